This design comes from an exercise in tuning for small area on the open sky130 flow, not from production work. Function was checked by simulation only, so behaviour that the tests miss may differ from the original. The runs stand in the order in which they began. Some may have run side by side, so a run need not build on the results above it, and the first need not be the original design. Some runs may be left out. An edit can pass the tests and still lose a function that they never use. Power and IR drop assume default switching activity.

==> design/flow/design.v <==
`timescale 1ns / 1ps
module Digits(input [3:0] digit, input [5:0] row, input [5:0] col, output reg data);
always @(*) begin
	case(digit)
	4'd0: data = (row >= 13 && row < 41 && col >= 36 && col < 43) ||
		(row >= 13 && row < 41 && col >= 14 && col < 21) ||
		(row >= 41 && row < 47 && col >= 21 && col < 37) ||
		(row >= 8 && row < 14 && col >= 20 && col < 36) ||
		(row >= 19 && row < 35 && col >= 9 && col < 21) ||
		(row >= 20 && row < 36 && col >= 36 && col < 48) ||
		(row >= 12 && row < 20 && col >= 31 && col < 42) ||
		(row >= 35 && row < 42 && col >= 15 && col < 26) ||
		(row >= 41 && row < 46 && col >= 20 && col < 38) ||
		(row >= 9 && row < 13 && col >= 19 && col < 37) ||
		(row >= 13 && row < 15 && col >= 22 && col < 29) ||
		(row >= 18 && row < 36 && col >= 10 && col < 13) ||
		(row >= 33 && row < 42 && col >= 36 && col < 42) ||
		(row >= 19 && row < 26 && col >= 36 && col < 47) ||
		(row >= 12 && row < 38 && col >= 15 && col < 21) ||
		(row >= 18 && row < 22 && col >= 44 && col < 46) ||
		(row >= 34 && row < 37 && col >= 13 && col < 21) ||
		(row >= 19 && row < 37 && col >= 46 && col < 47) ||
		(row >= 24 && row < 37 && col >= 36 && col < 44) ||
		(row >= 14 && row < 15 && col >= 30 && col < 43);
	4'd1: data = (row >= 9 && row < 46 && col >= 27 && col < 39) ||
		(row >= 41 && row < 46 && col >= 16 && col < 50) ||
		(row >= 14 && row < 20 && col >= 21 && col < 39);
	4'd2: data = (row >= 25 && row < 36 && col >= 20 && col < 37) ||
		(row >= 41 && row < 46 && col >= 10 && col < 46) ||
		(row >= 9 && row < 14 && col >= 15 && col < 42) ||
		(row >= 13 && row < 24 && col >= 36 && col < 46) ||
		(row >= 30 && row < 41 && col >= 15 && col < 25) ||
		(row >= 14 && row < 20 && col >= 10 && col < 20) ||
		(row >= 20 && row < 30 && col >= 31 && col < 42) ||
		(row >= 36 && row < 43 && col >= 10 && col < 25);
	4'd3: data = (row >= 9 && row < 14 && col >= 15 && col < 46) ||
		(row >= 41 && row < 46 && col >= 15 && col < 42) ||
		(row >= 30 && row < 41 && col >= 36 && col < 46) ||
		(row >= 20 && row < 30 && col >= 25 && col < 36) ||
		(row >= 14 && row < 20 && col >= 32 && col < 42) ||
		(row >= 25 && row < 30 && col >= 20 && col < 41) ||
		(row >= 36 && row < 41 && col >= 10 && col < 20) ||
		(row >= 24 && row < 26 && col >= 25 && col < 37);
	4'd4: data = (row >= 9 && row < 46 && col >= 31 && col < 41) ||
		(row >= 30 && row < 36 && col >= 10 && col < 46) ||
		(row >= 9 && row < 20 && col >= 25 && col < 41) ||
		(row >= 14 && row < 25 && col >= 20 && col < 25) ||
		(row >= 20 && row < 34 && col >= 15 && col < 20) ||
		(row >= 25 && row < 32 && col >= 10 && col < 20);
	4'd5: data = (row >= 9 && row < 14 && col >= 10 && col < 42) ||
		(row >= 25 && row < 41 && col >= 36 && col < 46) ||
		(row >= 20 && row < 25 && col >= 10 && col < 42) ||
		(row >= 41 && row < 46 && col >= 15 && col < 42) ||
		(row >= 11 && row < 22 && col >= 10 && col < 20) ||
		(row >= 36 && row < 41 && col >= 10 && col < 20);
	4'd6: data = (row >= 19 && row < 41 && col >= 10 && col < 20) ||
		(row >= 41 && row < 46 && col >= 15 && col < 42) ||
		(row >= 30 && row < 41 && col >= 36 && col < 46) ||
		(row >= 25 && row < 30 && col >= 10 && col < 41) ||
		(row >= 9 && row < 14 && col >= 20 && col < 41) ||
		(row >= 14 && row < 19 && col >= 15 && col < 25);
	4'd7: data = (row >= 9 && row < 14 && col >= 10 && col < 46) ||
		(row >= 30 && row < 46 && col >= 20 && col < 31) ||
		(row >= 9 && row < 20 && col >= 36 && col < 46) ||
		(row >= 9 && row < 20 && col >= 10 && col < 20) ||
		(row >= 25 && row < 30 && col >= 25 && col < 36) ||
		(row >= 20 && row < 25 && col >= 31 && col < 41);
	4'd8: data = (row >= 41 && row < 46 && col >= 15 && col < 42) ||
		(row >= 30 && row < 36 && col >= 25 && col < 46) ||
		(row >= 14 && row < 25 && col >= 10 && col < 20) ||
		(row >= 9 && row < 14 && col >= 15 && col < 36) ||
		(row >= 25 && row < 30 && col >= 15 && col < 36) ||
		(row >= 13 && row < 24 && col >= 36 && col < 41) ||
		(row >= 30 && row < 41 && col >= 10 && col < 15) ||
		(row >= 31 && row < 41 && col >= 36 && col < 46) ||
		(row >= 20 && row < 28 && col >= 15 && col < 25);
	4'd9: data = (row >= 14 && row < 36 && col >= 36 && col < 46) ||
		(row >= 9 && row < 14 && col >= 15 && col < 42) ||
		(row >= 14 && row < 25 && col >= 10 && col < 20) ||
		(row >= 25 && row < 30 && col >= 15 && col < 46) ||
		(row >= 41 && row < 46 && col >= 15 && col < 36) ||
		(row >= 36 && row < 41 && col >= 31 && col < 41);
	default: data = 1'b0;
	endcase
end
endmodule
`timescale 1ns / 1ps
module Messages_ROM(input [1:0] player, input [5:0] row, input [6:0] col, output reg data);
always @(*) begin
	case(player)
	2'd1: data = (row >= 8 && row < 43 && col >= 27 && col < 32) ||
		(row >= 8 && row < 43 && col >= 86 && col < 91) ||
		(row >= 22 && row < 33 && col >= 42 && col < 57) ||
		(row >= 8 && row < 43 && col >= 65 && col < 69) ||
		(row >= 8 && row < 43 && col >= 76 && col < 80) ||
		(row >= 8 && row < 43 && col >= 4 && col < 8) ||
		(row >= 8 && row < 43 && col >= 53 && col < 57) ||
		(row >= 8 && row < 43 && col >= 42 && col < 46) ||
		(row >= 8 && row < 18 && col >= 115 && col < 121) ||
		(row >= 13 && row < 28 && col >= 15 && col < 19) ||
		(row >= 23 && row < 28 && col >= 95 && col < 106) ||
		(row >= 38 && row < 43 && col >= 95 && col < 106) ||
		(row >= 28 && row < 33 && col >= 4 && col < 17) ||
		(row >= 8 && row < 13 && col >= 60 && col < 73) ||
		(row >= 8 && row < 13 && col >= 4 && col < 17) ||
		(row >= 8 && row < 13 && col >= 95 && col < 104) ||
		(row >= 38 && row < 43 && col >= 60 && col < 73) ||
		(row >= 17 && row < 28 && col >= 76 && col < 84) ||
		(row >= 13 && row < 23 && col >= 93 && col < 97) ||
		(row >= 28 && row < 38 && col >= 104 && col < 108) ||
		(row >= 38 && row < 43 && col >= 23 && col < 36) ||
		(row >= 18 && row < 28 && col >= 113 && col < 117) ||
		(row >= 22 && row < 38 && col >= 84 && col < 91) ||
		(row >= 12 && row < 17 && col >= 101 && col < 106) ||
		(row >= 33 && row < 38 && col >= 93 && col < 97) ||
		(row >= 38 && row < 43 && col >= 110 && col < 113) ||
		(row >= 18 && row < 31 && col >= 48 && col < 51) ||
		(row >= 12 && row < 26 && col >= 76 && col < 82) ||
		(row >= 24 && row < 33 && col >= 82 && col < 91) ||
		(row >= 26 && row < 33 && col >= 113 && col < 115) ||
		(row >= 24 && row < 43 && col >= 42 && col < 47) ||
		(row >= 13 && row < 18 && col >= 25 && col < 32) ||
		(row >= 15 && row < 23 && col >= 115 && col < 119) ||
		(row >= 31 && row < 38 && col >= 51 && col < 57) ||
		(row >= 32 && row < 37 && col >= 42 && col < 48);
	2'd2: data = (row >= 22 && row < 33 && col >= 42 && col < 57) ||
		(row >= 8 && row < 43 && col >= 65 && col < 69) ||
		(row >= 8 && row < 43 && col >= 76 && col < 80) ||
		(row >= 8 && row < 43 && col >= 87 && col < 91) ||
		(row >= 8 && row < 43 && col >= 4 && col < 8) ||
		(row >= 8 && row < 43 && col >= 53 && col < 57) ||
		(row >= 8 && row < 43 && col >= 42 && col < 46) ||
		(row >= 38 && row < 43 && col >= 21 && col < 36) ||
		(row >= 23 && row < 33 && col >= 25 && col < 32) ||
		(row >= 8 && row < 18 && col >= 115 && col < 121) ||
		(row >= 13 && row < 28 && col >= 15 && col < 19) ||
		(row >= 23 && row < 28 && col >= 95 && col < 106) ||
		(row >= 38 && row < 43 && col >= 95 && col < 106) ||
		(row >= 8 && row < 13 && col >= 23 && col < 34) ||
		(row >= 22 && row < 33 && col >= 82 && col < 91) ||
		(row >= 28 && row < 33 && col >= 4 && col < 17) ||
		(row >= 8 && row < 13 && col >= 60 && col < 73) ||
		(row >= 8 && row < 13 && col >= 4 && col < 17) ||
		(row >= 8 && row < 13 && col >= 95 && col < 104) ||
		(row >= 38 && row < 43 && col >= 60 && col < 73) ||
		(row >= 13 && row < 23 && col >= 93 && col < 97) ||
		(row >= 28 && row < 38 && col >= 104 && col < 108) ||
		(row >= 18 && row < 28 && col >= 113 && col < 117) ||
		(row >= 12 && row < 22 && col >= 32 && col < 36) ||
		(row >= 33 && row < 38 && col >= 21 && col < 28) ||
		(row >= 17 && row < 28 && col >= 76 && col < 84) ||
		(row >= 18 && row < 28 && col >= 30 && col < 34) ||
		(row >= 33 && row < 38 && col >= 93 && col < 97) ||
		(row >= 13 && row < 18 && col >= 21 && col < 25) ||
		(row >= 12 && row < 17 && col >= 102 && col < 106) ||
		(row >= 32 && row < 38 && col >= 84 && col < 91) ||
		(row >= 38 && row < 43 && col >= 110 && col < 113) ||
		(row >= 30 && row < 37 && col >= 42 && col < 49) ||
		(row >= 12 && row < 26 && col >= 76 && col < 82) ||
		(row >= 28 && row < 33 && col >= 23 && col < 32) ||
		(row >= 26 && row < 33 && col >= 113 && col < 115) ||
		(row >= 15 && row < 23 && col >= 115 && col < 119) ||
		(row >= 31 && row < 38 && col >= 51 && col < 57) ||
		(row >= 18 && row < 23 && col >= 49 && col < 51) ||
		(row >= 24 && row < 43 && col >= 42 && col < 47);
	default: data = 1'b0;
	endcase
end
endmodule
`timescale 1ns / 1ps
module CLK_DIV #(parameter divider = 250, parameter W = 8) (
    input clk_in,
    input reset,
    output clk_out
    );
	localparam [W-1:0] LAST = divider - 1;
	reg [W-1:0] counter;
	assign clk_out = &(counter | ~LAST);
	always @ (posedge clk_in)
	begin
		if (reset || clk_out)
			counter <= {W{1'b0}};
		else
			counter <= counter + 1'b1;
	end
endmodule
`timescale 1ns / 1ps
module Main(
	input clk,
	input Pause, Reset, P1_Left, P1_Right, P2_Left, P2_Right, P1_Press, P2_Press,
	output reg hsync, vsync,
	output reg [2:0] pixel
	);
	localparam [1:0] LEFT = 2'd0, CENTER = 2'd1, RIGHT = 2'd2;
	localparam DOWN = 1'b0, UP = 1'b1;
	wire input_tick, score_tick;
	CLK_DIV #(.divider(250), .W(8)) input_clk_div(clk, Reset, input_tick);
	CLK_DIV #(.divider(499), .W(9)) score_clk_div(clk, Reset, score_tick);
	reg [3:0] P1_Score, P2_Score;
	reg [9:0] ball_x;
	reg [8:0] ball_y;
	wire goal_top = ball_y <= 9'd10;         
	wire goal_bot = ball_y >= 9'd460;        
	wire win1 = P1_Score == 4'd9;
	wire win2 = !win1 && P2_Score == 4'd9;
	wire ignore = win1 || (P2_Score == 4'd9);
	always @(posedge clk)
		if (Reset) begin
			P1_Score <= 4'd0;
			P2_Score <= 4'd0;
		end else if (score_tick) begin
			if (goal_top)
				P1_Score <= P1_Score + 1'b1;
			else if (goal_bot)
				P2_Score <= P2_Score + 1'b1;
		end
	reg [9:0] paddle1_x, paddle2_x;
	always @(posedge clk)
		if (Reset) begin
			paddle1_x <= 10'd270;
			paddle2_x <= 10'd270;
		end else if (input_tick && !ignore) begin
			if (P1_Left) begin
				if (paddle1_x != 10'd10) paddle1_x <= paddle1_x - 1'b1;
			end else if (P1_Right) begin
				if (paddle1_x != 10'd530) paddle1_x <= paddle1_x + 1'b1;
			end
			if (P2_Left) begin
				if (paddle2_x != 10'd10) paddle2_x <= paddle2_x - 1'b1;
			end else if (P2_Right) begin
				if (paddle2_x != 10'd530) paddle2_x <= paddle2_x + 1'b1;
			end
		end
	reg resting, player, y_direction;
	reg [1:0] x_direction;
	reg n_resting, n_player, n_y_direction, move_x, move_y;
	reg [1:0] n_x_direction;
	wire [9:0] hit_px = ball_y[8] ? paddle2_x : paddle1_x;
	wire [10:0] hit_d = {1'b0, ball_x} + 11'd10 - {1'b0, hit_px};
	wire hit_x = !hit_d[10] && hit_d[9:0] <= 10'd110;
	wire hit = hit_x && ((ball_y >= 9'd440 && ball_y <= 9'd460) || (ball_y <= 9'd30 && ball_y >= 9'd20));
	always @(*) begin
		n_resting = resting;
		n_player = player;
		n_x_direction = x_direction;
		n_y_direction = y_direction;
		move_x = 1'b0;
		move_y = 1'b0;
		if (resting) begin
			if (!player) begin
				n_resting = !P1_Press;
				n_x_direction = P1_Left ? LEFT : P1_Right ? RIGHT : CENTER;
			end else begin
				n_resting = !P2_Press;
				n_x_direction = P2_Left ? LEFT : P2_Right ? RIGHT : CENTER;
			end
		end else begin
			if (goal_top || goal_bot) begin
				n_resting = 1'b1;
				n_player = goal_bot;
			end
			if (hit) begin
				if (x_direction == 2'd3)
					n_x_direction = CENTER;
				if (y_direction == DOWN) begin
					if (P2_Left) n_x_direction = LEFT;
					else if (P2_Right) n_x_direction = RIGHT;
					n_y_direction = UP;
				end else begin
					if (P1_Left) n_x_direction = LEFT;
					else if (P1_Right) n_x_direction = RIGHT;
					n_y_direction = DOWN;
				end
			end
			case (n_x_direction)
				LEFT:
					if (ball_x <= 10'd10)
						n_x_direction = RIGHT;
					else begin
						move_x = 1'b1;
						move_y = 1'b1;
					end
				CENTER:
					move_y = 1'b1;
				RIGHT:
					if (ball_x >= 10'd620)
						n_x_direction = LEFT;
					else begin
						move_x = 1'b1;
						move_y = 1'b1;
					end
				default: ;
			endcase
		end
	end
	always @(posedge clk)
		if (Reset) begin
			ball_x <= 10'd315;
			ball_y <= 9'd35;
			resting <= 1'b1;
			x_direction <= CENTER;
			y_direction <= DOWN;
			player <= 1'b0;
		end else if (input_tick) begin
			if (resting) begin
				ball_x <= (player ? paddle2_x : paddle1_x) + 10'd45;
				ball_y <= player ? 9'd435 : 9'd35;
			end else begin
				if (move_x)
					ball_x <= (n_x_direction == LEFT) ? ball_x - 1'b1 : ball_x + 1'b1;
				if (move_y)
					ball_y <= (n_y_direction == DOWN) ? ball_y + 1'b1 : ball_y - 1'b1;
			end
			resting <= n_resting;
			x_direction <= n_x_direction;
			y_direction <= n_y_direction;
			player <= n_player;
		end
	reg [9:0] hcount, vcount;
	reg [3:0] digit;
	reg [12:0] msg_addr;
	wire visible = hcount < 10'd640 && vcount < 10'd480;
	wire border = vcount < 10'd10 || vcount >= 10'd470 || hcount < 10'd10 || hcount >= 10'd630 ||
	              (vcount >= 10'd235 && vcount < 10'd245);
	wire [10:0] pad_d = {1'b0, hcount} - {1'b0, vcount[8] ? paddle2_x : paddle1_x};
	wire pad_x = !pad_d[10] && pad_d[9:0] < 10'd100;
	wire pad1 = vcount >= 10'd20 && vcount < 10'd30 && pad_x;
	wire pad2 = vcount >= 10'd450 && vcount < 10'd460 && pad_x;
	wire dcol = hcount >= 10'd288 && hcount < 10'd352;
	wire box1 = dcol && vcount >= 10'd161 && vcount < 10'd225;
	wire box2 = dcol && vcount >= 10'd255 && vcount < 10'd319;
	wire mcol = hcount >= 10'd256 && hcount < 10'd384;
	wire msg1 = mcol && vcount >= 10'd87 && vcount < 10'd151 && win2;
	wire msg2 = mcol && vcount >= 10'd329 && vcount < 10'd393 && win1;
	wire [10:0] ball_dy = {1'b0, vcount} - {2'b0, ball_y};
	wire [10:0] ball_dx = {1'b0, hcount} - {1'b0, ball_x};
	wire ball = !ball_dy[10] && ball_dy[9:0] < 10'd10 && !ball_dx[10] && ball_dx[9:0] < 10'd10;
	wire [5:0] drow = box2 ? vcount[5:0] - 6'd63 : vcount[5:0] - 6'd33;
	wire [5:0] dcolumn = {~hcount[5], hcount[4:0]};
	wire digit_data, message_data;
	Digits digits_rom(.digit(digit), .row(drow), .col(dcolumn), .data(digit_data));
	Messages_ROM messages(.player({win2, win1}), .row(msg_addr[12:7]), .col(msg_addr[6:0]), .data(message_data));
	always @(posedge clk)
		if (Reset) begin
			hcount <= 10'd0;
			vcount <= 10'd0;
			hsync <= 1'b1;
			vsync <= 1'b1;
			pixel <= 3'b000;
			digit <= 4'd0;
			msg_addr <= 13'd0;
		end else begin
			if (hcount == 10'd799) begin
				hcount <= 10'd0;
				vcount <= (vcount == 10'd524) ? 10'd0 : vcount + 1'b1;
			end else
				hcount <= hcount + 1'b1;
			vsync <= !(vcount >= 10'd490 && vcount < 10'd492);
			hsync <= !(hcount >= 10'd656 && hcount < 10'd752);
			if (hcount == 10'd351 && vcount == 10'd224)
				digit <= P1_Score;
			else if (hcount == 10'd351 && vcount == 10'd318)
				digit <= P2_Score;
			if (visible && !border && !pad1 && !pad2 && !box1 && !box2 && (msg1 || msg2))
				msg_addr <= msg_addr + 1'b1;
			if (!visible)
				pixel <= 3'b000;
			else if (border)
				pixel <= 3'b010;
			else if (pad1)
				pixel <= 3'b100;
			else if (pad2)
				pixel <= 3'b001;
			else if (box1)
				pixel <= digit_data ? 3'b100 : 3'b000;
			else if (box2)
				pixel <= digit_data ? 3'b001 : 3'b000;
			else if (msg1 || msg2)
				pixel <= message_data ? 3'b111 : 3'b000;
			else if (ball)
				pixel <= 3'b111;
			else
				pixel <= 3'b000;
		end
endmodule
==> design/flow/run.sh <==
#!/bin/bash
# synth_recipe.tcl (not shown) runs the flow's synth.tcl, then flattens the netlist and writes it again
# the make line also repeats each setting of config.mk as NAME=value (left out here)
make -C /OpenROAD-flow-scripts/flow DESIGN_CONFIG=/design/flow/config.mk WORK_HOME=/design/flow/orfs CLKGATE_MAP_FILE= SYNTH_SCRIPT=/design/flow/synth_recipe.tcl finish
==> design/flow/config.mk <==
export PLATFORM = sky130hd
export DESIGN_NAME = Main
export DESIGN_NICKNAME = Main
export VERILOG_FILES = /design/flow/design.v
export SDC_FILE = /design/flow/constraint.sdc
export NUM_CORES = 4
export LEC_CHECK = 0
export CAP_MARGIN = 20
export CORE_MARGIN = 2
export CORE_UTILIZATION = 40
export SLEW_MARGIN = 20
export SYNTH_MEMORY_MAX_BITS = 65536
==> design/flow/constraint.sdc <==
create_clock -name core_clock -period 40.0 [get_ports {clk}]
set_input_delay 8.0000 -clock core_clock [delete_from_list [all_inputs] [get_ports {clk}]]
set_output_delay 8.0000 -clock core_clock [all_outputs]
set_load 0.01 [all_outputs]
==> results of run 1 <==
-- per-layer routing --
metal  track usage, %  share of wire [%]  vias up
met5                0                  0        -
met1             32.2                 46     5947
met4             7.65                2.4        0
met3             2.91                6.1       69
li1                 -                  -     6197
met2             37.2                 45      430
-- cell usage in the layout, fill, tap and decap left out, types with 9 or more instances in the layout --
master / netlist / final
a2111oi_0: 10 / 10
a211o_1: 9 / 9
a211oi_1: 35 / 35
a21o_1: 26 / 26
a21oi_1: 101 / 101
a31oi_1: 24 / 24
and2_1: 12 / 12
and3_1: 20 / 20
buf_4: 0 / 15
clkbuf_16: 0 / 9
clkdlybuf4s50_1: 0 / 11
dfxtp_1: 111 / 111
ha_1: 100 / 100
inv_1: 85 / 85
mux2i_1: 39 / 39
nand2_1: 119 / 119
nand2b_1: 34 / 34
nand3_1: 64 / 64
nand3b_1: 12 / 12
nand4_1: 22 / 22
nor2_1: 197 / 197
nor2b_1: 28 / 28
nor3_1: 54 / 54
nor3b_1: 14 / 14
nor4_1: 28 / 28
o2111ai_1: 11 / 11
o211ai_1: 31 / 31
o21a_1: 16 / 16
o21ai_0: 91 / 91
o22ai_1: 19 / 19
o31ai_1: 13 / 13
or2_2: 12 / 12
or3_1: 11 / 11
or4_1: 11 / 11
xnor2_1: 60 / 60
xor2_1: 45 / 45
-- path summary, 6_finish.rpt --
path | endpoint | depth (start not counted) | start
max reg2reg | ball_x[9]$_SDFFE_PP0P_ | 26 | ball_y[8]$_SDFFE_PP0P_
min reg2reg | score_clk_div.counter[0]$_SDFF_PP0_ | 1 | score_clk_div.counter[0]$_SDFF_PP0_
max | ball_x[9]$_SDFFE_PP0P_ | 20 | P1_Left
min | score_clk_div.counter[0]$_SDFF_PP0_ | 1 | score_clk_div.counter[0]$_SDFF_PP0_
-- worst max-delay path, delay by kind of cell --
kind / cells / cell delay, ns
AND/OR/NAND/NOR: 1 / 0.35
AO/OA/AOI/OAI: 12 / 2.33
multiplexers: 1 / 0.26
XOR/XNOR: 2 / 0.23
adder cells (fa/ha/maj): 1 / 0.29
buffers and inverters: 3 / 1.56
-- sequential cells by signal, indices dropped and copies added, names as in the netlist, 2 cells and up --
| signal | cells |
|---|---|
| P2_Score | 4 |
| vcount | 10 |
| input_clk_div.counter | 8 |
| msg_addr | 13 |
| ball_y | 9 |
| paddle2_x | 10 |
| x_direction | 2 |
| score_clk_div.counter | 9 |
| ball_x | 10 |
| pixel | 3 |
| paddle1_x | 10 |
| hcount | 10 |
| P1_Score | 4 |
| digit | 4 |
-- report_power, final --
part	leakage (nW)	switching [mW]	total, mW	internal [mW]
Sequential	0.897	0.00141	0.113	0.111
Combinational	4.00	0.0126	0.0207	0.00807
Clock	0.167	0.0469	0.106	0.0590
-- cell families (layout without fill, tap and decap cells) --
group,after synthesis,after routing,synth area share [%]
flip-flops,111,111,17.8
buffers and inverters,187,131,5.76
AO/OA/AOI/OAI,493,493,26.9
XOR/XNOR,106,106,7.52
AND/OR/NAND/NOR,664,664,26.8
adder cells (fa/ha/maj),108,108,11.3
multiplexers,46,46,3.86
-- area by class of cell --
type / instances / area [µm²] / area share, %
Clock buffer: 11 / 253 / 1.93
Clock inverter: 5 / 86.3 / 0.658
Inverter: 88 / 330 / 2.52
Multi-Input combinational cell: 1417 / 9510 / 72.5
Sequential cell: 111 / 2220 / 16.9
Tap cell: 396 / 495 / 3.78
Timing Repair Buffer: 27 / 228 / 1.73
==> results.cfg, run 1 <==
[outcome]
status = no timing/DRC/antenna violations

[synth]
async_flop_share_pct = 0
yosys.cell_count.top_type = nor2_1
synth_edf_count = 0
synth_fp_nets = 1832
postSynthAreaPerCell_um2 = 7.26
ys_seq_area_share_pct = 17.8
synth.top_cells.by_area = dfxtp_1 18%, ha_1 10%, nor2_1 5.9%
syn-instance-count = 1715
yosysWarnings = 5
synth_commonest_cells = 197 x nor2_1, 119 x nand2_1, 111 x dfxtp_1, 101 x a21oi_1, 100 x ha_1
synth.cell_area_um2 = 12400
synth.distinct_cells = 83
synth_top_cell_area_share_pct = 17.8
yosysTopAreaCell = dfxtp_1
ys_ff_latch = 111
ys.flop_type = dfxtp_1

[grt]
grt_usage_pct = 23.2
antenna_found_initial = 0
grt_max_degree = 62
grt_pass1_wl_um = 62600
grt.overflow.total = 0
grt_pass1_vias = 11700

[clock_network]
clock-sinks = 111
hold_buffers = 0
cts_tree = done
clk_latency_ns = 0.38
cts_resized = 0
post_cts_buffers = 0
root_buffer = clkbuf_16
clk_pin_slew_worst_paths_ns = 0.08
cts_buffers = 9
cts_max_level = 3
clockBufferDepth = 2

[worst_setup_path]
cp_cell_sequence = clkdlybuf4s50_1, inv_1, o211ai_1, o21ai_0, mux2i_4, a21boi_2, a21oi_1, or2_2, inv_1, ha_1, a21o_1, a21oi_1, o21ai_0, a21oi_1, o21ai_0, a21o_1, a21oi_1, xnor2_1, xnor2_1, o41ai_1
cpPeakStageDelay_ns = 0.97
critical_path_class = input pin to flip-flop
crit_required_ns = 40.28
cp-end-kind = flip-flop
slowest_stage = clkdlybuf4s50_1
r2r_slack_ns = 33.10
start_kind = input pin
cp.arrival_ns = 13.04
crit_fanout = 18
cpMostUsedCell = a21oi_1

[sta]
max_freq_mhz = 78.4
rsz0062_at_grt = no
drv_slew = 0
period_minus_slack_ns = 12.76
finalSetupViolations = 0
hold_viol = 0
fin_setup_tns_ns = 0
min_period_over_period_pct = 31.9
fin_ws_ns = 27.24
maxSlewHeadroom_pct = 28.9
worst_pin_slew_ns = 1.06
fin_hold_ws_ns = 0.470
fin_worst_skew_ns = 0.00866

[die]
core_um2 = 30600
start_util_pct = 40.7
placementRows = 64
die_area_um2 = 32600
die_w_um = 180
pin_count = 14
die_h_um = 180

[final_layout]
fin_cells = 2055
synthToLayoutAreaGrowth_pct = 5.43
utilization_pct = 42.9
fillCellCount = 3202
fin_area_um2 = 13100
drive_gt1_share_pct = 4.10
n_antenna_cell = 0
nets = 1771

[placed_design]
place_inst = 2039
place_ws_ns = 26.93
port_buffers = 12
dpl-instance-area_um2 = 12800
gp_congestion = 0.961
place_hpwl_um = 28200

[job]
max_cap_violations = 0

[route]
ant_nets = 0
drc = 0
drt-initial-drc-count = 1332
avgViaCountPerCell = 6.15
vias = 12600
routedWlPerCell_um = 18.6
routed_wirelength_um = 38300
first_pass_iters = 6

[pwr]
power.density_nw_per_um2 = 18.2
vdd_drop_max_uv = 22.4
power.total_mw = 0.239
p_leak_nw = 5.07

[min_path]
hold_class = flip-flop to flip-flop
==> inputs of run 2 (changes only) <==
==> design/flow/design.v (replaced) <==
`timescale 1ns / 1ps
module Digits(input [3:0] digit, input [5:0] row, input [5:0] col, output reg data);
function ge7; input [6:0] x; input [6:0] k; integer i; reg r; begin r = 1'b1; for (i=0;i<7;i=i+1) r = k[i] ? (x[i] & r) : (x[i] | r); ge7 = r; end endfunction
always @(*) begin
	case(digit)
	4'd0: data = (ge7(row, 7'd13) && !ge7(row, 7'd41) && ge7(col, 7'd36) && !ge7(col, 7'd43)) ||
		(ge7(row, 7'd13) && !ge7(row, 7'd41) && ge7(col, 7'd14) && !ge7(col, 7'd21)) ||
		(ge7(row, 7'd41) && !ge7(row, 7'd47) && ge7(col, 7'd21) && !ge7(col, 7'd37)) ||
		(ge7(row, 7'd8) && !ge7(row, 7'd14) && ge7(col, 7'd20) && !ge7(col, 7'd36)) ||
		(ge7(row, 7'd19) && !ge7(row, 7'd35) && ge7(col, 7'd9) && !ge7(col, 7'd21)) ||
		(ge7(row, 7'd20) && !ge7(row, 7'd36) && ge7(col, 7'd36) && !ge7(col, 7'd48)) ||
		(ge7(row, 7'd12) && !ge7(row, 7'd20) && ge7(col, 7'd31) && !ge7(col, 7'd42)) ||
		(ge7(row, 7'd35) && !ge7(row, 7'd42) && ge7(col, 7'd15) && !ge7(col, 7'd26)) ||
		(ge7(row, 7'd41) && !ge7(row, 7'd46) && ge7(col, 7'd20) && !ge7(col, 7'd38)) ||
		(ge7(row, 7'd9) && !ge7(row, 7'd13) && ge7(col, 7'd19) && !ge7(col, 7'd37)) ||
		(ge7(row, 7'd13) && !ge7(row, 7'd15) && ge7(col, 7'd22) && !ge7(col, 7'd29)) ||
		(ge7(row, 7'd18) && !ge7(row, 7'd36) && ge7(col, 7'd10) && !ge7(col, 7'd13)) ||
		(ge7(row, 7'd33) && !ge7(row, 7'd42) && ge7(col, 7'd36) && !ge7(col, 7'd42)) ||
		(ge7(row, 7'd19) && !ge7(row, 7'd26) && ge7(col, 7'd36) && !ge7(col, 7'd47)) ||
		(ge7(row, 7'd12) && !ge7(row, 7'd38) && ge7(col, 7'd15) && !ge7(col, 7'd21)) ||
		(ge7(row, 7'd18) && !ge7(row, 7'd22) && ge7(col, 7'd44) && !ge7(col, 7'd46)) ||
		(ge7(row, 7'd34) && !ge7(row, 7'd37) && ge7(col, 7'd13) && !ge7(col, 7'd21)) ||
		(ge7(row, 7'd19) && !ge7(row, 7'd37) && ge7(col, 7'd46) && !ge7(col, 7'd47)) ||
		(ge7(row, 7'd24) && !ge7(row, 7'd37) && ge7(col, 7'd36) && !ge7(col, 7'd44)) ||
		(ge7(row, 7'd14) && !ge7(row, 7'd15) && ge7(col, 7'd30) && !ge7(col, 7'd43));
	4'd1: data = (ge7(row, 7'd9) && !ge7(row, 7'd46) && ge7(col, 7'd27) && !ge7(col, 7'd39)) ||
		(ge7(row, 7'd41) && !ge7(row, 7'd46) && ge7(col, 7'd16) && !ge7(col, 7'd50)) ||
		(ge7(row, 7'd14) && !ge7(row, 7'd20) && ge7(col, 7'd21) && !ge7(col, 7'd39));
	4'd2: data = (ge7(row, 7'd25) && !ge7(row, 7'd36) && ge7(col, 7'd20) && !ge7(col, 7'd37)) ||
		(ge7(row, 7'd41) && !ge7(row, 7'd46) && ge7(col, 7'd10) && !ge7(col, 7'd46)) ||
		(ge7(row, 7'd9) && !ge7(row, 7'd14) && ge7(col, 7'd15) && !ge7(col, 7'd42)) ||
		(ge7(row, 7'd13) && !ge7(row, 7'd24) && ge7(col, 7'd36) && !ge7(col, 7'd46)) ||
		(ge7(row, 7'd30) && !ge7(row, 7'd41) && ge7(col, 7'd15) && !ge7(col, 7'd25)) ||
		(ge7(row, 7'd14) && !ge7(row, 7'd20) && ge7(col, 7'd10) && !ge7(col, 7'd20)) ||
		(ge7(row, 7'd20) && !ge7(row, 7'd30) && ge7(col, 7'd31) && !ge7(col, 7'd42)) ||
		(ge7(row, 7'd36) && !ge7(row, 7'd43) && ge7(col, 7'd10) && !ge7(col, 7'd25));
	4'd3: data = (ge7(row, 7'd9) && !ge7(row, 7'd14) && ge7(col, 7'd15) && !ge7(col, 7'd46)) ||
		(ge7(row, 7'd41) && !ge7(row, 7'd46) && ge7(col, 7'd15) && !ge7(col, 7'd42)) ||
		(ge7(row, 7'd30) && !ge7(row, 7'd41) && ge7(col, 7'd36) && !ge7(col, 7'd46)) ||
		(ge7(row, 7'd20) && !ge7(row, 7'd30) && ge7(col, 7'd25) && !ge7(col, 7'd36)) ||
		(ge7(row, 7'd14) && !ge7(row, 7'd20) && ge7(col, 7'd32) && !ge7(col, 7'd42)) ||
		(ge7(row, 7'd25) && !ge7(row, 7'd30) && ge7(col, 7'd20) && !ge7(col, 7'd41)) ||
		(ge7(row, 7'd36) && !ge7(row, 7'd41) && ge7(col, 7'd10) && !ge7(col, 7'd20)) ||
		(ge7(row, 7'd24) && !ge7(row, 7'd26) && ge7(col, 7'd25) && !ge7(col, 7'd37));
	4'd4: data = (ge7(row, 7'd9) && !ge7(row, 7'd46) && ge7(col, 7'd31) && !ge7(col, 7'd41)) ||
		(ge7(row, 7'd30) && !ge7(row, 7'd36) && ge7(col, 7'd10) && !ge7(col, 7'd46)) ||
		(ge7(row, 7'd9) && !ge7(row, 7'd20) && ge7(col, 7'd25) && !ge7(col, 7'd41)) ||
		(ge7(row, 7'd14) && !ge7(row, 7'd25) && ge7(col, 7'd20) && !ge7(col, 7'd25)) ||
		(ge7(row, 7'd20) && !ge7(row, 7'd34) && ge7(col, 7'd15) && !ge7(col, 7'd20)) ||
		(ge7(row, 7'd25) && !ge7(row, 7'd32) && ge7(col, 7'd10) && !ge7(col, 7'd20));
	4'd5: data = (ge7(row, 7'd9) && !ge7(row, 7'd14) && ge7(col, 7'd10) && !ge7(col, 7'd42)) ||
		(ge7(row, 7'd25) && !ge7(row, 7'd41) && ge7(col, 7'd36) && !ge7(col, 7'd46)) ||
		(ge7(row, 7'd20) && !ge7(row, 7'd25) && ge7(col, 7'd10) && !ge7(col, 7'd42)) ||
		(ge7(row, 7'd41) && !ge7(row, 7'd46) && ge7(col, 7'd15) && !ge7(col, 7'd42)) ||
		(ge7(row, 7'd11) && !ge7(row, 7'd22) && ge7(col, 7'd10) && !ge7(col, 7'd20)) ||
		(ge7(row, 7'd36) && !ge7(row, 7'd41) && ge7(col, 7'd10) && !ge7(col, 7'd20));
	4'd6: data = (ge7(row, 7'd19) && !ge7(row, 7'd41) && ge7(col, 7'd10) && !ge7(col, 7'd20)) ||
		(ge7(row, 7'd41) && !ge7(row, 7'd46) && ge7(col, 7'd15) && !ge7(col, 7'd42)) ||
		(ge7(row, 7'd30) && !ge7(row, 7'd41) && ge7(col, 7'd36) && !ge7(col, 7'd46)) ||
		(ge7(row, 7'd25) && !ge7(row, 7'd30) && ge7(col, 7'd10) && !ge7(col, 7'd41)) ||
		(ge7(row, 7'd9) && !ge7(row, 7'd14) && ge7(col, 7'd20) && !ge7(col, 7'd41)) ||
		(ge7(row, 7'd14) && !ge7(row, 7'd19) && ge7(col, 7'd15) && !ge7(col, 7'd25));
	4'd7: data = (ge7(row, 7'd9) && !ge7(row, 7'd14) && ge7(col, 7'd10) && !ge7(col, 7'd46)) ||
		(ge7(row, 7'd30) && !ge7(row, 7'd46) && ge7(col, 7'd20) && !ge7(col, 7'd31)) ||
		(ge7(row, 7'd9) && !ge7(row, 7'd20) && ge7(col, 7'd36) && !ge7(col, 7'd46)) ||
		(ge7(row, 7'd9) && !ge7(row, 7'd20) && ge7(col, 7'd10) && !ge7(col, 7'd20)) ||
		(ge7(row, 7'd25) && !ge7(row, 7'd30) && ge7(col, 7'd25) && !ge7(col, 7'd36)) ||
		(ge7(row, 7'd20) && !ge7(row, 7'd25) && ge7(col, 7'd31) && !ge7(col, 7'd41));
	4'd8: data = (ge7(row, 7'd41) && !ge7(row, 7'd46) && ge7(col, 7'd15) && !ge7(col, 7'd42)) ||
		(ge7(row, 7'd30) && !ge7(row, 7'd36) && ge7(col, 7'd25) && !ge7(col, 7'd46)) ||
		(ge7(row, 7'd14) && !ge7(row, 7'd25) && ge7(col, 7'd10) && !ge7(col, 7'd20)) ||
		(ge7(row, 7'd9) && !ge7(row, 7'd14) && ge7(col, 7'd15) && !ge7(col, 7'd36)) ||
		(ge7(row, 7'd25) && !ge7(row, 7'd30) && ge7(col, 7'd15) && !ge7(col, 7'd36)) ||
		(ge7(row, 7'd13) && !ge7(row, 7'd24) && ge7(col, 7'd36) && !ge7(col, 7'd41)) ||
		(ge7(row, 7'd30) && !ge7(row, 7'd41) && ge7(col, 7'd10) && !ge7(col, 7'd15)) ||
		(ge7(row, 7'd31) && !ge7(row, 7'd41) && ge7(col, 7'd36) && !ge7(col, 7'd46)) ||
		(ge7(row, 7'd20) && !ge7(row, 7'd28) && ge7(col, 7'd15) && !ge7(col, 7'd25));
	4'd9: data = (ge7(row, 7'd14) && !ge7(row, 7'd36) && ge7(col, 7'd36) && !ge7(col, 7'd46)) ||
		(ge7(row, 7'd9) && !ge7(row, 7'd14) && ge7(col, 7'd15) && !ge7(col, 7'd42)) ||
		(ge7(row, 7'd14) && !ge7(row, 7'd25) && ge7(col, 7'd10) && !ge7(col, 7'd20)) ||
		(ge7(row, 7'd25) && !ge7(row, 7'd30) && ge7(col, 7'd15) && !ge7(col, 7'd46)) ||
		(ge7(row, 7'd41) && !ge7(row, 7'd46) && ge7(col, 7'd15) && !ge7(col, 7'd36)) ||
		(ge7(row, 7'd36) && !ge7(row, 7'd41) && ge7(col, 7'd31) && !ge7(col, 7'd41));
	default: data = 1'b0;
	endcase
end
endmodule
`timescale 1ns / 1ps
module Messages_ROM(input [1:0] player, input [5:0] row, input [6:0] col, output reg data);
function ge7; input [6:0] x; input [6:0] k; integer i; reg r; begin r = 1'b1; for (i=0;i<7;i=i+1) r = k[i] ? (x[i] & r) : (x[i] | r); ge7 = r; end endfunction
always @(*) begin
	case(player)
	2'd1: data = (ge7(row, 7'd8) && !ge7(row, 7'd43) && ge7(col, 7'd27) && !ge7(col, 7'd32)) ||
		(ge7(row, 7'd8) && !ge7(row, 7'd43) && ge7(col, 7'd86) && !ge7(col, 7'd91)) ||
		(ge7(row, 7'd22) && !ge7(row, 7'd33) && ge7(col, 7'd42) && !ge7(col, 7'd57)) ||
		(ge7(row, 7'd8) && !ge7(row, 7'd43) && ge7(col, 7'd65) && !ge7(col, 7'd69)) ||
		(ge7(row, 7'd8) && !ge7(row, 7'd43) && ge7(col, 7'd76) && !ge7(col, 7'd80)) ||
		(ge7(row, 7'd8) && !ge7(row, 7'd43) && ge7(col, 7'd4) && !ge7(col, 7'd8)) ||
		(ge7(row, 7'd8) && !ge7(row, 7'd43) && ge7(col, 7'd53) && !ge7(col, 7'd57)) ||
		(ge7(row, 7'd8) && !ge7(row, 7'd43) && ge7(col, 7'd42) && !ge7(col, 7'd46)) ||
		(ge7(row, 7'd8) && !ge7(row, 7'd18) && ge7(col, 7'd115) && !ge7(col, 7'd121)) ||
		(ge7(row, 7'd13) && !ge7(row, 7'd28) && ge7(col, 7'd15) && !ge7(col, 7'd19)) ||
		(ge7(row, 7'd23) && !ge7(row, 7'd28) && ge7(col, 7'd95) && !ge7(col, 7'd106)) ||
		(ge7(row, 7'd38) && !ge7(row, 7'd43) && ge7(col, 7'd95) && !ge7(col, 7'd106)) ||
		(ge7(row, 7'd28) && !ge7(row, 7'd33) && ge7(col, 7'd4) && !ge7(col, 7'd17)) ||
		(ge7(row, 7'd8) && !ge7(row, 7'd13) && ge7(col, 7'd60) && !ge7(col, 7'd73)) ||
		(ge7(row, 7'd8) && !ge7(row, 7'd13) && ge7(col, 7'd4) && !ge7(col, 7'd17)) ||
		(ge7(row, 7'd8) && !ge7(row, 7'd13) && ge7(col, 7'd95) && !ge7(col, 7'd104)) ||
		(ge7(row, 7'd38) && !ge7(row, 7'd43) && ge7(col, 7'd60) && !ge7(col, 7'd73)) ||
		(ge7(row, 7'd17) && !ge7(row, 7'd28) && ge7(col, 7'd76) && !ge7(col, 7'd84)) ||
		(ge7(row, 7'd13) && !ge7(row, 7'd23) && ge7(col, 7'd93) && !ge7(col, 7'd97)) ||
		(ge7(row, 7'd28) && !ge7(row, 7'd38) && ge7(col, 7'd104) && !ge7(col, 7'd108)) ||
		(ge7(row, 7'd38) && !ge7(row, 7'd43) && ge7(col, 7'd23) && !ge7(col, 7'd36)) ||
		(ge7(row, 7'd18) && !ge7(row, 7'd28) && ge7(col, 7'd113) && !ge7(col, 7'd117)) ||
		(ge7(row, 7'd22) && !ge7(row, 7'd38) && ge7(col, 7'd84) && !ge7(col, 7'd91)) ||
		(ge7(row, 7'd12) && !ge7(row, 7'd17) && ge7(col, 7'd101) && !ge7(col, 7'd106)) ||
		(ge7(row, 7'd33) && !ge7(row, 7'd38) && ge7(col, 7'd93) && !ge7(col, 7'd97)) ||
		(ge7(row, 7'd38) && !ge7(row, 7'd43) && ge7(col, 7'd110) && !ge7(col, 7'd113)) ||
		(ge7(row, 7'd18) && !ge7(row, 7'd31) && ge7(col, 7'd48) && !ge7(col, 7'd51)) ||
		(ge7(row, 7'd12) && !ge7(row, 7'd26) && ge7(col, 7'd76) && !ge7(col, 7'd82)) ||
		(ge7(row, 7'd24) && !ge7(row, 7'd33) && ge7(col, 7'd82) && !ge7(col, 7'd91)) ||
		(ge7(row, 7'd26) && !ge7(row, 7'd33) && ge7(col, 7'd113) && !ge7(col, 7'd115)) ||
		(ge7(row, 7'd24) && !ge7(row, 7'd43) && ge7(col, 7'd42) && !ge7(col, 7'd47)) ||
		(ge7(row, 7'd13) && !ge7(row, 7'd18) && ge7(col, 7'd25) && !ge7(col, 7'd32)) ||
		(ge7(row, 7'd15) && !ge7(row, 7'd23) && ge7(col, 7'd115) && !ge7(col, 7'd119)) ||
		(ge7(row, 7'd31) && !ge7(row, 7'd38) && ge7(col, 7'd51) && !ge7(col, 7'd57)) ||
		(ge7(row, 7'd32) && !ge7(row, 7'd37) && ge7(col, 7'd42) && !ge7(col, 7'd48));
	2'd2: data = (ge7(row, 7'd22) && !ge7(row, 7'd33) && ge7(col, 7'd42) && !ge7(col, 7'd57)) ||
		(ge7(row, 7'd8) && !ge7(row, 7'd43) && ge7(col, 7'd65) && !ge7(col, 7'd69)) ||
		(ge7(row, 7'd8) && !ge7(row, 7'd43) && ge7(col, 7'd76) && !ge7(col, 7'd80)) ||
		(ge7(row, 7'd8) && !ge7(row, 7'd43) && ge7(col, 7'd87) && !ge7(col, 7'd91)) ||
		(ge7(row, 7'd8) && !ge7(row, 7'd43) && ge7(col, 7'd4) && !ge7(col, 7'd8)) ||
		(ge7(row, 7'd8) && !ge7(row, 7'd43) && ge7(col, 7'd53) && !ge7(col, 7'd57)) ||
		(ge7(row, 7'd8) && !ge7(row, 7'd43) && ge7(col, 7'd42) && !ge7(col, 7'd46)) ||
		(ge7(row, 7'd38) && !ge7(row, 7'd43) && ge7(col, 7'd21) && !ge7(col, 7'd36)) ||
		(ge7(row, 7'd23) && !ge7(row, 7'd33) && ge7(col, 7'd25) && !ge7(col, 7'd32)) ||
		(ge7(row, 7'd8) && !ge7(row, 7'd18) && ge7(col, 7'd115) && !ge7(col, 7'd121)) ||
		(ge7(row, 7'd13) && !ge7(row, 7'd28) && ge7(col, 7'd15) && !ge7(col, 7'd19)) ||
		(ge7(row, 7'd23) && !ge7(row, 7'd28) && ge7(col, 7'd95) && !ge7(col, 7'd106)) ||
		(ge7(row, 7'd38) && !ge7(row, 7'd43) && ge7(col, 7'd95) && !ge7(col, 7'd106)) ||
		(ge7(row, 7'd8) && !ge7(row, 7'd13) && ge7(col, 7'd23) && !ge7(col, 7'd34)) ||
		(ge7(row, 7'd22) && !ge7(row, 7'd33) && ge7(col, 7'd82) && !ge7(col, 7'd91)) ||
		(ge7(row, 7'd28) && !ge7(row, 7'd33) && ge7(col, 7'd4) && !ge7(col, 7'd17)) ||
		(ge7(row, 7'd8) && !ge7(row, 7'd13) && ge7(col, 7'd60) && !ge7(col, 7'd73)) ||
		(ge7(row, 7'd8) && !ge7(row, 7'd13) && ge7(col, 7'd4) && !ge7(col, 7'd17)) ||
		(ge7(row, 7'd8) && !ge7(row, 7'd13) && ge7(col, 7'd95) && !ge7(col, 7'd104)) ||
		(ge7(row, 7'd38) && !ge7(row, 7'd43) && ge7(col, 7'd60) && !ge7(col, 7'd73)) ||
		(ge7(row, 7'd13) && !ge7(row, 7'd23) && ge7(col, 7'd93) && !ge7(col, 7'd97)) ||
		(ge7(row, 7'd28) && !ge7(row, 7'd38) && ge7(col, 7'd104) && !ge7(col, 7'd108)) ||
		(ge7(row, 7'd18) && !ge7(row, 7'd28) && ge7(col, 7'd113) && !ge7(col, 7'd117)) ||
		(ge7(row, 7'd12) && !ge7(row, 7'd22) && ge7(col, 7'd32) && !ge7(col, 7'd36)) ||
		(ge7(row, 7'd33) && !ge7(row, 7'd38) && ge7(col, 7'd21) && !ge7(col, 7'd28)) ||
		(ge7(row, 7'd17) && !ge7(row, 7'd28) && ge7(col, 7'd76) && !ge7(col, 7'd84)) ||
		(ge7(row, 7'd18) && !ge7(row, 7'd28) && ge7(col, 7'd30) && !ge7(col, 7'd34)) ||
		(ge7(row, 7'd33) && !ge7(row, 7'd38) && ge7(col, 7'd93) && !ge7(col, 7'd97)) ||
		(ge7(row, 7'd13) && !ge7(row, 7'd18) && ge7(col, 7'd21) && !ge7(col, 7'd25)) ||
		(ge7(row, 7'd12) && !ge7(row, 7'd17) && ge7(col, 7'd102) && !ge7(col, 7'd106)) ||
		(ge7(row, 7'd32) && !ge7(row, 7'd38) && ge7(col, 7'd84) && !ge7(col, 7'd91)) ||
		(ge7(row, 7'd38) && !ge7(row, 7'd43) && ge7(col, 7'd110) && !ge7(col, 7'd113)) ||
		(ge7(row, 7'd30) && !ge7(row, 7'd37) && ge7(col, 7'd42) && !ge7(col, 7'd49)) ||
		(ge7(row, 7'd12) && !ge7(row, 7'd26) && ge7(col, 7'd76) && !ge7(col, 7'd82)) ||
		(ge7(row, 7'd28) && !ge7(row, 7'd33) && ge7(col, 7'd23) && !ge7(col, 7'd32)) ||
		(ge7(row, 7'd26) && !ge7(row, 7'd33) && ge7(col, 7'd113) && !ge7(col, 7'd115)) ||
		(ge7(row, 7'd15) && !ge7(row, 7'd23) && ge7(col, 7'd115) && !ge7(col, 7'd119)) ||
		(ge7(row, 7'd31) && !ge7(row, 7'd38) && ge7(col, 7'd51) && !ge7(col, 7'd57)) ||
		(ge7(row, 7'd18) && !ge7(row, 7'd23) && ge7(col, 7'd49) && !ge7(col, 7'd51)) ||
		(ge7(row, 7'd24) && !ge7(row, 7'd43) && ge7(col, 7'd42) && !ge7(col, 7'd47));
	default: data = 1'b0;
	endcase
end
endmodule
`timescale 1ns / 1ps
module CLK_DIV #(parameter W = 8, parameter [W-1:0] TAPS = 8'hB8, parameter [W-1:0] LAST = 8'd236) (
    input clk_in,
    input reset,
    output clk_out
    );
	reg [W-1:0] state;
	assign clk_out = state == LAST;
	always @ (posedge clk_in)
	begin
		if (reset || clk_out)
			state <= {W{1'b0}};
		else
			state <= {state[W-2:0], ~^(state & TAPS)};
	end
endmodule
`timescale 1ns / 1ps
module Main(
	input clk,
	input Pause, Reset, P1_Left, P1_Right, P2_Left, P2_Right, P1_Press, P2_Press,
	output reg hsync, vsync,
	output reg [2:0] pixel
	);
	localparam [1:0] LEFT = 2'd0, CENTER = 2'd1, RIGHT = 2'd2;
	localparam DOWN = 1'b0, UP = 1'b1;
	function ge_k;
		input [10:0] x, k;
		integer i;
		reg r;
		begin
			r = 1'b1;
			for (i = 0; i < 11; i = i + 1)
				r = k[i] ? (x[i] & r) : (x[i] | r);
			ge_k = r;
		end
	endfunction
	function [10:0] sub;
		input [10:0] x, y;
		integer i;
		reg c;
		begin
			c = 1'b1;
			for (i = 0; i < 11; i = i + 1) begin
				sub[i] = x[i] ^ ~y[i] ^ c;
				c = (x[i] & ~y[i]) | (c & (x[i] ^ ~y[i]));
			end
		end
	endfunction
	function [12:0] add;
		input [12:0] x, y;
		integer i;
		reg c;
		begin
			c = 1'b0;
			for (i = 0; i < 13; i = i + 1) begin
				add[i] = x[i] ^ y[i] ^ c;
				c = (x[i] & y[i]) | (c & (x[i] ^ y[i]));
			end
		end
	endfunction
	function [12:0] updn;
		input [12:0] x;
		input down;
		integer i;
		reg t;
		begin
			t = 1'b1;
			for (i = 0; i < 13; i = i + 1) begin
				updn[i] = x[i] ^ t;
				t = t & (x[i] ^ down);
			end
		end
	endfunction
	wire input_tick, score_tick;
	CLK_DIV #(.W(8), .TAPS(8'hB8), .LAST(8'd236)) input_clk_div(clk, Reset, input_tick);
	CLK_DIV #(.W(9), .TAPS(9'h110), .LAST(9'd272)) score_clk_div(clk, Reset, score_tick);
	reg [3:0] P1_Score, P2_Score;
	reg [9:0] ball_x;
	reg [8:0] ball_y;
	wire goal_top = !ge_k(ball_y, 11'd11);      
	wire goal_bot = ge_k(ball_y, 11'd460);      
	wire win1 = P1_Score == 4'd9;
	wire win2 = !win1 && P2_Score == 4'd9;
	wire ignore = win1 || (P2_Score == 4'd9);
	always @(posedge clk)
		if (Reset) begin
			P1_Score <= 4'd0;
			P2_Score <= 4'd0;
		end else if (score_tick) begin
			if (goal_top)
				P1_Score <= updn(P1_Score, 1'b0);
			else if (goal_bot)
				P2_Score <= updn(P2_Score, 1'b0);
		end
	reg [9:0] paddle1_x, paddle2_x;
	wire p1_en = P1_Left ? paddle1_x != 10'd10 : P1_Right && paddle1_x != 10'd530;
	wire p2_en = P2_Left ? paddle2_x != 10'd10 : P2_Right && paddle2_x != 10'd530;
	always @(posedge clk)
		if (Reset) begin
			paddle1_x <= 10'd270;
			paddle2_x <= 10'd270;
		end else if (input_tick && !ignore) begin
			if (p1_en) paddle1_x <= updn(paddle1_x, P1_Left);
			if (p2_en) paddle2_x <= updn(paddle2_x, P2_Left);
		end
	reg resting, player, y_direction;
	reg [1:0] x_direction;
	reg n_resting, n_player, n_y_direction, move_x, move_y;
	reg [1:0] n_x_direction;
	wire [10:0] hit_d = sub(ball_x, ball_y[8] ? paddle2_x : paddle1_x);
	wire hit_x = hit_d[10] ? ge_k(hit_d, 11'h7F6) : !ge_k(hit_d, 11'd101);
	wire hit = hit_x && (ball_y[8] ? ge_k(ball_y, 11'd440) && !ge_k(ball_y, 11'd461)
	                               : ge_k(ball_y, 11'd20) && !ge_k(ball_y, 11'd31));
	always @(*) begin
		n_resting = resting;
		n_player = player;
		n_x_direction = x_direction;
		n_y_direction = y_direction;
		move_x = 1'b0;
		move_y = 1'b0;
		if (resting) begin
			if (!player) begin
				n_resting = !P1_Press;
				n_x_direction = P1_Left ? LEFT : P1_Right ? RIGHT : CENTER;
			end else begin
				n_resting = !P2_Press;
				n_x_direction = P2_Left ? LEFT : P2_Right ? RIGHT : CENTER;
			end
		end else begin
			if (goal_top || goal_bot) begin
				n_resting = 1'b1;
				n_player = goal_bot;
			end
			if (hit) begin
				if (x_direction == 2'd3)
					n_x_direction = CENTER;
				if (y_direction == DOWN) begin
					if (P2_Left) n_x_direction = LEFT;
					else if (P2_Right) n_x_direction = RIGHT;
					n_y_direction = UP;
				end else begin
					if (P1_Left) n_x_direction = LEFT;
					else if (P1_Right) n_x_direction = RIGHT;
					n_y_direction = DOWN;
				end
			end
			case (n_x_direction)
				LEFT:
					if (!ge_k(ball_x, 11'd11))
						n_x_direction = RIGHT;
					else begin
						move_x = 1'b1;
						move_y = 1'b1;
					end
				CENTER:
					move_y = 1'b1;
				RIGHT:
					if (ge_k(ball_x, 11'd620))
						n_x_direction = LEFT;
					else begin
						move_x = 1'b1;
						move_y = 1'b1;
					end
				default: ;
			endcase
		end
	end
	always @(posedge clk)
		if (Reset) begin
			ball_x <= 10'd315;
			ball_y <= 9'd35;
			resting <= 1'b1;
			x_direction <= CENTER;
			y_direction <= DOWN;
			player <= 1'b0;
		end else if (input_tick) begin
			if (resting) begin
				ball_x <= add(player ? paddle2_x : paddle1_x, 13'd45);
				ball_y <= player ? 9'd435 : 9'd35;
			end else begin
				if (move_x)
					ball_x <= updn(ball_x, n_x_direction == LEFT);
				if (move_y)
					ball_y <= updn(ball_y, n_y_direction == UP);
			end
			resting <= n_resting;
			x_direction <= n_x_direction;
			y_direction <= n_y_direction;
			player <= n_player;
		end
	reg [9:0] hcount, vcount;
	reg [3:0] digit;
	reg [12:0] msg_addr;
	wire hend = &{hcount[9:8], hcount[4:0]};    
	wire vend = vcount[9] & vcount[3] & vcount[2];   
	wire visible = !ge_k(hcount, 11'd640) && !ge_k(vcount, 11'd480);
	wire border = !ge_k(vcount, 11'd10) || ge_k(vcount, 11'd470) || !ge_k(hcount, 11'd10) || ge_k(hcount, 11'd630) ||
	              (ge_k(vcount, 11'd235) && !ge_k(vcount, 11'd245));
	wire [10:0] pad_d = sub(hcount, vcount[8] ? paddle2_x : paddle1_x);
	wire pad_x = !pad_d[10] && !ge_k(pad_d, 11'd100);
	wire pad1 = ge_k(vcount, 11'd20) && !ge_k(vcount, 11'd30) && pad_x;
	wire pad2 = ge_k(vcount, 11'd450) && !ge_k(vcount, 11'd460) && pad_x;
	wire dcol = ge_k(hcount, 11'd288) && !ge_k(hcount, 11'd352);
	wire box1 = dcol && ge_k(vcount, 11'd161) && !ge_k(vcount, 11'd225);
	wire box2 = dcol && ge_k(vcount, 11'd255) && !ge_k(vcount, 11'd319);
	wire mcol = ge_k(hcount, 11'd256) && !ge_k(hcount, 11'd384);
	wire msg1 = mcol && ge_k(vcount, 11'd87) && !ge_k(vcount, 11'd151) && win2;
	wire msg2 = mcol && ge_k(vcount, 11'd329) && !ge_k(vcount, 11'd393) && win1;
	wire [10:0] ball_dy = sub(vcount, ball_y);
	wire [10:0] ball_dx = sub(hcount, ball_x);
	wire ball = !ball_dy[10] && !ge_k(ball_dy, 11'd10) && !ball_dx[10] && !ge_k(ball_dx, 11'd10);
	wire [12:0] drow_sum = add(vcount[5:0], {8'd0, !box2, !box2, !box2, !box2, 1'b1});
	wire [5:0] drow = drow_sum[5:0];
	wire [5:0] dcolumn = {~hcount[5], hcount[4:0]};
	wire digit_data, message_data;
	Digits digits_rom(.digit(digit), .row(drow), .col(dcolumn), .data(digit_data));
	Messages_ROM messages(.player({win2, win1}), .row(msg_addr[12:7]), .col(msg_addr[6:0]), .data(message_data));
	wire [12:0] hcount_inc = updn(hcount, 1'b0);
	wire [12:0] vcount_inc = updn(vcount, 1'b0);
	wire [12:0] msg_addr_inc = updn(msg_addr, 1'b0);
	always @(posedge clk)
		if (Reset) begin
			hcount <= 10'd0;
			vcount <= 10'd0;
			hsync <= 1'b1;
			vsync <= 1'b1;
			pixel <= 3'b000;
			digit <= 4'd0;
			msg_addr <= 13'd0;
		end else begin
			if (hend) begin
				hcount <= 10'd0;
				vcount <= vend ? 10'd0 : vcount_inc[9:0];
			end else
				hcount <= hcount_inc[9:0];
			vsync <= !(ge_k(vcount, 11'd490) && !ge_k(vcount, 11'd492));
			hsync <= !(ge_k(hcount, 11'd656) && !ge_k(hcount, 11'd752));
			if (dcol && hcount[5:0] == 6'd31 && vcount == 10'd224)
				digit <= P1_Score;
			else if (dcol && hcount[5:0] == 6'd31 && vcount == 10'd318)
				digit <= P2_Score;
			if (visible && !border && !pad1 && !pad2 && !box1 && !box2 && (msg1 || msg2))
				msg_addr <= msg_addr_inc;
			if (!visible)
				pixel <= 3'b000;
			else if (border)
				pixel <= 3'b010;
			else if (pad1)
				pixel <= 3'b100;
			else if (pad2)
				pixel <= 3'b001;
			else if (box1)
				pixel <= digit_data ? 3'b100 : 3'b000;
			else if (box2)
				pixel <= digit_data ? 3'b001 : 3'b000;
			else if (msg1 || msg2)
				pixel <= message_data ? 3'b111 : 3'b000;
			else if (ball)
				pixel <= 3'b111;
			else
				pixel <= 3'b000;
		end
endmodule
==> results.cfg, run 2 <==
[route]
drc = 0
vias = 10200
avgViaCountPerCell = 6.09
routedWlPerCell_um = 18.3
ant_nets = 0
first_pass_iters = 5
drt-initial-drc-count = 1218
routed_wirelength_um = 30700

[final_layout]
largest_register = msg_addr
largest_reg_flops = 13
synthToLayoutAreaGrowth_pct = 5.47
n_antenna_cell = 0
drive_gt1_share_pct = 4.91
final_cell_mix = 129 x nand2_1, 129 x nor2_1, 111 x dfxtp_1
nets = 1451

[sta]
maxSlewHeadroom_pct = 27.4
fin_hold_ws_ns = 0.451
period_minus_slack_ns = 11.03
fin_worst_skew_ns = 0.0170
drv_slew = 0
max_freq_mhz = 90.7
finalSetupViolations = 0
hold_viol = 0
fin_setup_tns_ns = 0
worst_pin_slew_ns = 1.06
rsz0062_at_grt = no
min_period_over_period_pct = 27.6

[clock_network]
cts_tree = done
hold_buffers = 0
cts_resized = 0
cts_max_level = 3
cts_buffers = 9
clk_pin_slew_worst_paths_ns = 0.08
clock-sinks = 111
clk_latency_ns = 0.36
root_buffer = clkbuf_16
post_cts_buffers = 0
clockBufferDepth = 2

[pwr]
p_seq_share_pct = 50.8
clockPowerShare_pct = 43.8
p_sw_share_pct = 23.9
switchingPower_mw = 0.0528
p_leak_nw = 3.95
p_int_mw = 0.168
power.density_nw_per_um2 = 19.8
vdd_drop_max_uv = 21.2
power_frac_comb_pct = 5.4

[synth]
async_flop_share_pct = 0
synth_fp_nets = 1509
synth.distinct_cells = 74
syn-instance-count = 1398
ys_ff_latch = 111
synth_top_cell_area_share_pct = 21.0
synth.cell_area_um2 = 10600
yosysTopAreaCell = dfxtp_1
synth_commonest_cells = 129 x nand2_1, 129 x nor2_1, 111 x dfxtp_1, 86 x a21oi_1, 82 x o21ai_0
synth_edf_count = 0
postSynthAreaPerCell_um2 = 7.59
ys_seq_area_share_pct = 21.0
synth.top_cells.by_area = dfxtp_1 21%, ha_1 7.5%, fa_1 7.2%
yosysWarnings = 5
ys.flop_type = dfxtp_1

[worst_setup_path]
cp-end-kind = flip-flop
crit_required_ns = 40.29
start_kind = input pin
r2r_slack_ns = 32.59
cp.arrival_ns = 11.32
path_delay_family = simple AND/OR/NAND/NOR gates
critical_path_class = input pin to flip-flop
crit_fanout = 14
slowest_stage = clkdlybuf4s50_1
cp_cell_sequence = clkdlybuf4s50_1, nor3b_1, or2_2, a211oi_1, o31ai_1, or4_4, and2_1, mux2i_1, mux2_2, nor3_1
critPathBufInv = 1
cpPeakStageDelay_ns = 0.88

[grt]
grt.overflow.total = 0
grt_pass1_wl_um = 50300
grt_max_degree = 40
grt_pass1_vias = 9482
antenna_found_initial = 0
grt_usage_pct = 21.7

[die]
placementRows = 59
core_um2 = 26100
start_util_pct = 40.7
die_area_um2 = 27800
die_w_um = 167
die_h_um = 167
pin_count = 14

[placed_design]
port_buffers = 12
gp_congestion = 0.951
place_hpwl_um = 22400

[outcome]
status = no timing/DRC/antenna violations

[job]
max_cap_violations = 0

[min_path]
hold_class = flip-flop to flip-flop
==> run 2: changes by cell type after synthesis, moves of 13 or more <==
cell / change
nor2_1: -68
ha_1: -36
xnor2_1: -33
fa_1: +30
xor2_1: -23
nand3_1: -21
a21o_1: -20
a211oi_1: -18
mux2_2: +16
o211ai_1: -16
a21oi_1: -15
and2_1: +13
==> run 2: layout make-up <==
type	instances	area, µm²
Tap cell	335	419
Fill cell	2617	14900
Sequential cell	111	2220
Clock inverter	5	63.8
Multi-Input combinational cell	1118	7750
Timing Repair Buffer	20	175
Clock buffer	11	253
Inverter	80	300
==> run 2: metal layers <==
layer / share of wire (%) / vias to the layer above / wire (µm) / GRT usage [%]
met5: 0 / - / 0 / 0
met4: 2.8 / 0 / 846 / 6.41
met3: 6.7 / 75 / 2060 / 3.04
met2: 44 / 470 / 13400 / 34.2
met1: 47 / 4755 / 14400 / 30.9
li1: - / 4933 / - / -
==> run 2: worst reg2reg max path: stages, from the launching register on <==
cell and delay [ns]:
dfxtp_1 0.82, mux2_2 0.30, ha_1 0.13, inv_1 0.04, fa_1 0.37, fa_1 0.39
fa_1 0.38, fa_1 0.38, fa_1 0.38, fa_1 0.39, fa_1 0.38, fa_1 0.36
inv_1 0.07, fa_1 0.41, nand4b_1 0.18, nor3_1 0.13, nand2_1 0.18, a211oi_1 0.33
o31ai_1 0.20, or4_4 0.62, and2_1 0.19, mux2i_1 0.16, mux2_2 0.35, nor3_1 0.17
==> run 2: final timing paths <==
kind | from | to | cells past startpoint
max reg2reg | ball_y[8]$_SDFFE_PP0P_ | ball_x[8]$_SDFFE_PP1P_ | 23
max | P1_Left | ball_x[8]$_SDFFE_PP1P_ | 10
min reg2reg | hcount[0]$_SDFF_PP0_ | hcount[0]$_SDFF_PP0_ | 1
min | hcount[0]$_SDFF_PP0_ | hcount[0]$_SDFF_PP0_ | 1
==> run 2: metrics by stage <==
stage | util [%] | std cells | cell area [µm²] | setup WS, ns | power (mW)
4_1_cts | 42.9 | 1680 | 11200 | 28.97 | 0.224
6_report | 42.9 | 1680 | 11200 | 28.97 | 0.221
3_5_place_dp | 41.7 | 1664 | 10900 | 28.58 | 0.127
3_3_place_gp | 41.7 | 1664 | 10900 | 28.58 | 0.127
2_1_floorplan | - | 1398 | 10600 | 29.70 | 0.123
5_1_grt | 42.9 | 1680 | 11200 | 28.70 | 0.229
==> run 2: logic make-up (layout without fill, tap and decap cells) <==
family / after synthesis / after routing / share of synthesized area [%]
adder cells (fa/ha/maj): 102 / 102 / 14.7
buffers and inverters: 169 / 116 / 6.00
AND/OR/NAND/NOR: 553 / 553 / 26.4
AO/OA/AOI/OAI: 351 / 351 / 21.6
XOR/XNOR: 50 / 50 / 4.20
flip-flops: 111 / 111 / 21.0
multiplexers: 62 / 62 / 6.11
==> run 2: power groups by stage <==
| stage | Sequential, mW | Clock [mW] | Combinational [mW] |
|---|---|---|---|
| global route | 0.112 | 0.103 | 0.0134 |
| floorplan | 0.114 | 0 | 0.00853 |
| detailed placement | 0.115 | 0 | 0.0118 |
| finish | 0.112 | 0.0968 | 0.0119 |
| global placement | 0.115 | 0 | 0.0118 |
| CTS | 0.112 | 0.100 | 0.0119 |
==> inputs of run 3 (changes only) <==
==> design/flow/design.v (replaced) <==
`timescale 1ns / 1ps
module Digits(input [3:0] digit, input box2, input [5:0] v, input [5:0] h, output data);
	wire new_n19, new_n20, new_n21, new_n22, new_n23, new_n24, new_n25, new_n26, new_n27, new_n28, new_n29, new_n30, new_n31, new_n32, new_n33, new_n34, new_n35, new_n36, new_n37, new_n38, new_n39, new_n40, new_n41, new_n42, new_n43, new_n44, new_n45, new_n46, new_n47, new_n48, new_n49, new_n50, new_n51, new_n52, new_n53, new_n54, new_n55, new_n56, new_n57, new_n58, new_n59, new_n60, new_n61, new_n62, new_n63, new_n64, new_n65, new_n66, new_n67, new_n68, new_n69, new_n70, new_n71, new_n72, new_n73, new_n74, new_n75, new_n76, new_n77, new_n78, new_n79, new_n80, new_n81, new_n82, new_n83, new_n84, new_n85, new_n86, new_n87, new_n88, new_n89, new_n90, new_n91, new_n92, new_n93, new_n94, new_n95, new_n96, new_n97, new_n98, new_n99, new_n100, new_n101, new_n102, new_n103, new_n104, new_n105, new_n106, new_n107, new_n108, new_n109, new_n110, new_n111, new_n112, new_n113, new_n114, new_n115, new_n116, new_n117, new_n118, new_n119, new_n120, new_n121, new_n122, new_n123, new_n124, new_n125, new_n126, new_n127, new_n128, new_n129, new_n130, new_n131, new_n132, new_n133, new_n134, new_n135, new_n136, new_n137, new_n138, new_n139, new_n140, new_n141, new_n142, new_n143, new_n144, new_n145, new_n146, new_n147, new_n148, new_n149, new_n150, new_n151, new_n152, new_n153, new_n154, new_n155, new_n156, new_n157, new_n158, new_n159, new_n160, new_n161, new_n162, new_n163, new_n164, new_n165, new_n166, new_n167, new_n168, new_n169, new_n170, new_n171, new_n172, new_n173, new_n174, new_n175, new_n176, new_n177, new_n178, new_n179, new_n180, new_n181, new_n182, new_n183, new_n184, new_n185, new_n186, new_n187, new_n188, new_n189, new_n190, new_n191, new_n192, new_n193, new_n194, new_n195, new_n196, new_n197, new_n198, new_n199, new_n200, new_n201, new_n202, new_n203, new_n204, new_n205, new_n206, new_n207, new_n208, new_n209, new_n210, new_n211, new_n212, new_n213, new_n214, new_n215, new_n216, new_n217, new_n218, new_n219, new_n220, new_n221, new_n222, new_n223, new_n224, new_n225, new_n226, new_n227, new_n228, new_n229, new_n230, new_n231, new_n232, new_n233, new_n234, new_n235, new_n236, new_n237, new_n238, new_n239, new_n240, new_n241, new_n242, new_n243, new_n244, new_n245, new_n246, new_n247, new_n248, new_n249, new_n250, new_n251, new_n252, new_n253, new_n254, new_n255, new_n256, new_n257, new_n258, new_n259, new_n260, new_n261, new_n262, new_n263, new_n264, new_n265, new_n266, new_n267, new_n268, new_n269, new_n270, new_n271, new_n272, new_n273, new_n274, new_n275, new_n276, new_n277, new_n278, new_n279, new_n280, new_n281, new_n282, new_n283, new_n284, new_n285, new_n286, new_n287, new_n288, new_n289, new_n290, new_n291, new_n292, new_n293, new_n294, new_n295, new_n296, new_n297;
	assign new_n19 = ~box2 & ~v[1] ;
	assign new_n20 = v[2] & ~new_n19;
	assign new_n21 = ~v[3] & ~new_n20;
	assign new_n22 = box2 & v[1] ;
	assign new_n23 = ~v[2] & ~new_n22;
	assign new_n24 = v[0] & ~new_n23;
	assign new_n25 = new_n21 & ~new_n24;
	assign new_n26 = v[2] & new_n22;
	assign new_n27 = v[3] & new_n26;
	assign new_n28 = v[0] & v[3] ;
	assign new_n29 = new_n20 & new_n28;
	assign new_n30 = ~box2 & ~v[5] ;
	assign new_n31 = box2 & v[5] ;
	assign new_n32 = ~new_n30 & ~new_n31;
	assign new_n33 = ~new_n29 & new_n32;
	assign new_n34 = ~new_n27 & new_n33;
	assign new_n35 = ~new_n25 & new_n34;
	assign new_n36 = ~v[2] & new_n19;
	assign new_n37 = v[3] & ~new_n36;
	assign new_n38 = ~v[4] & ~new_n27;
	assign new_n39 = ~new_n29 & new_n38;
	assign new_n40 = ~new_n32 & new_n39;
	assign new_n41 = new_n37 & new_n40;
	assign new_n42 = ~h[1] & ~h[2] ;
	assign new_n43 = h[3] & ~new_n42;
	assign new_n44 = ~h[4] & ~new_n43;
	assign new_n45 = h[5] & ~new_n44;
	assign new_n46 = h[0] & h[3] ;
	assign new_n47 = ~new_n43 & ~new_n46;
	assign new_n48 = h[1] & h[2] ;
	assign new_n49 = new_n46 & new_n48;
	assign new_n50 = ~h[4] & ~new_n49;
	assign new_n51 = ~new_n47 & new_n50;
	assign new_n52 = new_n45 & ~new_n51;
	assign new_n53 = ~h[5] & new_n44;
	assign new_n54 = ~new_n52 & ~new_n53;
	assign new_n55 = new_n41 & ~new_n54;
	assign new_n56 = ~v[4] & new_n37;
	assign new_n57 = v[4] & new_n25;
	assign new_n58 = ~new_n56 & ~new_n57;
	assign new_n59 = new_n32 & ~new_n39;
	assign new_n60 = ~new_n40 & ~new_n59;
	assign new_n61 = ~new_n41 & ~new_n60;
	assign new_n62 = new_n58 & new_n61;
	assign new_n63 = v[4] & ~new_n37;
	assign new_n64 = ~new_n56 & ~new_n63;
	assign new_n65 = ~h[4] & ~h[5] ;
	assign new_n66 = ~new_n48 & new_n65;
	assign new_n67 = ~new_n45 & ~new_n53;
	assign new_n68 = ~new_n66 & new_n67;
	assign new_n69 = ~h[2] & ~h[3] ;
	assign new_n70 = ~h[5] & ~new_n69;
	assign new_n71 = ~new_n68 & new_n70;
	assign new_n72 = new_n64 & new_n71;
	assign new_n73 = new_n62 & new_n72;
	assign new_n74 = ~new_n55 & ~new_n73;
	assign new_n75 = ~new_n35 & ~new_n74;
	assign new_n76 = new_n32 & ~new_n58;
	assign new_n77 = ~v[3] & ~new_n26;
	assign new_n78 = v[0] & ~new_n77;
	assign new_n79 = new_n35 & ~new_n64;
	assign new_n80 = ~new_n78 & new_n79;
	assign new_n81 = ~new_n76 & ~new_n80;
	assign new_n82 = new_n35 & new_n37;
	assign new_n83 = ~new_n20 & new_n82;
	assign new_n84 = ~new_n81 & ~new_n83;
	assign new_n85 = new_n70 & new_n84;
	assign new_n86 = ~new_n41 & ~new_n85;
	assign new_n87 = ~new_n68 & ~new_n86;
	assign new_n88 = new_n47 & new_n87;
	assign new_n89 = ~h[4] & ~new_n69;
	assign new_n90 = h[4] & new_n47;
	assign new_n91 = ~new_n89 & ~new_n90;
	assign new_n92 = new_n52 & ~new_n91;
	assign new_n93 = ~new_n35 & ~new_n92;
	assign new_n94 = h[4] & h[5] ;
	assign new_n95 = ~new_n69 & new_n94;
	assign new_n96 = ~h[3] & new_n66;
	assign new_n97 = ~new_n95 & ~new_n96;
	assign new_n98 = new_n45 & new_n97;
	assign new_n99 = ~new_n25 & new_n39;
	assign new_n100 = h[0] & h[2] ;
	assign new_n101 = ~new_n94 & new_n100;
	assign new_n102 = ~new_n97 & ~new_n101;
	assign new_n103 = new_n64 & new_n102;
	assign new_n104 = ~new_n99 & new_n103;
	assign new_n105 = ~new_n98 & ~new_n104;
	assign new_n106 = new_n93 & ~new_n105;
	assign new_n107 = new_n35 & new_n92;
	assign new_n108 = ~new_n106 & ~new_n107;
	assign new_n109 = new_n62 & ~new_n108;
	assign new_n110 = new_n61 & new_n98;
	assign new_n111 = ~new_n64 & new_n110;
	assign new_n112 = ~new_n54 & new_n82;
	assign new_n113 = ~new_n70 & new_n112;
	assign new_n114 = digit[3] & ~new_n113;
	assign new_n115 = ~new_n111 & new_n114;
	assign new_n116 = ~new_n109 & new_n115;
	assign new_n117 = ~new_n88 & new_n116;
	assign new_n118 = new_n62 & ~new_n91;
	assign new_n119 = ~new_n52 & ~new_n66;
	assign new_n120 = ~new_n118 & ~new_n119;
	assign new_n121 = new_n82 & new_n120;
	assign new_n122 = digit[0] & ~new_n121;
	assign new_n123 = new_n35 & new_n62;
	assign new_n124 = ~h[0] & ~h[3] ;
	assign new_n125 = new_n65 & new_n124;
	assign new_n126 = ~h[1] & new_n125;
	assign new_n127 = new_n78 & new_n126;
	assign new_n128 = ~new_n120 & ~new_n127;
	assign new_n129 = new_n123 & ~new_n128;
	assign new_n130 = new_n62 & ~new_n99;
	assign new_n131 = new_n110 & ~new_n130;
	assign new_n132 = ~new_n76 & new_n131;
	assign new_n133 = new_n53 & new_n76;
	assign new_n134 = new_n49 & new_n94;
	assign new_n135 = ~new_n53 & ~new_n134;
	assign new_n136 = ~new_n51 & ~new_n135;
	assign new_n137 = ~new_n95 & ~new_n136;
	assign new_n138 = new_n82 & ~new_n137;
	assign new_n139 = ~new_n133 & ~new_n138;
	assign new_n140 = ~new_n132 & new_n139;
	assign new_n141 = ~new_n129 & new_n140;
	assign new_n142 = new_n122 & new_n141;
	assign new_n143 = ~new_n117 & ~new_n142;
	assign new_n144 = ~new_n75 & ~new_n143;
	assign new_n145 = ~new_n62 & ~new_n84;
	assign new_n146 = ~new_n62 & ~new_n135;
	assign new_n147 = ~h[0] & ~h[2] ;
	assign new_n148 = new_n71 & new_n147;
	assign new_n149 = new_n48 & new_n98;
	assign new_n150 = ~h[3] & ~new_n48;
	assign new_n151 = new_n94 & ~new_n100;
	assign new_n152 = new_n150 & new_n151;
	assign new_n153 = ~new_n149 & ~new_n152;
	assign new_n154 = ~new_n148 & new_n153;
	assign new_n155 = ~new_n146 & new_n154;
	assign new_n156 = ~new_n145 & ~new_n155;
	assign new_n157 = ~v[0] & new_n23;
	assign new_n158 = new_n37 & ~new_n157;
	assign new_n159 = ~v[3] & new_n23;
	assign new_n160 = h[5] & ~new_n43;
	assign new_n161 = ~new_n89 & ~new_n160;
	assign new_n162 = ~new_n54 & ~new_n161;
	assign new_n163 = ~new_n159 & ~new_n162;
	assign new_n164 = ~new_n158 & ~new_n163;
	assign new_n165 = new_n102 & ~new_n152;
	assign new_n166 = new_n158 & new_n165;
	assign new_n167 = ~new_n32 & ~new_n166;
	assign new_n168 = ~new_n164 & new_n167;
	assign new_n169 = ~new_n51 & new_n159;
	assign new_n170 = ~new_n32 & ~new_n169;
	assign new_n171 = v[2] & new_n28;
	assign new_n172 = new_n100 & new_n171;
	assign new_n173 = new_n102 & ~new_n172;
	assign new_n174 = h[0] & h[1] ;
	assign new_n175 = new_n94 & new_n174;
	assign new_n176 = ~new_n173 & ~new_n175;
	assign new_n177 = h[5] & new_n69;
	assign new_n178 = ~new_n70 & ~new_n177;
	assign new_n179 = new_n78 & new_n178;
	assign new_n180 = ~new_n37 & ~new_n179;
	assign new_n181 = ~new_n176 & ~new_n180;
	assign new_n182 = ~new_n170 & ~new_n181;
	assign new_n183 = new_n38 & ~new_n182;
	assign new_n184 = ~new_n168 & new_n183;
	assign new_n185 = new_n89 & ~new_n160;
	assign new_n186 = new_n130 & new_n185;
	assign new_n187 = ~v[4] & new_n112;
	assign new_n188 = ~new_n19 & ~new_n22;
	assign new_n189 = v[0] & ~new_n188;
	assign new_n190 = new_n187 & new_n189;
	assign new_n191 = h[1] & ~h[5] ;
	assign new_n192 = h[0] & ~h[1] ;
	assign new_n193 = h[5] & new_n192;
	assign new_n194 = ~new_n191 & ~new_n193;
	assign new_n195 = ~v[4] & ~new_n42;
	assign new_n196 = new_n21 & new_n195;
	assign new_n197 = ~new_n194 & new_n196;
	assign new_n198 = ~new_n32 & ~new_n197;
	assign new_n199 = v[4] & ~new_n159;
	assign new_n200 = new_n32 & ~new_n199;
	assign new_n201 = v[0] & v[4] ;
	assign new_n202 = ~new_n19 & new_n201;
	assign new_n203 = new_n194 & new_n202;
	assign new_n204 = new_n200 & ~new_n203;
	assign new_n205 = new_n51 & ~new_n204;
	assign new_n206 = ~new_n198 & new_n205;
	assign new_n207 = new_n41 & ~new_n97;
	assign new_n208 = ~digit[2] & ~digit[3] ;
	assign new_n209 = ~new_n207 & new_n208;
	assign new_n210 = ~new_n206 & new_n209;
	assign new_n211 = ~new_n190 & new_n210;
	assign new_n212 = ~new_n186 & new_n211;
	assign new_n213 = ~new_n184 & new_n212;
	assign new_n214 = ~new_n156 & new_n213;
	assign new_n215 = ~new_n64 & ~new_n92;
	assign new_n216 = ~new_n68 & ~new_n82;
	assign new_n217 = ~new_n98 & ~new_n216;
	assign new_n218 = ~new_n215 & ~new_n217;
	assign new_n219 = new_n130 & new_n218;
	assign new_n220 = new_n60 & ~new_n76;
	assign new_n221 = new_n136 & ~new_n220;
	assign new_n222 = new_n39 & new_n47;
	assign new_n223 = new_n95 & ~new_n222;
	assign new_n224 = new_n76 & new_n223;
	assign new_n225 = digit[2] & ~new_n224;
	assign new_n226 = ~new_n221 & new_n225;
	assign new_n227 = ~new_n219 & new_n226;
	assign new_n228 = ~digit[0] & ~digit[1] ;
	assign new_n229 = ~new_n227 & new_n228;
	assign new_n230 = ~new_n214 & new_n229;
	assign new_n231 = new_n35 & new_n135;
	assign new_n232 = ~new_n93 & ~new_n231;
	assign new_n233 = ~new_n104 & ~new_n232;
	assign new_n234 = new_n62 & ~new_n233;
	assign new_n235 = ~digit[0] & ~new_n187;
	assign new_n236 = ~new_n234 & new_n235;
	assign new_n237 = ~new_n131 & new_n236;
	assign new_n238 = ~new_n87 & new_n237;
	assign new_n239 = digit[1] & new_n208;
	assign new_n240 = ~new_n238 & new_n239;
	assign new_n241 = ~new_n230 & ~new_n240;
	assign new_n242 = ~new_n144 & ~new_n241;
	assign new_n243 = ~new_n35 & new_n62;
	assign new_n244 = ~new_n41 & ~new_n243;
	assign new_n245 = ~new_n49 & new_n95;
	assign new_n246 = ~new_n244 & new_n245;
	assign new_n247 = ~new_n71 & ~new_n98;
	assign new_n248 = new_n76 & ~new_n247;
	assign new_n249 = ~new_n37 & new_n136;
	assign new_n250 = new_n123 & new_n249;
	assign new_n251 = ~new_n248 & ~new_n250;
	assign new_n252 = ~new_n246 & new_n251;
	assign new_n253 = new_n122 & new_n252;
	assign new_n254 = digit[1] & digit[2] ;
	assign new_n255 = ~new_n253 & new_n254;
	assign new_n256 = ~new_n67 & new_n79;
	assign new_n257 = digit[2] & ~new_n256;
	assign new_n258 = new_n74 & new_n257;
	assign new_n259 = ~new_n131 & new_n258;
	assign new_n260 = digit[0] & ~digit[1] ;
	assign new_n261 = ~new_n259 & new_n260;
	assign new_n262 = ~new_n255 & ~new_n261;
	assign new_n263 = ~new_n92 & new_n200;
	assign new_n264 = ~new_n98 & ~new_n200;
	assign new_n265 = ~new_n263 & ~new_n264;
	assign new_n266 = new_n61 & new_n265;
	assign new_n267 = ~digit[0] & ~new_n138;
	assign new_n268 = ~new_n266 & new_n267;
	assign new_n269 = ~new_n75 & new_n268;
	assign new_n270 = ~new_n71 & ~new_n99;
	assign new_n271 = new_n99 & ~new_n136;
	assign new_n272 = new_n61 & ~new_n271;
	assign new_n273 = ~new_n270 & new_n272;
	assign new_n274 = new_n55 & ~new_n71;
	assign new_n275 = ~new_n187 & ~new_n274;
	assign new_n276 = ~new_n273 & new_n275;
	assign new_n277 = new_n115 & new_n276;
	assign new_n278 = new_n76 & new_n165;
	assign new_n279 = ~new_n79 & new_n278;
	assign new_n280 = new_n94 & ~new_n147;
	assign new_n281 = new_n43 & new_n280;
	assign new_n282 = ~new_n96 & ~new_n125;
	assign new_n283 = ~new_n281 & new_n282;
	assign new_n284 = ~new_n220 & ~new_n283;
	assign new_n285 = ~new_n70 & ~new_n191;
	assign new_n286 = h[4] & ~new_n285;
	assign new_n287 = ~h[4] & new_n285;
	assign new_n288 = ~new_n286 & ~new_n287;
	assign new_n289 = new_n41 & new_n288;
	assign new_n290 = new_n208 & ~new_n289;
	assign new_n291 = ~new_n284 & new_n290;
	assign new_n292 = ~new_n279 & new_n291;
	assign new_n293 = ~new_n277 & ~new_n292;
	assign new_n294 = ~new_n269 & new_n293;
	assign new_n295 = ~new_n262 & new_n294;
	assign new_n296 = ~new_n242 & ~new_n295;
	assign new_n297 = digit[2] & digit[3] ;
	assign data = ~new_n296 & ~new_n297;
endmodule
`timescale 1ns / 1ps
module Messages_ROM(input sel, input [12:0] addr, output data);
	wire new_n16, new_n17, new_n18, new_n19, new_n20, new_n21, new_n22, new_n23, new_n24, new_n25, new_n26, new_n27, new_n28, new_n29, new_n30, new_n31, new_n32, new_n33, new_n34, new_n35, new_n36, new_n37, new_n38, new_n39, new_n40, new_n41, new_n42, new_n43, new_n44, new_n45, new_n46, new_n47, new_n48, new_n49, new_n50, new_n51, new_n52, new_n53, new_n54, new_n55, new_n56, new_n57, new_n58, new_n59, new_n60, new_n61, new_n62, new_n63, new_n64, new_n65, new_n66, new_n67, new_n68, new_n69, new_n70, new_n71, new_n72, new_n73, new_n74, new_n75, new_n76, new_n77, new_n78, new_n79, new_n80, new_n81, new_n82, new_n83, new_n84, new_n85, new_n86, new_n87, new_n88, new_n89, new_n90, new_n91, new_n92, new_n93, new_n94, new_n95, new_n96, new_n97, new_n98, new_n99, new_n100, new_n101, new_n102, new_n103, new_n104, new_n105, new_n106, new_n107, new_n108, new_n109, new_n110, new_n111, new_n112, new_n113, new_n114, new_n115, new_n116, new_n117, new_n118, new_n119, new_n120, new_n121, new_n122, new_n123, new_n124, new_n125, new_n126, new_n127, new_n128, new_n129, new_n130, new_n131, new_n132, new_n133, new_n134, new_n135, new_n136, new_n137, new_n138, new_n139, new_n140, new_n141, new_n142, new_n143, new_n144, new_n145, new_n146, new_n147, new_n148, new_n149, new_n150, new_n151, new_n152, new_n153, new_n154, new_n155, new_n156, new_n157, new_n158, new_n159, new_n160, new_n161, new_n162, new_n163, new_n164, new_n165, new_n166, new_n167, new_n168, new_n169, new_n170, new_n171, new_n172, new_n173, new_n174, new_n175, new_n176, new_n177, new_n178, new_n179, new_n180, new_n181, new_n182, new_n183, new_n184, new_n185, new_n186, new_n187, new_n188, new_n189, new_n190, new_n191, new_n192, new_n193, new_n194, new_n195, new_n196, new_n197, new_n198, new_n199, new_n200, new_n201, new_n202, new_n203, new_n204, new_n205, new_n206, new_n207, new_n208, new_n209, new_n210, new_n211, new_n212, new_n213;
	assign new_n16 = addr[9] & addr[10] ;
	assign new_n17 = addr[11] & ~addr[12] ;
	assign new_n18 = new_n16 & new_n17;
	assign new_n19 = ~addr[10] & ~addr[11] ;
	assign new_n20 = ~addr[12] & ~new_n19;
	assign new_n21 = ~new_n18 & new_n20;
	assign new_n22 = ~addr[8] & ~addr[9] ;
	assign new_n23 = addr[11] & ~new_n22;
	assign new_n24 = ~addr[7] & ~addr[8] ;
	assign new_n25 = new_n16 & ~new_n24;
	assign new_n26 = ~addr[11] & ~new_n25;
	assign new_n27 = addr[10] & addr[11] ;
	assign new_n28 = ~new_n26 & ~new_n27;
	assign new_n29 = ~new_n23 & new_n28;
	assign new_n30 = ~addr[2] & ~addr[3] ;
	assign new_n31 = ~addr[0] & ~addr[1] ;
	assign new_n32 = ~addr[3] & new_n31;
	assign new_n33 = ~new_n30 & ~new_n32;
	assign new_n34 = addr[0] & addr[1] ;
	assign new_n35 = ~addr[2] & ~new_n34;
	assign new_n36 = addr[8] & addr[9] ;
	assign new_n37 = addr[12] & ~new_n36;
	assign new_n38 = new_n19 & new_n37;
	assign new_n39 = ~new_n18 & ~new_n38;
	assign new_n40 = ~new_n35 & ~new_n39;
	assign new_n41 = ~new_n33 & ~new_n40;
	assign new_n42 = ~addr[10] & ~new_n36;
	assign new_n43 = ~addr[9] & ~addr[11] ;
	assign new_n44 = new_n24 & new_n43;
	assign new_n45 = new_n42 & ~new_n44;
	assign new_n46 = ~addr[11] & ~new_n42;
	assign new_n47 = ~new_n45 & ~new_n46;
	assign new_n48 = new_n41 & ~new_n47;
	assign new_n49 = ~addr[1] & ~addr[2] ;
	assign new_n50 = ~addr[0] & new_n49;
	assign new_n51 = addr[3] & ~new_n50;
	assign new_n52 = addr[4] & ~new_n51;
	assign new_n53 = ~new_n48 & new_n52;
	assign new_n54 = new_n29 & new_n53;
	assign new_n55 = ~addr[4] & addr[5] ;
	assign new_n56 = new_n30 & new_n55;
	assign new_n57 = addr[1] & ~new_n16;
	assign new_n58 = ~new_n42 & new_n57;
	assign new_n59 = new_n56 & ~new_n58;
	assign new_n60 = ~new_n54 & ~new_n59;
	assign new_n61 = new_n21 & ~new_n60;
	assign new_n62 = addr[7] & addr[11] ;
	assign new_n63 = new_n28 & ~new_n62;
	assign new_n64 = ~new_n45 & ~new_n63;
	assign new_n65 = ~new_n39 & new_n64;
	assign new_n66 = ~new_n25 & new_n46;
	assign new_n67 = new_n20 & new_n66;
	assign new_n68 = ~new_n65 & ~new_n67;
	assign new_n69 = addr[1] & addr[2] ;
	assign new_n70 = ~new_n64 & ~new_n69;
	assign new_n71 = new_n17 & ~new_n70;
	assign new_n72 = addr[7] & addr[8] ;
	assign new_n73 = new_n43 & ~new_n72;
	assign new_n74 = ~new_n19 & ~new_n73;
	assign new_n75 = addr[12] & ~new_n74;
	assign new_n76 = ~new_n42 & new_n75;
	assign new_n77 = addr[2] & addr[3] ;
	assign new_n78 = ~new_n39 & ~new_n77;
	assign new_n79 = ~new_n76 & ~new_n78;
	assign new_n80 = ~new_n71 & new_n79;
	assign new_n81 = ~addr[3] & new_n35;
	assign new_n82 = addr[4] & ~new_n81;
	assign new_n83 = ~addr[12] & ~new_n51;
	assign new_n84 = new_n82 & new_n83;
	assign new_n85 = addr[4] & new_n33;
	assign new_n86 = ~new_n29 & new_n85;
	assign new_n87 = ~new_n84 & new_n86;
	assign new_n88 = ~new_n80 & new_n87;
	assign new_n89 = new_n68 & ~new_n88;
	assign new_n90 = addr[0] & new_n69;
	assign new_n91 = ~addr[3] & ~new_n90;
	assign new_n92 = ~new_n68 & new_n91;
	assign new_n93 = ~addr[5] & ~new_n92;
	assign new_n94 = ~new_n89 & new_n93;
	assign new_n95 = ~new_n61 & ~new_n94;
	assign new_n96 = ~addr[6] & ~new_n95;
	assign new_n97 = addr[7] & addr[9] ;
	assign new_n98 = ~new_n39 & ~new_n97;
	assign new_n99 = addr[4] & addr[5] ;
	assign new_n100 = ~addr[6] & new_n99;
	assign new_n101 = new_n50 & new_n100;
	assign new_n102 = new_n98 & new_n101;
	assign new_n103 = ~new_n49 & ~new_n69;
	assign new_n104 = addr[1] & addr[3] ;
	assign new_n105 = addr[6] & ~new_n104;
	assign new_n106 = ~new_n43 & new_n105;
	assign new_n107 = ~new_n23 & ~new_n62;
	assign new_n108 = new_n106 & new_n107;
	assign new_n109 = addr[5] & new_n20;
	assign new_n110 = new_n108 & new_n109;
	assign new_n111 = ~new_n103 & new_n110;
	assign new_n112 = ~sel & ~new_n111;
	assign new_n113 = ~new_n102 & new_n112;
	assign new_n114 = ~new_n96 & new_n113;
	assign new_n115 = new_n33 & ~new_n77;
	assign new_n116 = ~new_n50 & ~new_n115;
	assign new_n117 = ~addr[4] & ~new_n116;
	assign new_n118 = new_n110 & ~new_n117;
	assign new_n119 = ~addr[12] & new_n23;
	assign new_n120 = new_n101 & new_n119;
	assign new_n121 = sel & ~new_n120;
	assign new_n122 = ~new_n110 & new_n121;
	assign new_n123 = ~new_n118 & ~new_n122;
	assign new_n124 = addr[3] & ~new_n35;
	assign new_n125 = new_n47 & ~new_n49;
	assign new_n126 = addr[2] & ~new_n39;
	assign new_n127 = new_n91 & ~new_n126;
	assign new_n128 = ~new_n125 & new_n127;
	assign new_n129 = ~new_n124 & ~new_n128;
	assign new_n130 = new_n76 & new_n129;
	assign new_n131 = new_n69 & new_n105;
	assign new_n132 = ~new_n29 & new_n35;
	assign new_n133 = ~addr[6] & new_n51;
	assign new_n134 = ~new_n132 & new_n133;
	assign new_n135 = ~new_n131 & ~new_n134;
	assign new_n136 = ~new_n130 & new_n135;
	assign new_n137 = addr[4] & ~addr[5] ;
	assign new_n138 = ~new_n20 & ~new_n75;
	assign new_n139 = new_n137 & ~new_n138;
	assign new_n140 = ~new_n136 & new_n139;
	assign new_n141 = ~new_n123 & ~new_n140;
	assign new_n142 = ~new_n114 & ~new_n141;
	assign new_n143 = addr[4] & ~new_n129;
	assign new_n144 = ~new_n51 & new_n66;
	assign new_n145 = new_n117 & ~new_n144;
	assign new_n146 = ~new_n143 & ~new_n145;
	assign new_n147 = ~new_n31 & ~new_n64;
	assign new_n148 = new_n77 & new_n147;
	assign new_n149 = ~addr[5] & ~new_n148;
	assign new_n150 = ~new_n146 & new_n149;
	assign new_n151 = ~new_n23 & ~new_n47;
	assign new_n152 = ~new_n34 & new_n147;
	assign new_n153 = ~new_n151 & ~new_n152;
	assign new_n154 = new_n84 & ~new_n153;
	assign new_n155 = addr[4] & ~new_n50;
	assign new_n156 = ~new_n151 & new_n155;
	assign new_n157 = new_n41 & new_n156;
	assign new_n158 = addr[5] & ~new_n157;
	assign new_n159 = addr[3] & ~addr[4] ;
	assign new_n160 = ~new_n32 & ~new_n159;
	assign new_n161 = ~new_n103 & ~new_n160;
	assign new_n162 = new_n76 & new_n161;
	assign new_n163 = new_n78 & new_n159;
	assign new_n164 = ~new_n162 & ~new_n163;
	assign new_n165 = new_n158 & new_n164;
	assign new_n166 = ~new_n154 & new_n165;
	assign new_n167 = ~new_n150 & ~new_n166;
	assign new_n168 = new_n90 & new_n137;
	assign new_n169 = addr[11] & new_n49;
	assign new_n170 = addr[3] & ~new_n169;
	assign new_n171 = new_n55 & ~new_n170;
	assign new_n172 = ~new_n168 & ~new_n171;
	assign new_n173 = ~new_n65 & ~new_n172;
	assign new_n174 = ~new_n56 & ~new_n64;
	assign new_n175 = ~new_n147 & ~new_n174;
	assign new_n176 = new_n173 & new_n175;
	assign new_n177 = addr[6] & ~new_n176;
	assign new_n178 = ~new_n167 & new_n177;
	assign new_n179 = addr[4] & new_n161;
	assign new_n180 = ~new_n159 & ~new_n179;
	assign new_n181 = ~new_n68 & ~new_n180;
	assign new_n182 = addr[2] & ~addr[3] ;
	assign new_n183 = ~addr[4] & new_n182;
	assign new_n184 = ~addr[5] & ~new_n183;
	assign new_n185 = ~new_n181 & new_n184;
	assign new_n186 = ~addr[0] & addr[12] ;
	assign new_n187 = new_n69 & ~new_n186;
	assign new_n188 = ~new_n47 & new_n187;
	assign new_n189 = ~new_n98 & new_n188;
	assign new_n190 = ~new_n49 & new_n159;
	assign new_n191 = ~new_n189 & new_n190;
	assign new_n192 = addr[5] & ~new_n191;
	assign new_n193 = ~new_n53 & new_n192;
	assign new_n194 = ~new_n185 & ~new_n193;
	assign new_n195 = addr[4] & new_n77;
	assign new_n196 = new_n66 & new_n195;
	assign new_n197 = ~addr[6] & ~new_n196;
	assign new_n198 = ~new_n194 & new_n197;
	assign new_n199 = ~new_n138 & ~new_n198;
	assign new_n200 = ~new_n178 & new_n199;
	assign new_n201 = addr[1] & new_n108;
	assign new_n202 = addr[4] & ~new_n201;
	assign new_n203 = ~new_n90 & ~new_n202;
	assign new_n204 = ~new_n66 & ~new_n82;
	assign new_n205 = ~new_n106 & ~new_n204;
	assign new_n206 = addr[2] & new_n106;
	assign new_n207 = new_n21 & ~new_n206;
	assign new_n208 = ~new_n205 & new_n207;
	assign new_n209 = ~new_n203 & new_n208;
	assign new_n210 = ~new_n158 & new_n209;
	assign new_n211 = new_n56 & new_n76;
	assign new_n212 = ~new_n210 & ~new_n211;
	assign new_n213 = ~new_n200 & new_n212;
	assign data = new_n142 | ~new_n213;
endmodule
`timescale 1ns / 1ps
module CLK_DIV #(parameter W = 8, parameter [W-1:0] TAPS = 8'hB8, parameter [W-1:0] LAST = 8'd236) (
    input clk_in,
    input reset,
    output clk_out
    );
	reg [W-1:0] state;
	assign clk_out = state == LAST;
	always @ (posedge clk_in)
	begin
		if (reset || clk_out)
			state <= {W{1'b0}};
		else
			state <= {state[W-2:0], ~^(state & TAPS)};
	end
endmodule
`timescale 1ns / 1ps
module Main(
	input clk,
	input Pause, Reset, P1_Left, P1_Right, P2_Left, P2_Right, P1_Press, P2_Press,
	output hsync, vsync,
	output reg [2:0] pixel
	);
	localparam [1:0] LEFT = 2'd0, CENTER = 2'd1, RIGHT = 2'd2;
	localparam DOWN = 1'b0, UP = 1'b1;
	function ge_k;
		input [10:0] x, k;
		integer i;
		reg r;
		begin
			r = 1'b1;
			for (i = 0; i < 11; i = i + 1)
				r = k[i] ? (x[i] & r) : (x[i] | r);
			ge_k = r;
		end
	endfunction
	function [9:0] sub;
		input [9:0] x, y;
		integer i;
		reg c;
		begin
			c = 1'b1;
			for (i = 0; i < 10; i = i + 1) begin
				sub[i] = x[i] ^ ~y[i] ^ c;
				c = (x[i] & ~y[i]) | (c & (x[i] ^ ~y[i]));
			end
		end
	endfunction
	function [12:0] step;
		input [12:0] x;
		input down, en;
		integer i;
		reg t;
		begin
			t = en;
			for (i = 0; i < 13; i = i + 1) begin
				step[i] = x[i] ^ t;
				t = t & (x[i] ^ down);
			end
		end
	endfunction
	wire input_tick, score_tick;
	CLK_DIV #(.W(8), .TAPS(8'hB8), .LAST(8'd236)) input_clk_div(clk, Reset, input_tick);
	CLK_DIV #(.W(9), .TAPS(9'h110), .LAST(9'd272)) score_clk_div(clk, Reset, score_tick);
	reg [3:0] P1_Score, P2_Score;
	reg [9:0] ball_xo;     
	reg [8:0] ball_y;
	wire goal_top = !ge_k(ball_y, 11'd11);      
	wire goal_bot = ge_k(ball_y, 11'd460);      
	wire win1 = P1_Score == 4'd9;
	wire win2 = !win1 && P2_Score == 4'd9;
	wire ignore = win1 || (P2_Score == 4'd9);
	wire [12:0] p1_score_n = step(P1_Score, 1'b0, score_tick && goal_top);
	wire [12:0] p2_score_n = step(P2_Score, 1'b0, score_tick && !goal_top && goal_bot);
	always @(posedge clk)
		if (Reset) begin
			P1_Score <= 4'd0;
			P2_Score <= 4'd0;
		end else begin
			P1_Score <= p1_score_n[3:0];
			P2_Score <= p2_score_n[3:0];
		end
	reg [9:0] paddle1_x, paddle2_x;
	wire p1_en = input_tick && !ignore && (P1_Left ? paddle1_x != 10'd10 : P1_Right && paddle1_x != 10'd530);
	wire p2_en = input_tick && !ignore && (P2_Left ? paddle2_x != 10'd10 : P2_Right && paddle2_x != 10'd530);
	wire [12:0] paddle1_n = step(paddle1_x, P1_Left, p1_en);
	wire [12:0] paddle2_n = step(paddle2_x, P2_Left, p2_en);
	always @(posedge clk)
		if (Reset) begin
			paddle1_x <= 10'd270;
			paddle2_x <= 10'd270;
		end else begin
			paddle1_x <= paddle1_n[9:0];
			paddle2_x <= paddle2_n[9:0];
		end
	reg resting, player, y_direction;
	reg [1:0] x_direction;
	reg n_resting, n_player, n_y_direction, move_x, move_y;
	reg [1:0] n_x_direction;
	wire [9:0] hit_d = sub(ball_xo, ball_y[8] ? paddle2_x : paddle1_x);
	wire hit_x = hit_d[9] ? ge_k(hit_d, 11'd969) : !ge_k(hit_d, 11'd56);
	wire hit = hit_x && (ball_y[8] ? ge_k(ball_y, 11'd440) && !ge_k(ball_y, 11'd461)
	                               : ge_k(ball_y, 11'd20) && !ge_k(ball_y, 11'd31));
	wire at_left = ball_xo == 10'd989;      
	wire at_right = ball_xo == 10'd575;     
	always @(*) begin
		n_resting = resting;
		n_player = player;
		n_x_direction = x_direction;
		n_y_direction = y_direction;
		move_x = 1'b0;
		move_y = 1'b0;
		if (resting) begin
			if (!player) begin
				n_resting = !P1_Press;
				n_x_direction = P1_Left ? LEFT : P1_Right ? RIGHT : CENTER;
			end else begin
				n_resting = !P2_Press;
				n_x_direction = P2_Left ? LEFT : P2_Right ? RIGHT : CENTER;
			end
		end else begin
			if (goal_top || goal_bot) begin
				n_resting = 1'b1;
				n_player = goal_bot;
			end
			if (hit) begin
				if (x_direction == 2'd3)
					n_x_direction = CENTER;
				if (y_direction == DOWN) begin
					if (P2_Left) n_x_direction = LEFT;
					else if (P2_Right) n_x_direction = RIGHT;
					n_y_direction = UP;
				end else begin
					if (P1_Left) n_x_direction = LEFT;
					else if (P1_Right) n_x_direction = RIGHT;
					n_y_direction = DOWN;
				end
			end
			case (n_x_direction)
				LEFT:
					if (at_left)
						n_x_direction = RIGHT;
					else begin
						move_x = 1'b1;
						move_y = 1'b1;
					end
				CENTER:
					move_y = 1'b1;
				RIGHT:
					if (at_right)
						n_x_direction = LEFT;
					else begin
						move_x = 1'b1;
						move_y = 1'b1;
					end
				default: ;
			endcase
		end
	end
	wire [12:0] ball_xo_n = step(ball_xo, n_x_direction == LEFT, input_tick && move_x);
	wire [12:0] ball_y_n = step(ball_y, n_y_direction == UP, input_tick && move_y);
	always @(posedge clk)
		if (Reset) begin
			ball_xo <= 10'd270;
			ball_y <= 9'd35;
			resting <= 1'b1;
			x_direction <= CENTER;
			y_direction <= DOWN;
			player <= 1'b0;
		end else begin
			if (input_tick && resting) begin
				ball_xo <= player ? paddle2_x : paddle1_x;
				ball_y <= player ? 9'd435 : 9'd35;
			end else begin
				ball_xo <= ball_xo_n[9:0];
				ball_y <= ball_y_n[8:0];
			end
			if (input_tick) begin
				resting <= n_resting;
				x_direction <= n_x_direction;
				y_direction <= n_y_direction;
				player <= n_player;
			end
		end
	reg [9:0] hcount, vcount;
	reg [3:0] digit;
	reg [12:0] msg_addr;
	wire hend = &{hcount[9:8], hcount[4:0]};    
	wire vend = vcount[9] & vcount[3] & vcount[2];   
	assign hsync = !(ge_k(hcount, 11'd657) && !ge_k(hcount, 11'd753));
	wire hzero = hcount == 10'd0;
	assign vsync = !(hzero ? (vcount == 10'd491 || vcount == 10'd492) : (vcount[9:1] == 9'd245));
	wire visible = !ge_k(hcount, 11'd640) && !ge_k(vcount, 11'd480);
	wire border = !ge_k(vcount, 11'd10) || ge_k(vcount, 11'd470) || !ge_k(hcount, 11'd10) || ge_k(hcount, 11'd630) ||
	              (ge_k(vcount, 11'd235) && !ge_k(vcount, 11'd245));
	wire [9:0] pad_d = sub(hcount, vcount[8] ? paddle2_x : paddle1_x);
	wire pad_x = !ge_k(pad_d, 11'd100);
	wire pad1 = ge_k(vcount, 11'd20) && !ge_k(vcount, 11'd30) && pad_x;
	wire pad2 = ge_k(vcount, 11'd450) && !ge_k(vcount, 11'd460) && pad_x;
	wire dcol = ge_k(hcount, 11'd288) && !ge_k(hcount, 11'd352);
	wire box1 = dcol && ge_k(vcount, 11'd161) && !ge_k(vcount, 11'd225);
	wire box2 = dcol && ge_k(vcount, 11'd255) && !ge_k(vcount, 11'd319);
	wire mcol = ge_k(hcount, 11'd256) && !ge_k(hcount, 11'd384);
	wire msg1 = mcol && ge_k(vcount, 11'd87) && !ge_k(vcount, 11'd151) && win2;
	wire msg2 = mcol && ge_k(vcount, 11'd329) && !ge_k(vcount, 11'd393) && win1;
	wire msg = msg1 || msg2;
	wire [9:0] ball_dy = sub(vcount, {1'b0, ball_y});
	wire [9:0] ball_dx = sub(hcount, ball_xo);
	wire ball = !ge_k(ball_dy, 11'd10) && ge_k(ball_dx, 11'd45) && !ge_k(ball_dx, 11'd55);
	wire digit_data, message_data;
	Digits digits_rom(.digit(digit), .box2(box2), .v(vcount[5:0]), .h(hcount[5:0]), .data(digit_data));
	Messages_ROM messages(.sel(win1), .addr(msg_addr), .data(message_data));
	wire [12:0] hcount_n = step(hcount, 1'b0, 1'b1);
	wire [12:0] vcount_n = step(vcount, 1'b0, 1'b1);
	wire [12:0] msg_addr_n = step(msg_addr, 1'b0, msg);
	wire lit = msg && message_data;
	wire ball_px = visible && !border && !pad1 && !pad2 && !box1 && !box2 && !msg && ball;
	always @(posedge clk)
		if (Reset) begin
			hcount <= 10'd0;
			vcount <= 10'd0;
			pixel <= 3'b000;
			digit <= 4'd0;
			msg_addr <= 13'd0;
		end else begin
			if (hend) begin
				hcount <= 10'd0;
				vcount <= vend ? 10'd0 : vcount_n[9:0];
			end else
				hcount <= hcount_n[9:0];
			if (dcol && hcount[5:0] == 6'd31 && vcount == 10'd224)
				digit <= P1_Score;
			else if (dcol && hcount[5:0] == 6'd31 && vcount == 10'd318)
				digit <= P2_Score;
			msg_addr <= msg_addr_n[12:0];
			pixel[2] <= pad1 || (box1 && digit_data) || lit || ball_px;
			pixel[1] <= (visible && border) || lit || ball_px;
			pixel[0] <= pad2 || (box2 && digit_data) || lit || ball_px;
		end
endmodule
--- a/design/flow/config.mk
+++ b/design/flow/config.mk
@@ -5,6 +5,7 @@
 export SDC_FILE = /design/flow/constraint.sdc
 export NUM_CORES = 4
 export LEC_CHECK = 0
+export ABC_AREA = 1
 export CAP_MARGIN = 20
 export CORE_MARGIN = 2
 export CORE_UTILIZATION = 40
==> results.cfg, run 3 <==
[min_path]
hold_class = flip-flop to flip-flop
hold_end = score_clk_div.state[4]$_SDFF_PP0_
whs_path_depth = 2
min-delay-start = score_clk_div.state[3]$_SDFF_PP0_

[clock_network]
root_buffer = clkbuf_16
clockBufferDepth = 2
clock-sinks = 109
cts_resized = 0
clk_latency_ns = 0.37
clk_pin_slew_worst_paths_ns = 0.08
post_cts_buffers = 0
cts_buffers = 9
cts_max_level = 3
cts_tree = done
hold_buffers = 0

[final_layout]
fin_cells = 1637
mostFrequentLayoutCell = nand2_1
fin_area_um2 = 9560
final_cell_mix = 284 x nand2_1, 210 x inv_1, 160 x nor2_1
largest_register = msg_addr
ff_latch_area_um2 = 2180
multi_input_area_um2 = 5760
drive_gt1_share_pct = 4.64
utilization_pct = 43.8
fillCellCount = 2306
n_antenna_cell = 0
nets = 1446
largest_reg_flops = 13
synthToLayoutAreaGrowth_pct = 7.16

[sta]
drv_slew = 0
fin_worst_skew_ns = 0.0156
worst_pin_slew_ns = 0.871
hold_viol = 0
finalSetupViolations = 0
period_minus_slack_ns = 10.72
maxSlewHeadroom_pct = 40.5
rsz0062_at_grt = no
fin_hold_ws_ns = 0.424
min_period_over_period_pct = 26.8
max_freq_mhz = 93.2
fin_setup_tns_ns = 0

[pwr]
vdd_drop_max_uv = 18.1
p_leak_nw = 4.13
power.density_nw_per_um2 = 22.4

[die]
die_area_um2 = 23500
pin_count = 14
placementRows = 54
die_w_um = 153
die_h_um = 153
core_um2 = 21800
start_util_pct = 40.9

[synth]
synth_simple_gate_area_share_pct = 29.6
yosys.cell_count.top_type = nand2_1
synthAdderAreaFrac_pct = 14.5
synth_commonest_cells = 284 x nand2_1, 210 x inv_1, 160 x nor2_1, 122 x o21ai_0, 109 x dfxtp_1
postSynthAreaPerCell_um2 = 6.58
ys_ff_latch = 109
synth.cell_area_um2 = 8920
synth_top_cell_area_share_pct = 24.5
synth_top_family_by_area = simple AND/OR/NAND/NOR gates
yosysTopAreaCell = dfxtp_1
synth_xor_area_share_pct = 2.26
synth_fp_nets = 1450
synth.top_cells.by_area = dfxtp_1 24%, nand2_1 12%, inv_1 8.8%
synth_compound_area_share_pct = 18.1
async_flop_share_pct = 0
synth_edf_count = 0
synth.distinct_cells = 55
yosysWarnings = 3
ys_seq_area_share_pct = 24.5
syn-instance-count = 1356
synthMuxAreaShare_pct = 0.112
ys.flop_type = dfxtp_1

[worst_setup_path]
r2r_slack_ns = 33.39
cp.arrival_ns = 2.72
critical_path_class = flip-flop to primary output
rr_endpoint = ball_y[8]$_SDFF_PP0_
crit_fanout = 13
r2r-start = ball_y[8]$_SDFF_PP0_
rr_worst_depth = 30
start_kind = flip-flop
cp-end-kind = primary output
crit_required_ns = 32.00

[route]
ant_nets = 0
first_pass_iters = 5
wl_met3_um = 1130
routed_wirelength_um = 25400
vias = 8714
highest_layer = met4
routedWlPerCell_um = 15.5
drt-initial-drc-count = 713
avgViaCountPerCell = 5.32
wl_met1_um = 12000
dr_wl_met2_um = 11700
drc = 0

[placed_design]
dpl-instance-area_um2 = 9270
place_inst = 1621
place_hpwl_um = 19700
gp_congestion = 0.920
port_buffers = 12

[grt]
grt.overflow.total = 0
grt_usage_pct = 21.7
antenna_found_initial = 0
grt_max_degree = 50
grt_pass1_vias = 8130
grt_pass1_wl_um = 41500

[job]
max_cap_violations = 0

[outcome]
status = no timing/DRC/antenna violations
[run 3: cells by family (layout without fill, tap and decap cells)]
| family | Yosys count | count (layout) |
|---|---|---|
| xor+xnor | 23 | 23 |
| buf+inv | 253 | 254 |
| flops | 109 | 109 |
| compound gates | 279 | 279 |
| mux | 1 | 1 |
| fa+ha+maj | 85 | 85 |
| simple gates | 606 | 606 |
[run 3: worst max-delay path by stage]
stage / to / slack, ns / depth (start not counted) / from
floorplan: ball_y[8]$_SDFF_PP0_ / 30.16 / 17 / P2_Left
global placement: ball_y[8]$_SDFF_PP0_ / 29.16 / 17 / P2_Left
detailed placement: ball_y[8]$_SDFF_PP0_ / 29.14 / 17 / P2_Left
CTS: vsync / 29.35 / 5 / vcount[4]$_SDFFE_PP0P_
global route: vsync / 29.22 / 5 / vcount[4]$_SDFFE_PP0P_
finish: vsync / 29.28 / 5 / vcount[4]$_SDFFE_PP0P_
[run 3: cell type report]
cell class / count / area share, %
clock inverters: 6 / 0.589
clock buffers: 10 / 2.40
well taps: 280 / 3.67
repair buffers: 15 / 1.44
inverters: 223 / 8.76
multi-input cells: 994 / 60.3
flip-flops and latches: 109 / 22.8
[run 3: critical path, stage by stage, from the launching register on]
cell and delay, ns:
dfxtp_1 0.67, clkinv_1 0.49, o2111ai_1 0.23, nor3_1 0.09, o311ai_0 0.22, clkdlybuf4s50_1 0.66
[run 3: routing by layer]
| metal | vias up | GRT usage (%) |
|---|---|---|
| met2 | 230 | 35.4 |
| met1 | 3991 | 29.5 |
| met4 | 0 | 6.53 |
| met5 | - | 0 |
| li1 | 4450 | - |
| met3 | 43 | 3.52 |
[run 3: per-stage QoR]
stage | setup slack, ns | power (mW)
2_1_floorplan | 30.16 | 0.122
3_3_place_gp | 29.16 | 0.126
3_5_place_dp | 29.14 | 0.126
4_1_cts | 29.35 | 0.216
5_1_grt | 29.22 | 0.222
6_report | 29.28 | 0.214
[run 3: power breakdown]
| part | internal, mW | total, mW | switching [mW] |
|---|---|---|---|
| registers | 0.109 | 0.110 | 0.000870 |
| clock network | 0.0437 | 0.0913 | 0.0476 |
| logic | 0.00417 | 0.0131 | 0.00888 |

[port drivers added, routing unchanged]
How much do the figures lean on ideal ports? The routed layouts below were timed once more, with nothing changed but the port constraints.
Step 1: set_driving_cell puts a clkbuf_16 on clk and a buf_2 on each other input, an assumption about the parent block.
Step 2 adds t to the input delays and takes it off the output delays; t is the mean of the earliest and latest rising clock arrival at the registers after step 1. Input paths then give back, and output paths get back, about the clock's delay inside the block.
a / b / c = ideal ports / drivers / drivers and shift; a / b = the first two.
| run | shift t [ns] | setup WS [ns] | latest minus earliest clock arrival (ns) | worst data-port slew with drivers (ns) |
|---|---|---|---|---|
| run 1 | 0.422 | 27.237 / 27.262 / 26.840 | 0.009 / 0.008 | 0.03 |
| run 2 | 0.396 | 28.969 / 28.992 / 28.596 | 0.017 / 0.017 | 0.03 |
| run 3 | 0.417 | 29.275 / 29.224 / 29.124 | 0.015 / 0.016 | 0.03 |
After both steps every run listed still meets setup and hold. For run 1, which loses most, drivers alone change the setup slack by +0.025 ns; drivers and shift together by -0.397 ns.
